Source: an optimization exercise on an open RTL-to-GDS flow (aim: small area, a short achievable clock period and few clock cycles). Production flows keep margins and buffers that such runs may drop. Only simulation tests tie the RTL to the original design; equivalence was not proved. Runs are listed by start time; runs that overlapped did not see each other's results, and the first one shown may already differ from the original design. Some runs may be left out. An edit can pass the tests and still lose a function that they never use. The flow treats the clock pin as an ideal source, which a real chip does not have.

<file path="constraint.sdc">
create_clock -name core_clock -period 12.0 [get_ports {Clk}]
set_input_delay 2.4000 -clock core_clock [delete_from_list [all_inputs] [get_ports {Clk}]]
set_output_delay 2.4000 -clock core_clock [all_outputs]
set_load 0.01 [all_outputs]
</file>
<file path="config.mk">
export PLATFORM = sky130hd
export DESIGN_NAME = mips_top
export DESIGN_NICKNAME = mips_top
export VERILOG_FILES = /design/flow/design.v
export SDC_FILE = /design/flow/constraint.sdc
export NUM_CORES = 4
export LEC_CHECK = 0
export CAP_MARGIN = 20
export CORE_MARGIN = 2
export CORE_UTILIZATION = 35
export PLACE_DENSITY = 0.5
export SLEW_MARGIN = 20
</file>
<file path="run.sh">
#!/bin/bash
# synth_recipe.tcl (not shown) runs the flow's synth.tcl, then flattens the netlist and writes it again
# the make line also repeats each setting of config.mk as NAME=value (left out here)
make -C /OpenROAD-flow-scripts/flow DESIGN_CONFIG=/design/flow/config.mk WORK_HOME=/design/flow/orfs CLKGATE_MAP_FILE= SYNTH_SCRIPT=/design/flow/synth_recipe.tcl finish
</file>
<file path="design.v">
`timescale 1ns / 1ps
module ALU32Bit(ALUControl, A, B, ALUResult, Zero);
	input [3:0] ALUControl;  
	input [31:0] A, B;	     
	output reg [31:0] ALUResult;     
	output Zero;                 
    wire [31:0] sub_result;
    assign sub_result = A - B;
    wire [31:0] right_shifter_out;
    assign right_shifter_out = A >> B[10:6];
    wire [31:0] left_shifter_out;
    assign left_shifter_out = A << B[10:6];
    wire aIsNeg;
    assign aIsNeg = A[31];
    always @(*) begin
        case (ALUControl)
            0: begin
                ALUResult <= A + B;
            end
            1: begin
                ALUResult <= sub_result;
            end
            2: begin
                ALUResult <= A & B;
            end
            3: begin
                ALUResult <= A | B;
            end
            4: begin
                ALUResult <= A * B;
            end
            5: begin
                ALUResult <= ~(A | B);
            end
            6: begin
                ALUResult <= A ^ B;
            end
            7: begin
                ALUResult <= right_shifter_out;
            end
            8: begin
                ALUResult <= left_shifter_out;
            end
            9: begin  
                ALUResult <= {31'b0, sub_result[31]};
            end
            10: begin  
                ALUResult <= aIsNeg;
            end
            11: begin  
                ALUResult <= A == B;
            end
            12: begin  
                ALUResult <= aIsNeg | (A == 32'b0);
            end
            13: begin  
                ALUResult <= (aIsNeg == 32'b0) & ((A == 32'b0) ^ 32'b1);
            end
            14: begin  
                ALUResult <= (aIsNeg == 32'b0);
            end
            15: begin   
                ALUResult <= 0;
            end
            default: begin
                ALUResult <= 32'bX;
            end
        endcase
    end
    assign Zero = (ALUResult == 32'b0);
endmodule
`timescale 1ns / 1ps
module Controller(Instruction, RegWrite, ALUSrc, ALUControl, RegDst, MemWrite, MemRead, Branch, MemToReg, MemSize);
    input [31:0] Instruction;
    output reg RegWrite, ALUSrc, RegDst, MemWrite, MemRead, Branch, MemToReg;
    output reg [3:0] ALUControl;
    output reg [1:0] MemSize;
    always @(*) begin
        case (Instruction)
            32'b0: begin
                RegWrite = 0;
                ALUSrc = 0;
                RegDst = 0;
                MemWrite = 0;
                MemRead = 0;
                Branch = 0;
                MemToReg = 0;
                MemSize = 2'b00;
                ALUControl = 0;
            end
            default: begin
        RegWrite = 0;
        ALUSrc = 0;
        RegDst = 0;
        MemWrite = 0;
        MemRead = 0;
        Branch = 0;
        MemToReg = 0;
        MemSize = 2'b00;
        ALUControl = 0;
        case (Instruction[31:26])  
            6'b00_0000: begin
                RegWrite = 1;
                ALUSrc = 0;
                RegDst = 1;
                MemWrite = 0;
                MemRead = 0;
                Branch = 0;
                MemToReg = 1;
                MemSize = 2'b00;
                case (Instruction[5:0])  
                    6'b10_0000: begin
                        ALUControl = 0;
                    end
                    6'b10_0010: begin  
                        ALUControl = 1;
                    end
                    6'b10_0100: begin  
                        ALUControl = 2;
                    end
                    6'b10_0101: begin  
                        ALUControl = 3;
                    end
                    6'b10_0111: begin  
                        ALUControl = 5;
                    end
                    6'b10_0110: begin  
                        ALUControl = 6;
                    end
                    6'b00_0000: begin  
                        ALUControl = 8;
                        ALUSrc = 1;
                    end
                    6'b10_1010: begin  
                        ALUControl = 9;
                    end
                    6'b00_0010: begin  
                        ALUControl = 7;
                        ALUSrc = 1;
                    end
                    6'b00_1000: begin  
                        ALUSrc = 1'b0;
                        RegWrite = 0;
                        RegDst = 1'b0;
                        ALUControl = 15;
                        MemWrite = 0;
                        MemRead = 0;
                        Branch = 1'b0;
                        MemToReg = 1'b0;
                        MemSize = 2'b00;
                    end
                endcase
            end
            6'b00_0001: begin
                ALUSrc = 0;
                RegWrite = 0;
                RegDst = 1'b0;
                MemWrite = 0;
                MemRead = 0;
                Branch = 1;
                MemToReg = 1'b0;
                MemSize = 2'b00;
                case (Instruction[20:16])
                    5'b0_0001: begin  
                        ALUControl = 10;
                    end
                    5'b0_0000: begin  
                        ALUControl = 14;
                    end
                endcase
            end
            6'b00_0110: begin  
                ALUSrc = 0;
                RegWrite = 0;
                RegDst = 1'b0;
                ALUControl = 13;
                MemWrite = 0;
                MemRead = 0;
                Branch = 1;
                MemToReg = 1'b0;
                MemSize = 2'b00;
            end
            6'b00_0111: begin  
                ALUSrc = 0;
                RegWrite = 0;
                RegDst = 1'b0;
                ALUControl = 12;
                MemWrite = 0;
                MemRead = 0;
                Branch = 1;
                MemToReg = 1'b0;
                MemSize = 2'b00;
            end
            6'b00_0101: begin  
                ALUSrc = 0;
                RegWrite = 0;
                RegDst = 1'b0;
                ALUControl = 11;
                MemWrite = 0;
                MemRead = 0;
                Branch = 1;
                MemToReg = 1'b0;
                MemSize = 2'b00;
            end
            6'b00_0100: begin  
                ALUSrc = 0;
                RegWrite = 0;
                RegDst = 1'b0;
                ALUControl = 6;
                MemWrite = 0;
                MemRead = 0;
                Branch = 1;
                MemToReg = 1'b0;
                MemSize = 2'b00;
            end
            6'b00_1010: begin  
                ALUSrc = 1;
                RegWrite = 1;
                RegDst = 0;
                ALUControl = 9;
                MemWrite = 0;
                MemRead = 0;
                Branch = 0;
                MemToReg = 1;
                MemSize = 2'b00;
            end
            6'b00_1110: begin  
                ALUSrc = 1;
                RegWrite = 1;
                RegDst = 0;
                ALUControl = 6;
                MemWrite = 0;
                MemRead = 0;
                Branch = 0;
                MemToReg = 1;
                MemSize = 2'b00;
            end
            6'b00_1101: begin  
                ALUSrc = 1;
                RegWrite = 1;
                RegDst = 0;
                ALUControl = 3;
                MemWrite = 0;
                MemRead = 0;
                Branch = 0;
                MemToReg = 1;
                MemSize = 2'b00;
            end
            6'b00_1100: begin  
                ALUSrc = 1;
                RegWrite = 1;
                RegDst = 0;
                ALUControl = 2;
                MemWrite = 0;
                MemRead = 0;
                Branch = 0;
                MemToReg = 1;
                MemSize = 2'b00;
            end
            6'b00_1000: begin  
                ALUSrc = 1;
                RegWrite = 1;
                RegDst = 0;
                ALUControl = 0;
                MemWrite = 0;
                MemRead = 0;
                Branch = 0;
                MemToReg = 1;
                MemSize = 2'b00;
            end
            6'b10_0011: begin  
                ALUSrc = 1;
                RegWrite = 1;
                RegDst = 0;
                ALUControl = 0;
                MemWrite = 0;
                MemRead = 1;
                Branch = 0;
                MemToReg = 0;
                MemSize = 0;  
            end
            6'b10_1011: begin  
                ALUSrc = 1;
                RegWrite = 0;
                RegDst = 1'b0;
                ALUControl = 0;
                MemWrite = 1;
                MemRead = 0;
                Branch = 0;
                MemToReg = 1'b0;
                MemSize = 0;  
            end
            6'b10_1000: begin  
                ALUSrc = 1;
                RegWrite = 0;
                RegDst = 1'b0;
                ALUControl = 0;
                MemWrite = 1;
                MemRead = 0;
                Branch = 0;
                MemToReg = 1'b0;
                MemSize = 2;  
            end
            6'b10_0001: begin  
                ALUSrc = 1;
                RegWrite = 1;
                RegDst = 0;
                ALUControl = 0;
                MemWrite = 0;
                MemRead = 1;
                Branch = 0;
                MemToReg = 0;
                MemSize = 1;  
            end
            6'b10_0000: begin  
                ALUSrc = 1;
                RegWrite = 1;
                RegDst = 0;
                ALUControl = 0;
                MemWrite = 0;
                MemRead = 1;
                Branch = 0;
                MemToReg = 0;
                MemSize = 2;  
            end
            6'b10_1001: begin  
                ALUSrc = 1;
                RegWrite = 0;
                RegDst = 1'b0;
                ALUControl = 0;
                MemWrite = 1;
                MemRead = 0;
                Branch = 0;
                MemToReg = 1'b0;
                MemSize = 1;  
            end
            6'b011100: begin  
                if (Instruction[5:0] == 2) begin
                    RegWrite = 1;
                    ALUSrc = 0;
                    RegDst = 1;
                    MemWrite = 0;
                    MemRead = 0;
                    Branch = 0;
                    MemToReg = 1;
                    ALUControl = 4;
                    MemSize = 2'b00;
                end else begin
                    RegWrite = 1'b0;
                    ALUSrc = 1'b0;
                    RegDst = 1'b0;
                    MemWrite = 1'b0;
                    MemRead = 1'b0;
                    Branch = 1'b0;
                    MemToReg = 1'b0;
                    ALUControl = 4'b0000;
                    MemSize = 2'b00;
                end
            end
            6'b00_0010: begin  
                ALUSrc = 1'b0;
                RegWrite = 0;
                RegDst = 1'b0;
                ALUControl = 15;
                MemWrite = 0;
                MemRead = 0;
                Branch = 0;
                MemToReg = 1'b0;
                MemSize = 2'b00;
            end
            6'b00_0011: begin  
                ALUSrc = 1'b0;
                RegWrite = 1;
                RegDst = 1'b0;
                ALUControl = 15;
                MemWrite = 0;
                MemRead = 0;
                Branch = 1'b0;
                MemToReg = 1;
                MemSize = 2'b00;
            end
            default: begin
                RegWrite = 1'b0;
                ALUSrc = 1'b0;
                RegDst = 1'b0;
                MemWrite = 1'b0;
                MemRead = 1'b0;
                Branch = 1'b0;
                MemToReg = 1'b0;
                ALUControl = 4'b0000;
                MemSize = 2'b00;
            end
        endcase
            end
        endcase
    end
endmodule
`timescale 1ns / 1ps
module HazardUnit(PCWrite, IF_ID_Write, ID_ControlMux, IF_Flush,
                  ID_rs, ID_rt, ID_Branch, ID_ALUControl,
                  EX_regWrite, EX_RegDstMux, EX_Branch,
                  MEM_regWrite, MEM_RegDstMux, MEM_Branch,
                  ID_opcode);
    output reg PCWrite, IF_ID_Write, ID_ControlMux, IF_Flush;
    input [4:0] ID_rs, ID_rt;
    input ID_Branch;
    input [3:0] ID_ALUControl;
    input EX_regWrite, MEM_regWrite;
    input [4:0] EX_RegDstMux, MEM_RegDstMux;
    input EX_Branch, MEM_Branch;
    input [5:0] ID_opcode;
    wire readData2Important = ~(ID_opcode == 8 ||    
                                ID_opcode == 35 ||   
                                ID_opcode == 33 ||   
                                ID_opcode == 32 ||   
                                ID_opcode == 12 ||   
                                ID_opcode == 13 ||   
                                ID_opcode == 14 ||   
                                ID_opcode == 10 ||   
                                ID_opcode == 1);     
    always @(*) begin
        PCWrite = 1;
        IF_ID_Write = 1;
        ID_ControlMux = 1;
        IF_Flush = 0;
        if (EX_regWrite == 1 &&
            (EX_RegDstMux == ID_rs || (EX_RegDstMux == ID_rt && readData2Important))) begin
            PCWrite = 0;
            IF_ID_Write = 0;
            ID_ControlMux = 0;
            IF_Flush = 0;
        end
        else if (MEM_regWrite == 1 &&
            (MEM_RegDstMux == ID_rs || MEM_RegDstMux == ID_rt && readData2Important)) begin
            PCWrite = 0;
            IF_ID_Write = 0;
            ID_ControlMux = 0;
            IF_Flush = 0;
        end
        else if (ID_Branch) begin
            PCWrite = 0;
            IF_ID_Write = 1;
            ID_ControlMux = 1;
            IF_Flush = 1;
        end
        else if (EX_Branch) begin
            PCWrite = 0;
            IF_ID_Write = 0;
            ID_ControlMux = 0;
            IF_Flush = 0;
        end
        else if (MEM_Branch) begin
            PCWrite = 1;
            IF_ID_Write = 0;
            ID_ControlMux = 0;
            IF_Flush = 0;
        end
        else if (ID_ALUControl == 15) begin  
            PCWrite = 1;
            IF_ID_Write = 1;
            ID_ControlMux = 1;
            IF_Flush = 1;
        end
    end
endmodule
`timescale 1ns / 1ps
module RegisterFile(ReadRegister1, ReadRegister2, WriteRegister, WriteData, RegWrite, Clk, ReadData1, ReadData2, Rst,
                    ReadData3, ReadData4);
    input [4:0] ReadRegister1;
    input [4:0] ReadRegister2;
    input [4:0] WriteRegister;
    input [31:0] WriteData;
    input RegWrite;
    input Clk, Rst;
    output reg [31:0] ReadData1;
    output reg [31:0] ReadData2;
    output reg [31:0] ReadData3;
    output reg [31:0] ReadData4;
    reg [31:0] registers [1:31];
    integer i;
    always @(posedge Clk or posedge Rst) begin
        if (Rst) begin
            for (i = 1; i < 32; i = i + 1) begin
                registers[i] <= 0;
            end
        end else if (RegWrite && WriteRegister != 0) begin
            registers[WriteRegister] <= WriteData;
        end
    end
    wire bypass1 = RegWrite && WriteRegister != 0 && WriteRegister == ReadRegister1;
    wire bypass2 = RegWrite && WriteRegister != 0 && WriteRegister == ReadRegister2;
    always @(*) begin
        ReadData1 = (ReadRegister1 == 0) ? 32'b0 : (bypass1 ? WriteData : registers[ReadRegister1]);
        ReadData2 = (ReadRegister2 == 0) ? 32'b0 : (bypass2 ? WriteData : registers[ReadRegister2]);
        ReadData3 = registers[2];
        ReadData4 = registers[3];
    end
endmodule
`timescale 1ns / 1ps
module ProgramCounter(Address, PCResult, Reset, Clk, PCWrite);
	input [31:0] Address;
	input Reset, Clk;
    input PCWrite;
	output reg [31:0] PCResult;
    always @(posedge Clk or posedge Reset) begin
        if (Reset) begin
            PCResult <= 0;
        end
        else begin
            if (PCWrite) begin
                PCResult <= Address;
            end
        end
    end
endmodule
`timescale 1ns / 1ps
module IF_ID_Register(Clk, Rst, IF_ID_Write, Instruction, PC, Instruction_out, PC_out, myPC, myPC_out);
    input Clk, Rst;
    input IF_ID_Write;
    input [31:0] Instruction;
    input [31:0] PC;
    input [31:0] myPC;
    output reg [31:0] Instruction_out;
    output reg [31:0] PC_out;
    output reg [31:0] myPC_out;
    always @(posedge Clk or posedge Rst) begin
        if (Rst) begin
            Instruction_out <= 0;
            PC_out <= 0;
            myPC_out <= 0;
        end else begin
            if (IF_ID_Write) begin
                PC_out <= PC;
                Instruction_out <= Instruction;
                myPC_out <= myPC;
            end
        end
    end
endmodule
`timescale 1ns / 1ps
module ID_EX_Register(Clk, Rst,
                      regDst_in, regDst_out,
                      aluSrc_in, aluSrc_out,
                      aluControl_in, aluControl_out,
                      memSize_in, memSize_out,
                      memRead_in, memRead_out,
                      memWrite_in, memWrite_out,
                      branch_in, branch_out,
                      regWrite_in, regWrite_out,
                      memToReg_in, memToReg_out,
                      pc_in, pc_out,
                      regRead1_in, regRead1_out,
                      regRead2_in, regRead2_out,
                      signExtend_in, signExtend_out,
                      instruction20_16_in, instruction20_16_out,
                      instruction15_11_in, instruction15_11_out,
                      myPC_in, myPC_out);
    input Clk, Rst;
    input regDst_in; output reg regDst_out;
    input aluSrc_in; output reg aluSrc_out;
    input [3:0] aluControl_in; output reg [3:0] aluControl_out;
    input [1:0] memSize_in; output reg [1:0] memSize_out;
    input memRead_in; output reg memRead_out;
    input memWrite_in; output reg memWrite_out;
    input branch_in; output reg branch_out;
    input regWrite_in; output reg regWrite_out;
    input memToReg_in; output reg memToReg_out;
    input [31:0] pc_in; output reg [31:0] pc_out;
    input [31:0] regRead1_in; output reg [31:0] regRead1_out;
    input [31:0] regRead2_in; output reg [31:0] regRead2_out;
    input [31:0] signExtend_in; output reg [31:0] signExtend_out;
    input [4:0] instruction20_16_in; output reg [4:0] instruction20_16_out;
    input [4:0] instruction15_11_in; output reg [4:0] instruction15_11_out;
    input [31:0] myPC_in; output reg [31:0] myPC_out;
    always @(posedge Clk or posedge Rst) begin
        if (Rst) begin
            regDst_out <= 0;
            aluSrc_out <= 0;
            aluControl_out <= 0;
            memSize_out <= 0;
            memRead_out <= 0;
            memWrite_out <= 0;
            branch_out <= 0;
            regWrite_out <= 0;
            memToReg_out <= 0;
            pc_out <= 0; 
            regRead1_out <= 0;
            regRead2_out <= 0;
            signExtend_out <= 0;
            instruction20_16_out <= 0;
            instruction15_11_out <= 0;
            myPC_out <= 0;
        end else begin
            regDst_out <= regDst_in;
            aluSrc_out <= aluSrc_in;
            aluControl_out <= aluControl_in;
            memSize_out <= memSize_in;
            memRead_out <= memRead_in;
            memWrite_out <= memWrite_in;
            branch_out <= branch_in;
            regWrite_out <= regWrite_in;
            memToReg_out <= memToReg_in;
            pc_out <= pc_in; 
            regRead1_out <= regRead1_in;
            regRead2_out <= regRead2_in;
            signExtend_out <= signExtend_in;
            instruction20_16_out <= instruction20_16_in;
            instruction15_11_out <= instruction15_11_in;
            myPC_out <= myPC_in;
        end
    end
endmodule
`timescale 1ns / 1ps
module EX_MEM_Register(Clk, Rst,
                       memRead_in, memRead_out,
                       memWrite_in, memWrite_out,
                       branch_in, branch_out,
                       regWrite_in, regWrite_out,
                       regRead2_in, regRead2_out,
                       ALUZero_in, ALUZero_out,
                       regDstMux_in, regDstMux_out,
                       memToReg_in, memToReg_out,
                       ALUResult_in, ALUResult_out,
                       memSize_in, memSize_out,
                       myPC_in, myPC_out,
                       pc_in, pc_out);
    input Clk, Rst;
    input memRead_in; output reg memRead_out;
    input memWrite_in; output reg memWrite_out;
    input branch_in; output reg branch_out;
    input regWrite_in; output reg regWrite_out;
    input [31:0] regRead2_in; output reg [31:0] regRead2_out;
    input ALUZero_in; output reg ALUZero_out;
    input [4:0] regDstMux_in; output reg [4:0] regDstMux_out;
    input memToReg_in; output reg memToReg_out;
    input [31:0] ALUResult_in; output reg [31:0] ALUResult_out;
    input [1:0] memSize_in; output reg [1:0] memSize_out;
    input [31:0] myPC_in; output reg [31:0] myPC_out;
    input [31:0] pc_in; output reg [31:0] pc_out;
    always @(posedge Clk or posedge Rst) begin
        if (Rst) begin
            memRead_out <= 0; 
            memWrite_out <= 0;
            branch_out <= 0;
            regWrite_out <= 0;
            regRead2_out <= 0;
            ALUZero_out <= 0;
            regDstMux_out <= 0;
            memToReg_out <= 0;
            ALUResult_out <= 0;
            memSize_out <= 0;
            myPC_out <= 0;
            pc_out <= 0;
        end else begin
            memRead_out <= memRead_in; 
            memWrite_out <= memWrite_in;
            branch_out <= branch_in;
            regWrite_out <= regWrite_in;
            regRead2_out <= regRead2_in;
            ALUZero_out <= ALUZero_in;
            regDstMux_out <= regDstMux_in;
            memToReg_out <= memToReg_in;
            ALUResult_out <= ALUResult_in;
            memSize_out <= memSize_in;
            myPC_out <= myPC_in;
            pc_out <= pc_in;
        end
    end
endmodule
`timescale 1ns / 1ps
module MEM_WB_Register(Clk, Rst,
                       regWrite_in, regWrite_out,
                       memToReg_in, memToReg_out,
                       readData_in, readData_out,
                       ALUResult_in, ALUResult_out,
                       regDstMux_in, regDstMux_out,
                       myPC_in, myPC_out);
    input Clk, Rst;
    input regWrite_in; output reg regWrite_out;
    input memToReg_in; output reg memToReg_out;
    input [31:0] readData_in; output reg [31:0] readData_out;
    input [31:0] ALUResult_in; output reg [31:0] ALUResult_out;
    input [4:0] regDstMux_in; output reg [4:0] regDstMux_out;
    input [31:0] myPC_in; output reg [31:0] myPC_out;
    always @(posedge Clk or posedge Rst)begin
        if (Rst) begin
            regWrite_out <= 0;
            memToReg_out <= 0;
            readData_out <= 0;
            ALUResult_out <= 0;
            regDstMux_out <= 0;
            myPC_out <= 0;
        end else begin
            regWrite_out <= regWrite_in;
            memToReg_out <= memToReg_in;
            readData_out <= readData_in;
            ALUResult_out <= ALUResult_in;
            regDstMux_out <= regDstMux_in;
            myPC_out <= myPC_in;
        end
    end
endmodule
`timescale 1ns / 1ps
module PCAdder(PCResult, PCAddResult);
    input [31:0] PCResult;
    output [31:0] PCAddResult;
    assign PCAddResult = PCResult + 4;
endmodule
`timescale 1ns / 1ps
module SignExtension(in, out);
    input [15:0] in;
    output [31:0] out;
    assign out = {{16{in[15]}}, in};
endmodule
`timescale 1ns / 1ps
module Mux32Bit2To1(out, inA, inB, sel);
    output reg [31:0] out;
    input [31:0] inA;
    input [31:0] inB;
    input sel;
    always @(*) begin
        if (sel == 1'b0) begin
            out = inA;  
        end else begin
            out = inB;  
        end
    end 
endmodule
`timescale 1ns / 1ps
module mips_top(Clk, Rst, imem_addr, imem_rdata,
                dmem_addr, dmem_wdata, dmem_wstrb, dmem_rdata,
                RegFileV0, RegFileV1);
    input Clk, Rst;
    output wire [31:0] imem_addr;
    input [31:0] imem_rdata;
    output wire [31:0] dmem_addr;
    output wire [31:0] dmem_wdata;
    output wire [3:0] dmem_wstrb;
    input [31:0] dmem_rdata;
    output wire [31:0] RegFileV0, RegFileV1;
    wire [31:0] WB_myPC, WB_WriteData;
    wire [31:0] IF_instr;
    wire [31:0] IF_pcAddResult;
    wire [31:0] IF_nextPC;
    wire [31:0] IF_realNextPC;
    wire [31:0] IF_tempInstr;
    wire [31:0] IF_myPC;
    wire [31:0] IF_curPC;
    wire [31:0] ID_instr;
    wire [31:0] ID_pc;
    wire [31:0] ID_readData1, ID_readData2;
    wire [31:0] ID_32imm;
    wire ID_regWrite, ID_ALUSrc, ID_RegDst, ID_MemWrite, ID_MemRead, ID_Branch, ID_MemToReg;
    wire [3:0] ID_ALUControl;
    wire [1:0] ID_MemSize;
    wire [31:0] ID_jumpAddr;
    wire [31:0] ID_myPC;
    wire PCWrite, IF_ID_Write, ID_ControlMux, IF_Flush;
    wire EX_RegDst;
    wire EX_ALUSrc;
    wire [3:0] EX_ALUControl;
    wire [1:0] EX_MemSize;
    wire EX_MemRead;
    wire EX_MemWrite;
    wire EX_Branch;
    wire EX_regWrite;
    wire EX_MemToReg;
    wire [31:0] EX_pc;
    wire [31:0] EX_readData1;
    wire [31:0] EX_readData2;
    wire [31:0] EX_32imm;
    wire [4:0] EX_instr20_16;
    wire [4:0] EX_instr15_11;
    wire [31:0] EX_ALUResult;
    wire EX_ALUZero;
    wire [31:0] EX_aluA;
    wire [31:0] EX_aluB;
    wire [4:0] EX_RegDstMux;
    wire [4:0] EX_tempRegDstMux;
    wire [31:0] EX_pcAddResult;
    wire [31:0] EX_tempALUResult;
    wire [31:0] EX_myPC;
    wire MEM_MemRead;
    wire MEM_MemWrite;
    wire MEM_Branch;
    wire MEM_regWrite;
    wire [31:0] MEM_readData2;
    wire MEM_ALUZero;
    wire [4:0] MEM_RegDstMux;
    wire MEM_MemToReg;
    wire [31:0] MEM_ALUResult;
    wire [1:0] MEM_MemSize;
    wire MEM_PCSrc;
    wire [31:0] MEM_ReadData;
    wire [31:0] MEM_myPC;
    wire [31:0] MEM_pc;
    wire WB_regWrite;
    wire WB_MemToReg;
    wire [31:0] WB_ReadData;
    wire [31:0] WB_ALUResult;
    wire [4:0] WB_RegDstMux;
    IF_ID_Register IF_ID_reg(Clk, Rst, IF_ID_Write,
                             IF_instr & {32{~IF_Flush}},
                             IF_pcAddResult & {32{~IF_Flush}},
                             ID_instr,
                             ID_pc,
                             IF_myPC & {32{~IF_Flush}},
                             ID_myPC);
    ID_EX_Register ID_EX_reg(Clk, Rst,
                             ID_RegDst & {1{ID_ControlMux}}, EX_RegDst,
                             ID_ALUSrc & {1{ID_ControlMux}}, EX_ALUSrc,
                             ID_ALUControl & {4{ID_ControlMux}}, EX_ALUControl,
                             ID_MemSize & {2{ID_ControlMux}}, EX_MemSize,
                             ID_MemRead & {1{ID_ControlMux}}, EX_MemRead,
                             ID_MemWrite & {1{ID_ControlMux}}, EX_MemWrite,
                             ID_Branch & {1{ID_ControlMux}}, EX_Branch,
                             ID_regWrite & {1{ID_ControlMux}}, EX_regWrite,
                             ID_MemToReg & {1{ID_ControlMux}}, EX_MemToReg,
                             ID_pc & {32{ID_ControlMux}}, EX_pc,
                             ID_readData1 & {32{ID_ControlMux}}, EX_readData1,
                             ID_readData2 & {32{ID_ControlMux}}, EX_readData2,
                             ID_32imm & {32{ID_ControlMux}}, EX_32imm,
                             ID_instr[20:16] & {5{ID_ControlMux}}, EX_instr20_16,
                             ID_instr[15:11] & {5{ID_ControlMux}}, EX_instr15_11,
                             ID_myPC & {32{ID_ControlMux}}, EX_myPC);
    EX_MEM_Register EX_MEM_reg(Clk, Rst,
                               EX_MemRead, MEM_MemRead,
                               EX_MemWrite, MEM_MemWrite,
                               EX_Branch, MEM_Branch,
                               EX_regWrite, MEM_regWrite,
                               EX_readData2, MEM_readData2,
                               EX_ALUZero, MEM_ALUZero,
                               EX_RegDstMux, MEM_RegDstMux,
                               EX_MemToReg, MEM_MemToReg,
                               EX_ALUResult, MEM_ALUResult,
                               EX_MemSize, MEM_MemSize,
                               EX_myPC, MEM_myPC,
                               EX_pcAddResult, MEM_pc);
    MEM_WB_Register MEM_WB_reg(Clk, Rst,
                               MEM_regWrite, WB_regWrite,
                               MEM_MemToReg, WB_MemToReg,
                               MEM_ReadData, WB_ReadData,
                               MEM_ALUResult, WB_ALUResult,
                               MEM_RegDstMux, WB_RegDstMux,
                               MEM_myPC, WB_myPC);
    assign IF_nextPC = ({32{~MEM_PCSrc}} & IF_pcAddResult) | ({32{MEM_PCSrc}} & MEM_pc);
    Mux32Bit2To1 IF_jumpMux(IF_realNextPC, IF_nextPC, ID_jumpAddr, ID_ALUControl == 15);
    ProgramCounter IF_pc_reg(IF_realNextPC, IF_curPC, Rst, Clk, PCWrite & (~MEM_Branch | MEM_PCSrc));
    assign imem_addr = IF_curPC;
    assign IF_tempInstr = imem_rdata;
    assign IF_instr = IF_tempInstr & {32{ID_ALUControl != 15}};
    PCAdder IF_pcadder(IF_curPC, IF_pcAddResult);
    assign IF_myPC = IF_curPC;
    Mux32Bit2To1 ID_jumpAddrMux(ID_jumpAddr, ID_readData1, {ID_pc[31:28], ID_instr[25:0], 2'b0}, ID_instr[31:26] == 2 | ID_instr[31:26] == 3);
    RegisterFile ID_regfile(ID_instr[25:21], ID_instr[20:16],
                            WB_RegDstMux, WB_WriteData, WB_regWrite, Clk,
                            ID_readData1, ID_readData2, Rst,
                            RegFileV0, RegFileV1);
    SignExtension ID_signEx(ID_instr[15:0], ID_32imm);
    Controller ID_controller(ID_instr, ID_regWrite, ID_ALUSrc, ID_ALUControl,
                             ID_RegDst, ID_MemWrite, ID_MemRead, ID_Branch,
                             ID_MemToReg, ID_MemSize);
    HazardUnit ID_hazardUnit(PCWrite, IF_ID_Write, ID_ControlMux, IF_Flush,
                             ID_instr[25:21], ID_instr[20:16], ID_Branch, ID_ALUControl,
                             EX_regWrite, EX_RegDstMux, EX_Branch,
                             MEM_regWrite, MEM_RegDstMux, MEM_Branch,
                             ID_instr[31:26]);
    Mux32Bit2To1 EX_shiftMux(EX_aluA, EX_readData1, EX_readData2, EX_ALUControl == 7 | EX_ALUControl == 8);
    assign EX_aluB = ({32{~EX_ALUSrc}} & EX_readData2) | ({32{EX_ALUSrc}} & EX_32imm);
    assign EX_tempRegDstMux = ({5{~EX_RegDst}} & EX_instr20_16) | ({5{EX_RegDst}} & EX_instr15_11);
    assign EX_pcAddResult = EX_pc + {EX_32imm[29:0], 2'b0};
    ALU32Bit EX_alu(EX_ALUControl, EX_aluA, EX_aluB, EX_tempALUResult, EX_ALUZero);
    Mux32Bit2To1 EX_ALUResultMux(EX_ALUResult, EX_tempALUResult, EX_pc, EX_ALUControl == 15);
    assign EX_RegDstMux = (EX_tempRegDstMux & {5{EX_ALUControl != 15}}) | (31 & {5{EX_ALUControl == 15}});
    assign MEM_PCSrc = MEM_Branch & MEM_ALUZero;
    assign dmem_addr = MEM_ALUResult;
    assign dmem_wdata = (MEM_MemSize == 2) ? {4{MEM_readData2[7:0]}} :
                        (MEM_MemSize == 1) ? {2{MEM_readData2[15:0]}} :
                                             MEM_readData2;
    assign dmem_wstrb = ~MEM_MemWrite ? 4'b0000 :
                        (MEM_MemSize == 2) ? (4'b0001 << MEM_ALUResult[1:0]) :
                        (MEM_MemSize == 1) ? (MEM_ALUResult[1] ? 4'b1100 : 4'b0011) :
                                             4'b1111;
    wire [15:0] MEM_half = MEM_ALUResult[1] ? dmem_rdata[31:16] : dmem_rdata[15:0];
    reg [7:0] MEM_byte;
    always @(*) begin
        case (MEM_ALUResult[1:0])
            2'd0: MEM_byte = dmem_rdata[7:0];
            2'd1: MEM_byte = dmem_rdata[15:8];
            2'd2: MEM_byte = dmem_rdata[23:16];
            default: MEM_byte = dmem_rdata[31:24];
        endcase
    end
    assign MEM_ReadData = ~MEM_MemRead ? 32'b0 :
                          (MEM_MemSize == 2) ? {{24{MEM_byte[7]}}, MEM_byte} :
                          (MEM_MemSize == 1) ? {{16{MEM_half[15]}}, MEM_half} :
                                               dmem_rdata;
    assign WB_WriteData = {32{WB_regWrite}} & (({32{~WB_MemToReg}} & WB_ReadData) | ({32{WB_MemToReg}} & WB_ALUResult));
endmodule
</file>
==> summary.txt, run 1 <==
Critical path
  • Max Fanout on Critical Path: 50
  • R2R Path End: EX_MEM_reg.ALUZero_out
  • Largest delay share family, worst path: adder cells
  • Path length in cells of the critical path: 31
  • CP Launch Type: flop
  • Worst Setup EP: EX_MEM_reg.ALUZero_out
  • CP max stage delay: 0.65 ns
  • Crit. End Element: flop
  • Reg2Reg Depth: 31
  • Reg2reg start: ID_EX_reg.aluControl_out[3]
  • Req. time, crit path: ~13 ns
  • Buf/Inv on CP: 5
  • WP data arrival: 12.09 ns
  • Top cell by count, worst path: fa_1
  • Worst Setup SP: ID_EX_reg.aluControl_out[3]
  • Flop2flop setup slack: between 0.6 and 0.7 ns
  • Slowest-stage cell, CP: inv_1
  • CP Class: flop to flop

Timing
  • Slew margin rel.: 14.3%
  • Setup Skew: 0.0492 ns
  • Hold Fails Final Rpt: 0
  • Transition time of the tightest slew-check pin: 1.29 ns
  • Finish-stage setup viols: 0
  • RSZ-0062 raised after global routing: false
  • Period utilisation layout: a little over nine tenths
  • Max-slew violations: 0
  • Fmax: slightly below 90 MHz
  • Minimum clock period: 11.38 ns
  • Sum of negative setup slack: 0 ns

Logic synthesis
  • Yosys reg bits: 1398
  • Synth async-reset ratio: 100%
  • Post-synthesis compound-gate area fraction: 22.6%
  • Mux cell area share after synthesis: 2.63%
  • Xor/xnor share of the synthesized area: approximately 1.8%
  • Synth area leader: dfrtp_1
  • Post-synthesis cell count: 10100
  • Unique cell type count in the Yosys netlist: 91
  • Sequential area share after synthesis: 38.7%
  • Post-synth EDFFs: 0
  • Adder-cell share of the synthesized area: 12.5%
  • Mapped Area: ~91000 µm²
  • Largest family of logic cells by synthesized area: compound AO/OA/AOI/OAI gates
  • Yosys warnings: 12
  • Avg Cell Area, Syn: 8.95 µm²
  • Synth area leaders: dfrtp_1 (39%), fa_1 (9.1%), o21ai_0 (6.6%)
  • Most used DFF post-synth: dfrtp_1
  • Simple-Gate Fraction of Synth Area: 15.9%
  • Synth top area share: 38.7%

Routing
  • Per-cell routed wire length: 39.5 µm
  • Vias: 89200
  • Routed wl met3: 61.3 mm
  • Number of detailed-route iterations in the first pass: 10
  • DRC: 0
  • Vias per inst: 6.60
  • DRT met1 WL: between 200 and 250 mm
  • Routed WL: 533 mm
  • Antenna violation net count after detailed routing: 0
  • Initial DRC count: about 14000
  • DR top layer: met5
  • Met2 WL post-DR: 222 mm

Clock network
  • Htree depth: 4
  • Worst-path clk slew: ~0.060 ns
  • Clock sinks: ~1400
  • Clock buffer count from CTS: 149
  • Post-cts sizing count: 0
  • Clock latency (worst-skew pair): ~0.85 ns
  • Setup repair bufs after CTS: 0
  • Max Buffers Root-to-Sink: 3
  • Root Buffer: clkbuf_16
  • # hold bufs at CTS: 0
  • TritonCTS clock tree: yes

Floorplan
  • Starting Density: 35.2%
  • # rows: 186
  • Core Region: 257000 µm²
  • Die Area: between 200000 and 300000 µm²
  • Die height: 513 µm
  • Die W: 513 µm
  • Ports: 230

Placed design
  • Count of input and output buffers: 229
  • Detail Placement HPWL: between 300 and 400 mm
  • Gp weighted congestion: 1.06
  • Area after DPL: 97400 µm²

Finish
  • Multi-input gate area: between 50000 and 60000 µm²
  • Fin nets: 10700
  • Final instance area: approximately 100000 µm²
  • Share of cells above drive strength 1: a little under a tenth
  • Syn-to-layout area delta: 13.5%
  • # fillers: 25700
  • Seq. cell area: 35000 µm²

Global route
  • Global-route wire length before repair: 727 mm
  • Vias in the first global route: 86000
  • Antenna violations before repair: 31
  • Pin count of the biggest net entering global routing: 179
  • Total Routing Usage GR: 39.6%
  • GRT overflow: 0

Run
  • Max-Cap Viols: 0

Status
  • Run status: timing/DRC/antenna clean

Min path
  • Min-delay worst type: flop to flop
==> metrics by stage <==
step | cells | worst slack, ns | utilization, % | hold slack (ns)
after detailed placement | 13200 | 0.592 | 37.9 | 0.346
after CTS | 13500 | 0.507 | 39.9 | 0.362
final | 13500 | 0.619 | 40.0 | 0.365
after global routing | 13500 | 0.258 | 40.0 | 0.376
after global placement | 13200 | 0.696 | 37.9 | 0.337
after floorplan | 10100 | -9.75 | - | 0.331
==> synth_stat cells (19+ instances only) <==
cell	number
a21o_1	43
o22a_1	22
nor3_1	141
mux4_2	44
nor2b_1	75
mux2_2	66
xnor2_1	122
a22oi_1	414
o21ai_0	1194
o221ai_1	20
buf_2	42
o221a_2	19
o211ai_1	37
nor4_1	47
nand2_1	1555
o22ai_1	28
o2111ai_1	21
clkbuf_1	738
dfrtp_1	1398
o21a_1	32
a211oi_1	88
mux2i_1	65
a222oi_1	67
fa_1	411
inv_1	496
nand2b_1	40
nand3_1	135
nor2_1	778
a22o_1	260
nor4bb_1	32
a21oi_1	281
a221oi_1	295
buf_1	66
and3_1	59
o21bai_1	27
nand4_1	169
a31oi_1	77
or3_1	35
and2_1	98
xor2_1	61
ha_1	248
==> metal layers <==
layer / up-vias / global-route usage (%)
met5: - / 0
met4: 18 / 29.0
met3: 2198 / 12.0
met2: 6902 / 57.7
met1: 44400 / 49.6
li1: 35700 / -
==> cell type report <==
cell class | count | area share [%]
well taps | 3384 | 4.12
clock buffers | 202 | 4.10
repair buffers | 580 | 5.00
diodes | 24 | 0.0585
inverters | 512 | 1.87
multi-input cells | 7341 | 49.9
flip-flops and latches | 1398 | 34.1
clock inverters | 72 | 0.900
==> worst register-to-register path, delay by kind of cell (launching register included) <==
| family | cells | cell delay (ns) |
|---|---|---|
| AND/OR/NAND/NOR | 7 | 1.79 |
| AO/OA/AOI/OAI | 10 | 2.92 |
| buffers and inverters | 5 | 1.55 |
| adder cells (fa/ha/maj) | 9 | 4.41 |
| flip-flops | 1 | 0.61 |
==> flip-flops by register name (all words and copies together) (netlist names), 32 cells and up, named ones only <==
register and flops:
EX_MEM_reg.ALUResult_out 32, EX_MEM_reg.pc_out 32, EX_MEM_reg.regRead2_out 32, ID_EX_reg.pc_out 32
ID_EX_reg.regRead1_out 32, ID_EX_reg.regRead2_out 32, ID_regfile.registers 992, IF_ID_reg.Instruction_out 32
IF_ID_reg.PC_out 32, MEM_WB_reg.ALUResult_out 32, MEM_WB_reg.readData_out 32
==> cells in the final DEF, fill, tap and decap left out, types with 260 or more instances in the layout <==
master / count
nand2_1: 1523
dfrtp_1: 1392
o21ai_0: 1193
nor2_1: 709
inv_1: 491
a22oi_1: 414
fa_1: 411
buf_4: 335
a221oi_1: 282
a21oi_1: 277
a22o_1: 260
==> worst min path at each step <==
stage / startpoint / to / slack, ns / depth (start not counted)
CTS: ID_EX_reg.memToReg_out / EX_MEM_reg.memToReg_out / 0.36 / 0
global placement: ID_EX_reg.memToReg_out / EX_MEM_reg.memToReg_out / 0.34 / 0
finish: ID_EX_reg.memRead_out / EX_MEM_reg.memRead_out / 0.37 / 0
floorplan: ID_EX_reg.memRead_out / EX_MEM_reg.memRead_out / 0.33 / 0
global route: ID_EX_reg.memToReg_out / EX_MEM_reg.memToReg_out / 0.38 / 0
detailed placement: ID_EX_reg.memToReg_out / EX_MEM_reg.memToReg_out / 0.35 / 0
==> logic make-up (layout without fill, tap and decap cells) <==
family / Yosys count / after routing
adders and majority gates: 660 / 660
and+or+nand+nor: 3248 / 3248
xor gates and xnor gates: 184 / 184
buffers and inverters: 1377 / 1366
other: 0 / 24
muxes: 175 / 175
AOI/OAI and AO/OA: 3074 / 3074
DFF: 1398 / 1398
Testbench counts, summed over its fixed seeds: cycles 567,410.
Power of run 1 is not shown: the default activity estimate is doubtful for this run.
==> run 2, diff against run 1 <==
==> design.v (replaced) <==
`timescale 1ns / 1ps
module mips_top(Clk, Rst, imem_addr, imem_rdata,
                dmem_addr, dmem_wdata, dmem_wstrb, dmem_rdata,
                RegFileV0, RegFileV1);
    input Clk, Rst;
    output wire [31:0] imem_addr;
    input [31:0] imem_rdata;
    output wire [31:0] dmem_addr;
    output wire [31:0] dmem_wdata;
    output wire [3:0] dmem_wstrb;
    input [31:0] dmem_rdata;
    output wire [31:0] RegFileV0, RegFileV1;
    wire        wen;
    wire [4:0]  wa;
    wire [31:0] wd;
    wire [31:0] R [0:31];
    assign R[0] = 32'b0;
    genvar gi;
    generate
        for (gi = 1; gi < 32; gi = gi + 1) begin : regs
            reg [31:0] q;
            always @(posedge Clk)
                if (Rst) q <= 32'b0;
                else if (wen && wa == gi) q <= wd;
            assign R[gi] = q;
        end
    endgenerate
    assign RegFileV0 = R[2];
    assign RegFileV1 = R[3];
    reg  [9:0] pc;
    wire [31:0] ir = imem_rdata;
    wire [5:0] op = ir[31:26];
    wire [4:0] rs = ir[25:21];
    wire [4:0] rt = ir[20:16];
    wire [4:0] rd = ir[15:11];
    wire [5:0] fn = ir[5:0];
    wire rtype  = (op == 6'h00);
    wire d_add  = rtype & (fn == 6'h20);
    wire d_sub  = rtype & (fn == 6'h22);
    wire d_and  = rtype & (fn == 6'h24);
    wire d_or   = rtype & (fn == 6'h25);
    wire d_xor  = rtype & (fn == 6'h26);
    wire d_nor  = rtype & (fn == 6'h27);
    wire d_slt  = rtype & (fn == 6'h2A);
    wire d_sll  = rtype & (fn == 6'h00);
    wire d_srl  = rtype & (fn == 6'h02);
    wire d_jr   = rtype & (fn == 6'h08);
    wire d_mul  = (op == 6'h1C) & (fn == 6'h02);
    wire d_addi = (op == 6'h08);
    wire d_slti = (op == 6'h0A);
    wire d_andi = (op == 6'h0C);
    wire d_ori  = (op == 6'h0D);
    wire d_xori = (op == 6'h0E);
    wire d_lw   = (op == 6'h23);
    wire d_lh   = (op == 6'h21);
    wire d_lb   = (op == 6'h20);
    wire d_sw   = (op == 6'h2B);
    wire d_sh   = (op == 6'h29);
    wire d_sb   = (op == 6'h28);
    wire d_beq  = (op == 6'h04);
    wire d_bne  = (op == 6'h05);
    wire d_blez = (op == 6'h06);
    wire d_bgtz = (op == 6'h07);
    wire d_bltz = (op == 6'h01) & (rt == 5'd0);
    wire d_bgez = (op == 6'h01) & (rt == 5'd1);
    wire d_j    = (op == 6'h02);
    wire d_jal  = (op == 6'h03);
    wire d_ld   = d_lw | d_lh | d_lb;
    wire d_st   = d_sw | d_sh | d_sb;
    wire d_imm  = d_addi | d_slti | d_andi | d_ori | d_xori | d_ld | d_st;
    wire d_bz   = d_blez | d_bgtz;
    wire [4:0] d_dst = d_jal ? 5'd31 : rtype | d_mul ? rd : rt;
    wire d_wr   = (d_add | d_sub | d_and | d_or | d_xor | d_nor | d_slt | d_sll |
                   d_srl | d_mul | d_addi | d_slti | d_andi | d_ori | d_xori |
                   d_ld | d_jal) & (d_dst != 5'd0);
    wire [31:0] simm = {{16{ir[15]}}, ir[15:0]};
    reg        e_wr, e_st, e_br, e_jr, e_mul, mph;
    reg [4:0]  e_dst;
    reg        e_sub, e_ld;
    reg [1:0]  e_sz;        
    reg        e_beq, e_bne, e_blez, e_bgtz, e_bltz, e_bgez;
    reg        r_add, r_slt, r_and, r_or, r_xor, r_nor, r_sll, r_srl, r_link;
    reg [4:0]  e_sh;
    reg [10:0] e_pcv;       
    reg [31:0] ea, eb, esd;
    reg [31:0] m_lo;
    reg [15:0] m_hi;
    wire [31:0] bx  = e_sub ? ~eb : eb;
    wire [32:0] s33 = {ea, 1'b1} + {bx, e_sub};
    wire [31:0] sum = s33[32:1];
    wire eq = (ea == eb);
    wire taken = (e_beq & eq) | (e_bne & ~eq) | (e_blez & (ea[31] | eq)) |
                 (e_bgtz & ~ea[31] & ~eq) | (e_bltz & ea[31]) | (e_bgez & ~ea[31]);
    wire redirect = (e_br & taken) | e_jr;
    wire [9:0] target = e_jr ? ea[11:2] : e_pcv[9:0];
    wire stall = e_mul & ~mph;
    wire [31:0] mres = m_lo + {m_hi, 16'b0};
    wire [15:0] ld_half = sum[1] ? dmem_rdata[31:16] : dmem_rdata[15:0];
    reg  [7:0]  ld_byte;
    always @(*) begin
        case (sum[1:0])
            2'd0: ld_byte = dmem_rdata[7:0];
            2'd1: ld_byte = dmem_rdata[15:8];
            2'd2: ld_byte = dmem_rdata[23:16];
            default: ld_byte = dmem_rdata[31:24];
        endcase
    end
    wire [31:0] ld_data = (e_sz == 2'd2) ? {{24{ld_byte[7]}}, ld_byte} :
                          (e_sz == 2'd1) ? {{16{ld_half[15]}}, ld_half} :
                                           dmem_rdata;
    wire [31:0] ex_res =
        ({32{r_add}}  & sum) |
        ({32{r_slt}}  & {31'b0, sum[31]}) |
        ({32{r_and}}  & (ea & eb)) |
        ({32{r_or}}   & (ea | eb)) |
        ({32{r_xor}}  & (ea ^ eb)) |
        ({32{r_nor}}  & ~(ea | eb)) |
        ({32{r_sll}}  & (eb << e_sh)) |
        ({32{r_srl}}  & (eb >> e_sh)) |
        ({32{r_link}} & {19'b0, e_pcv, 2'b0}) |
        ({32{e_mul}}  & mres) |
        ({32{e_ld}}   & ld_data);
    assign wen = e_wr & ~stall;
    assign wa  = e_dst;
    assign wd  = ex_res;
    assign dmem_addr  = {16'b0, sum[15:0]};
    assign dmem_wdata = esd;
    assign dmem_wstrb = ~e_st ? 4'b0000 :
                        (e_sz == 2'd2) ? (4'b0001 << sum[1:0]) :
                        (e_sz == 2'd1) ? (sum[1] ? 4'b1100 : 4'b0011) :
                                         4'b1111;
    wire fa = e_wr & (e_dst == rs);
    wire fb = e_wr & (e_dst == rt);
    wire [31:0] va = fa ? ex_res : R[rs];
    wire [31:0] vb = fb ? ex_res : R[rt];
    wire [10:0] pc1 = {1'b0, pc} + 11'd1;
    wire valid_d = ~redirect;
    assign imem_addr = {20'b0, pc, 2'b0};
    always @(posedge Clk or posedge Rst) begin
        if (Rst) begin
            pc <= 10'd0;
            e_wr <= 1'b0; e_st <= 1'b0; e_br <= 1'b0; e_jr <= 1'b0;
            e_mul <= 1'b0; mph <= 1'b0;
        end else if (stall) begin
            mph <= 1'b1;
        end else begin
            mph <= 1'b0;
            pc <= redirect ? target : (d_j | d_jal) ? ir[9:0] : pc1[9:0];
            e_wr  <= valid_d & d_wr;
            e_st  <= valid_d & d_st;
            e_br  <= valid_d & (d_beq | d_bne | d_bz | d_bltz | d_bgez);
            e_jr  <= valid_d & d_jr;
            e_mul <= valid_d & d_mul;
        end
    end
    always @(posedge Clk) begin
        if (stall) begin
            m_lo <= ea * eb[15:0];
            m_hi <= ea[15:0] * eb[31:16];
        end else begin
            e_dst <= d_dst;
            e_sub <= d_sub | d_slt | d_slti;
            e_ld  <= valid_d & d_ld;
            e_sz  <= (d_lb | d_sb) ? 2'd2 : (d_lh | d_sh) ? 2'd1 : 2'd0;
            e_beq <= d_beq; e_bne <= d_bne; e_blez <= d_blez; e_bgtz <= d_bgtz;
            e_bltz <= d_bltz; e_bgez <= d_bgez;
            r_add <= d_add | d_sub | d_addi;
            r_slt <= d_slt | d_slti;
            r_and <= d_and | d_andi;
            r_or  <= d_or | d_ori;
            r_xor <= d_xor | d_xori;
            r_nor <= d_nor;
            r_sll <= d_sll;
            r_srl <= d_srl;
            r_link <= d_jal;
            e_sh  <= ir[10:6];
            e_pcv <= d_jal ? pc1 : {1'b0, pc1[9:0] + ir[9:0]};
            ea    <= va;
            eb    <= d_imm ? simm : d_bz ? 32'b0 : vb;
            esd   <= d_sb ? {4{vb[7:0]}} : d_sh ? {2{vb[15:0]}} : vb;
        end
    end
endmodule
==> run 2 against run 1 <==
Flip-flop and latch count decreased by 206. Worst hold slack improved by 0.15 ns. Register-to-register slack improved by 3.4 ns. First-iteration DRC count decreased by 16%. Largest cell class unchanged. Final area decreased by 15%. Cell count decreased by 13%. Maximum frequency increased by 43%. Highest routed layer unchanged.
==> summary.txt, run 2 <==
Finish
  • Share of cells above drive strength 1: 8.80% (-0.30 points)
  • Largest Register: regs.q
  • Largest register FFs: 992 (unchanged)
  • Most common cell after layout, fill and taps aside: nor2_1
  • Most frequent cells in the layout: nor2_1 (1304), dfxtp_1 (992), a211oi_1 (938)
  • Syn-to-layout area delta: 12.9%
  • Fin util: 39.6% (-0.36 points)
  • Fin nets: 9346 (-13%)
  • Post-route insts no fill: 11800 (-13%)

Logic synthesis
  • Avg Cell Area, Syn: 8.72 µm² (-2.5%)
  • Commonest cells in the netlist: nor2_1 (1386), dfxtp_1 (992), a211oi_1 (940)
  • Post-synthesis cell count: 8916 (-12%)
  • Mux cell area share after synthesis: 4.28% (+1.6 points)
  • Sequential area share after synthesis: 33.2% (-5.5 points)
  • Count leader, synth: nor2_1
  • Unique cell type count in the Yosys netlist: 97 (+6.6%)
  • Xor/xnor share of the synthesized area: 2.01% (+0.22 points)
  • Adder-cell share of the synthesized area: 13.7% (+1.2 points)
  • Yosys warnings: 1 (-11)
  • Mapped Area: 77800 µm² (-14%)
  • Synth top area share: 25.5% (-13 points)
  • Most used DFF post-synth: dfxtp_1
  • Simple-Gate Fraction of Synth Area: 14.3% (-1.7 points)
  • Post-synthesis compound-gate area fraction: 25.3% (+2.7 points)
  • Synth async-reset ratio: 1.34% (-99 points)
  • Synth area leader: dfxtp_1
  • Largest family of logic cells by synthesized area: compound AO/OA/AOI/OAI gates
  • Post-synth EDFFs: 184 (+184)
  • Yosys reg bits: 1192 (-15%)
  • Synth area leaders: dfxtp_1 (26%), fa_1 (9.9%), a211oi_1 (9.1%)

Timing
  • RSZ-0062 raised after global routing: false
  • Minimum clock period: 7.94 ns (-3.44 ns)
  • Fmax: 126 MHz (+43%)
  • Sum of negative setup slack: 0 ns (unchanged)
  • Setup Skew: 0.0589 ns (+0.00967 ns)
  • Transition time of the tightest slew-check pin: 1.30 ns (+0.0179 ns)
  • Finish-stage setup viols: 0 (unchanged)
  • Period utilisation layout: 66.2% (-29 points)
  • Max-slew violations: 0 (unchanged)
  • Hold Fails Final Rpt: 0 (unchanged)
  • Slew margin rel.: 13.1% (-1.2 points)

Critical path
  • Max Fanout on Critical Path: 15 (-70%)
  • Crit. End Element: flop
  • CP Launch Type: flop
  • Slowest-stage cell, CP: edfxtp_1
  • Worst Setup SP: ea[1]
  • CP max stage delay: 1.16 ns (+0.51 ns)
  • CP Class: flop to flop
  • Reg2reg start: ea[1]
  • Req. time, crit path: 12.59 ns (-0.12 ns)
  • Critical-path cell list: inv_1 > buf_4 > nor2_1 > fa_1 > ha_1 > inv_1 > fa_1 > fa_1 > inv_1 > fa_1 > inv_1 > fa_1 > inv_1 > ha_1 > a211oi_1 > nand3b_1 > o311a_1 > nor3_1 > nor3_1 > o41ai_1 > nand3_1 > o311ai_0
  • WP data arrival: 8.53 ns (-3.56 ns)

Global route
  • Vias in the first global route: 74100 (-14%)
  • Antenna violations before repair: 20 (-35%)
  • Total Routing Usage GR: 37.8% (-1.8 points)
  • Global-route wire length before repair: 603 mm (-17%)
  • GRT overflow: 0 (unchanged)
  • Pin count of the biggest net entering global routing: 182 (+1.7%)

Floorplan
  • Die height: 475 µm (-7.2%)
  • Die Area: 226000 µm² (-14%)
  • Die W: 475 µm (-7.2%)
  • # rows: 173 (-7.0%)
  • Ports: 230 (unchanged)
  • Core Region: 222000 µm² (-14%)
  • Starting Density: 35.1% (-0.14 points)

Clock network
  • Clock sinks: 1192 (-15%)
  • Setup repair bufs after CTS: 0 (unchanged)
  • Clock buffer count from CTS: 140 (-6.0%)
  • # hold bufs at CTS: 0 (unchanged)
  • Post-cts sizing count: 0 (unchanged)
  • Clock latency (worst-skew pair): 0.85 ns (about the same)
  • Htree depth: 4 (unchanged)
  • TritonCTS clock tree: yes
  • Worst-path clk slew: 0.06 ns (about the same)
  • Root Buffer: clkbuf_16
  • Max Buffers Root-to-Sink: 3 (unchanged)

Routing
  • Vias: 77400 (-13%)
  • Initial DRC count: 11900 (-16%)
  • DRC: 0 (unchanged)
  • Antenna violation net count after detailed routing: 0 (unchanged)
  • Vias per inst: 6.58 (-0.38%)
  • Routed WL: 440 mm (-18%)
  • Per-cell routed wire length: 37.4 µm (-5.3%)
  • Number of detailed-route iterations in the first pass: 13 (+3)

Placed design
  • Dpl cells: 11500 (-13%)
  • Detail Placement HPWL: 286 mm (-22%)
  • Count of input and output buffers: 191 (-17%)
  • Gp weighted congestion: 1.02 (-3.5%)

Run
  • Max-Cap Viols: 0 (unchanged)

Status
  • Run status: timing/DRC/antenna clean

Min path
  • Min-delay src: regs[10].q[28]
  • Min-delay worst type: flop to flop
-- run 2: cell types whose count changed after synthesis, sizes merged, moves of 80 or more --
cell and change:
a211oi +856, a22o -129, o21ai -1001, nand3 +80
dfrtp -1382, and2 -82, dfxtp +992, buf +80
a221oi -151, nor2 +608, a22oi +239, nand2 -983
edfxtp +184
-- run 2: critical path, delay by kind of cell (launching register included) --
family / cells / cell delay [ns]
flops: 1 / 1.16
buf+inv: 6 / 1.05
fa+ha+maj: 7 / 2.97
compound gates: 4 / 1.32
simple gates: 5 / 1.18
-- run 2: area by class of cell --
class                           instances  area [µm²]
Timing Repair Buffer                  454        3940
Inverter                              546        2050
Clock buffer                          198        4110
Multi-Input combinational cell       6326       47400
Sequential cell                      1192       25800
Clock inverter                         61         813
Antenna cell                           14        35.0
Fill cell                           22400      134000
Tap cell                             2975        3720
-- run 2: worst paths after layout --
path	to	slack, ns	depth (start not counted)
max	m_lo[30]	4.06	22
min	regs[10].q[28]	0.52	2
max reg2reg	m_lo[30]	4.06	22
min reg2reg	regs[10].q[28]	0.52	2
max in group asynchronous	e_jr	9.63	2
min in group asynchronous	e_wr	1.96	2
-- run 2: per-stage QoR --
stage | setup slack [ns] | hold slack, ns | area, µm²
after floorplan | 5.36 | 0.449 | 77900
after global placement | 4.20 | 0.489 | 82700
after detailed placement | 4.20 | 0.497 | 82800
after CTS | 4.19 | 0.510 | 87800
after global routing | 3.81 | 0.531 | 87800
final | 4.06 | 0.518 | 87800
-- run 2: logic make-up after synthesis --
kind of cell / Yosys count
AO/OA/AOI/OAI: 2654
XOR/XNOR: 178
adder cells (fa/ha/maj): 620
buffers and inverters: 1435
flip-flops: 1192
multiplexers: 237
other: 1
AND/OR/NAND/NOR: 2599
-- run 2: routing by layer --
metal  vias to the layer above  wire (µm)  track usage, %
li1                      31800          -               -
met3                      1839      51900            11.2
met2                      5977     187000            56.6
met5                         -        149          0.0853
met4                        16      37800            26.8
met1                     37700     163000            46.3
Testbench counts for the RTL of run 2, summed over its fixed seeds: cycles 271,171.
Power of run 2 is not shown: the default activity estimate is doubtful for this run.
==> run 3, diff against run 2 <==
==> design.v (replaced) <==
`timescale 1ns / 1ps
module mips_top(Clk, Rst, imem_addr, imem_rdata,
                dmem_addr, dmem_wdata, dmem_wstrb, dmem_rdata,
                RegFileV0, RegFileV1);
    input Clk, Rst;
    output wire [31:0] imem_addr;
    input [31:0] imem_rdata;
    output wire [31:0] dmem_addr;
    output wire [31:0] dmem_wdata;
    output wire [3:0] dmem_wstrb;
    input [31:0] dmem_rdata;
    output wire [31:0] RegFileV0, RegFileV1;
    wire        wen;
    wire [4:0]  wa;
    wire [31:0] wd;
    wire [31:0] R [0:31];
    wire [31:0] wdr = wd & {32{~Rst}};
    assign R[0] = 32'b0;
    genvar gi;
    generate
        for (gi = 1; gi < 32; gi = gi + 1) begin : regs
            reg [31:0] q;
            always @(posedge Clk)
                if (Rst | (wen && wa == gi)) q <= wdr;
            assign R[gi] = q;
        end
    endgenerate
    assign RegFileV0 = R[2];
    assign RegFileV1 = R[3];
    reg  [9:0] pc;
    wire [31:0] ir = imem_rdata;
    wire [5:0] op = ir[31:26];
    wire [4:0] rs = ir[25:21];
    wire [4:0] rt = ir[20:16];
    wire [4:0] rd = ir[15:11];
    wire [5:0] fn = ir[5:0];
    wire rtype  = (op == 6'h00);
    wire d_add  = rtype & (fn == 6'h20);
    wire d_sub  = rtype & (fn == 6'h22);
    wire d_and  = rtype & (fn == 6'h24);
    wire d_or   = rtype & (fn == 6'h25);
    wire d_xor  = rtype & (fn == 6'h26);
    wire d_nor  = rtype & (fn == 6'h27);
    wire d_slt  = rtype & (fn == 6'h2A);
    wire d_sll  = rtype & (fn == 6'h00);
    wire d_srl  = rtype & (fn == 6'h02);
    wire d_jr   = rtype & (fn == 6'h08);
    wire d_mul  = (op == 6'h1C) & (fn == 6'h02);
    wire d_addi = (op == 6'h08);
    wire d_slti = (op == 6'h0A);
    wire d_andi = (op == 6'h0C);
    wire d_ori  = (op == 6'h0D);
    wire d_xori = (op == 6'h0E);
    wire d_lw   = (op == 6'h23);
    wire d_lh   = (op == 6'h21);
    wire d_lb   = (op == 6'h20);
    wire d_sw   = (op == 6'h2B);
    wire d_sh   = (op == 6'h29);
    wire d_sb   = (op == 6'h28);
    wire d_beq  = (op == 6'h04);
    wire d_bne  = (op == 6'h05);
    wire d_blez = (op == 6'h06);
    wire d_bgtz = (op == 6'h07);
    wire d_bltz = (op == 6'h01) & (rt == 5'd0);
    wire d_bgez = (op == 6'h01) & (rt == 5'd1);
    wire d_j    = (op == 6'h02);
    wire d_jal  = (op == 6'h03);
    wire d_ld   = d_lw | d_lh | d_lb;
    wire d_st   = d_sw | d_sh | d_sb;
    wire d_imm  = d_addi | d_slti | d_andi | d_ori | d_xori | d_ld | d_st;
    wire d_bz   = d_blez | d_bgtz;
    wire [4:0] d_dst = d_jal ? 5'd31 : (rtype | d_mul) ? rd : rt;
    wire d_wr   = (d_add | d_sub | d_and | d_or | d_xor | d_nor | d_slt | d_sll |
                   d_srl | d_mul | d_addi | d_slti | d_andi | d_ori | d_xori |
                   d_ld | d_jal) & (d_dst != 5'd0);
    wire use_rs = ~(d_j | d_jal);
    wire use_rt = rtype | d_mul | d_beq | d_bne | d_st;
    wire [31:0] simm = {{16{ir[15]}}, ir[15:0]};
    reg        e_wr, e_st, e_br, e_jr, e_mul, e_ld;
    reg [2:0]  mcnt;
    reg [4:0]  e_dst;
    reg        e_sub;
    reg [1:0]  e_sz;        
    reg        e_beq, e_bne, e_blez, e_bgtz, e_bltz, e_bgez;
    reg        r_add, r_slt, r_and, r_or, r_xor, r_nor, r_sll, r_srl, r_link;
    reg [4:0]  e_sh;
    reg [10:0] e_pcv;       
    reg [31:0] ea, eb, esd;
    reg        m_wr, m_ld, m_mul;
    reg [3:0]  m_wstrb;
    reg [4:0]  m_dst;
    reg [1:0]  m_sz;
    reg [31:0] m_res, m_wdata;
    wire [31:0] bx  = e_sub ? ~eb : eb;
    wire [32:0] s33 = {ea, 1'b1} + {bx, e_sub};
    wire [31:0] sum = s33[32:1];
    wire eq = (ea == eb);
    wire taken = (e_beq & eq) | (e_bne & ~eq) | (e_blez & (ea[31] | eq)) |
                 (e_bgtz & ~ea[31] & ~eq) | (e_bltz & ea[31]) | (e_bgez & ~ea[31]);
    wire redirect = (e_br & taken) | e_jr;
    wire [9:0] target = e_jr ? ea[11:2] : e_pcv[9:0];
    function [31:0] rev32(input [31:0] x);
        integer i;
        begin
            for (i = 0; i < 32; i = i + 1) rev32[i] = x[31 - i];
        end
    endfunction
    wire [31:0] shr = (r_sll ? rev32(eb) : eb) >> e_sh;
    wire [31:0] ex_res =
        ({32{r_add}}  & sum) |
        ({32{r_slt}}  & {31'b0, sum[31]}) |
        ({32{r_and}}  & (ea & eb)) |
        ({32{r_or}}   & (ea | eb)) |
        ({32{r_xor}}  & (ea ^ eb)) |
        ({32{r_nor}}  & ~(ea | eb)) |
        ({32{r_sll}}  & rev32(shr)) |
        ({32{r_srl}}  & shr) |
        ({32{r_link}} & {19'b0, e_pcv, 2'b0});
    wire [3:0] wstrb = ~e_st ? 4'b0000 :
                       (e_sz == 2'd2) ? (4'b0001 << sum[1:0]) :
                       (e_sz == 2'd1) ? (sum[1] ? 4'b1100 : 4'b0011) :
                                        4'b1111;
    reg [3:0] mnib;
    always @(*) begin
        case (mcnt)
            3'd0: mnib = eb[31:28];
            3'd1: mnib = eb[27:24];
            3'd2: mnib = eb[23:20];
            3'd3: mnib = eb[19:16];
            3'd4: mnib = eb[15:12];
            3'd5: mnib = eb[11:8];
            3'd6: mnib = eb[7:4];
            default: mnib = eb[3:0];
        endcase
    end
    wire        mfirst = (mcnt == 3'd0);
    wire [31:0] acc_s = mfirst ? 32'b0 : {m_res[27:0], 4'b0};
    wire [31:0] acc_c = mfirst ? 32'b0 : {m_wdata[27:0], 4'b0};
    wire [31:0] pp0 = ea & {32{mnib[0]}};
    wire [31:0] pp1 = {ea[30:0], 1'b0} & {32{mnib[1]}};
    wire [31:0] pp2 = {ea[29:0], 2'b0} & {32{mnib[2]}};
    wire [31:0] pp3 = {ea[28:0], 3'b0} & {32{mnib[3]}};
    wire [31:0] s1 = pp0 ^ pp1 ^ pp2;
    wire [31:0] c1 = {((pp0 & pp1) | (pp0 & pp2) | (pp1 & pp2)), 1'b0};
    wire [31:0] s2 = pp3 ^ acc_s ^ acc_c;
    wire [31:0] c2 = {((pp3 & acc_s) | (pp3 & acc_c) | (acc_s & acc_c)), 1'b0};
    wire [31:0] s3 = s1 ^ c1 ^ s2;
    wire [31:0] c3 = {((s1 & c1) | (s1 & s2) | (c1 & s2)), 1'b0};
    wire [31:0] ms = s3 ^ c3 ^ c2;
    wire [31:0] mc = {((s3 & c3) | (s3 & c2) | (c3 & c2)), 1'b0};
    wire mbusy = e_mul & (mcnt != 3'd7);
    wire [15:0] ld_half = m_res[1] ? dmem_rdata[31:16] : dmem_rdata[15:0];
    reg  [7:0]  ld_byte;
    always @(*) begin
        case (m_res[1:0])
            2'd0: ld_byte = dmem_rdata[7:0];
            2'd1: ld_byte = dmem_rdata[15:8];
            2'd2: ld_byte = dmem_rdata[23:16];
            default: ld_byte = dmem_rdata[31:24];
        endcase
    end
    wire [31:0] ld_data = (m_sz == 2'd2) ? {{24{ld_byte[7]}}, ld_byte} :
                          (m_sz == 2'd1) ? {{16{ld_half[15]}}, ld_half} :
                                           dmem_rdata;
    wire [31:0] m_val = m_ld ? ld_data : m_mul ? m_res + m_wdata : m_res;
    assign wen = m_wr;
    assign wa  = m_dst;
    assign wd  = m_val;
    assign dmem_addr  = {16'b0, m_res[15:0]};
    assign dmem_wdata = m_wdata;
    assign dmem_wstrb = m_wstrb;
    wire fa_e = e_wr & (e_dst == rs);
    wire fb_e = e_wr & (e_dst == rt);
    wire fa_m = m_wr & (m_dst == rs);
    wire fb_m = m_wr & (m_dst == rt);
    wire [31:0] va = fa_e ? ex_res : fa_m ? m_val : R[rs];
    wire [31:0] vb = fb_e ? ex_res : fb_m ? m_val : R[rt];
    wire luse = (e_ld | e_mul) & ((fa_e & use_rs) | (fb_e & use_rt));
    wire [10:0] pc1 = {1'b0, pc} + 11'd1;
    wire hold_d = mbusy | luse;             
    wire bub_e  = luse | redirect;          
    assign imem_addr = {20'b0, pc, 2'b0};
    always @(posedge Clk or posedge Rst) begin
        if (Rst) begin
            pc <= 10'd0;
            e_wr <= 1'b0; e_st <= 1'b0; e_br <= 1'b0; e_jr <= 1'b0;
            e_mul <= 1'b0; e_ld <= 1'b0; mcnt <= 3'd0;
            m_wr <= 1'b0; m_wstrb <= 4'b0;
        end else begin
            m_wr    <= e_wr & ~mbusy;
            m_wstrb <= wstrb;
            mcnt <= mbusy ? mcnt + 3'd1 : 3'd0;
            if (!mbusy) begin
                e_wr  <= ~bub_e & d_wr;
                e_st  <= ~bub_e & d_st;
                e_br  <= ~bub_e & (d_beq | d_bne | d_bz | d_bltz | d_bgez);
                e_jr  <= ~bub_e & d_jr;
                e_mul <= ~bub_e & d_mul;
                e_ld  <= ~bub_e & d_ld;
            end
            if (!hold_d)
                pc <= redirect ? target : (d_j | d_jal) ? ir[9:0] : pc1[9:0];
        end
    end
    always @(posedge Clk) begin
        m_dst   <= e_dst;
        m_ld    <= e_ld;
        m_sz    <= e_sz;
        m_mul   <= e_mul;
        m_res   <= e_mul ? ms : ex_res;
        m_wdata <= e_mul ? mc : (e_sz == 2'd2) ? {4{esd[7:0]}} :
                                 (e_sz == 2'd1) ? {2{esd[15:0]}} : esd;
        if (!mbusy) begin
            e_dst <= d_dst;
            ea    <= va;
            eb    <= d_imm ? simm : d_bz ? 32'b0 : vb;
        end
        esd   <= vb;
        e_sub <= d_sub | d_slt | d_slti;
        e_sz  <= (d_lb | d_sb) ? 2'd2 : (d_lh | d_sh) ? 2'd1 : 2'd0;
        e_beq <= d_beq; e_bne <= d_bne; e_blez <= d_blez; e_bgtz <= d_bgtz;
        e_bltz <= d_bltz; e_bgez <= d_bgez;
        r_add <= d_add | d_sub | d_addi | d_ld | d_st;
        r_slt <= d_slt | d_slti;
        r_and <= d_and | d_andi;
        r_or  <= d_or | d_ori;
        r_xor <= d_xor | d_xori;
        r_nor <= d_nor;
        r_sll <= d_sll;
        r_srl <= d_srl;
        r_link <= d_jal;
        e_sh  <= ir[10:6];
        e_pcv <= d_jal ? pc1 : {1'b0, pc1[9:0] + ir[9:0]};
    end
endmodule
==> flow/run.sh (new file) <==
#!/bin/bash
# Standard ORFS layout, with timing repair asked to leave extra setup slack
# (the SDC and its clock period are unchanged).
set -euo pipefail
bash standard.sh SETUP_SLACK_MARGIN=8 finish > standard_make.log 2>&1
==> standard.sh (new file) <==
#!/bin/bash
# synth_recipe.tcl (not shown) runs the flow's synth.tcl, then flattens the netlist and writes it again
# the make line also repeats each setting of config.mk as NAME=value (left out here)
make -C /OpenROAD-flow-scripts/flow DESIGN_CONFIG=/design/flow/config.mk WORK_HOME=/design/flow/orfs CLKGATE_MAP_FILE= SYNTH_SCRIPT=/design/flow/synth_recipe.tcl "${@:-finish}"
removed: run.sh
==> run 3 against run 2 <==
Still clean. First-iteration DRC count up 5.0%. Synthesized area decreased by 14%. Register-to-register slack gained 3.9 ns. Clock skew is 0.012 ns lower. Worst hold slack got worse by 0.088 ns. Final area rose by 1.1%. Synthesized cell count shrank 34%. Core utilization up 7.1 points. Via count decreased by 17%. Critical endpoint is now eb[24].
==> summary.txt, run 3 <==
Status
  • Run status: timing/DRC/antenna clean

Critical path
  • Req. time, crit path: 12.54 ns (-0.05 ns)
  • Critical-path cell list: buf_16 > nand3b_1 > nor2_4 > buf_12 > a222oi_1 > nand3_1 > nor4_4 > buf_4 > nor2_4 > a2111oi_4 > a311oi_1
  • Flop2flop setup slack: 7.94 ns (+3.88 ns)
  • Reg2reg start: m_res[22]
  • CP Class: input port to flop
  • Reg2Reg Depth: 10 (-55%)
  • Crit. End Element: flop
  • Slowest-stage cell, CP: nor4_4
  • Max Fanout on Critical Path: 32 (+17)
  • WP data arrival: 5.01 ns (-3.52 ns)
  • Top cell by count, worst path: nor2_4
  • R2R Path End: eb[31]
  • CP max stage delay: 0.60 ns (-0.56 ns)
  • CP Launch Type: input port

Global route
  • GRT overflow: 0 (unchanged)
  • Global-route wire length before repair: 514 mm (-15%)
  • Antenna violations before repair: 31 (+55%)
  • Vias in the first global route: 59100 (-20%)
  • Pin count of the biggest net entering global routing: 76 (-58%)
  • Total Routing Usage GR: 38.8% (+0.96 points)

Logic synthesis
  • Xor/xnor share of the synthesized area: 1.54% (-0.47 points)
  • Synth top area share: 47.6% (+22 points)
  • Yosys warnings: 1 (unchanged)
  • Most used DFF post-synth: edfxtp_1
  • Avg Cell Area, Syn: 11.4 µm² (+31%)
  • Synth area leader: edfxtp_1
  • Unique cell type count in the Yosys netlist: 86 (-11%)
  • Commonest cells in the netlist: edfxtp_1 (1061), a22oi_1 (868), nand2_1 (551)
  • Adder-cell share of the synthesized area: 6.14% (-7.6 points)
  • Synth async-reset ratio: 1.96% (+0.62 points)
  • Post-synthesis compound-gate area fraction: 19.0% (-6.2 points)
  • Synth area leaders: edfxtp_1 (48%), a22oi_1 (9.7%), dfxtp_1 (4.2%)
  • Mux cell area share after synthesis: 5.24% (+0.96 points)
  • Mapped Area: 66900 µm² (-14%)
  • Count leader, synth: edfxtp_1
  • Yosys reg bits: 1224 (+2.7%)
  • Largest family of logic cells by synthesized area: compound AO/OA/AOI/OAI gates
  • Simple-Gate Fraction of Synth Area: 10.9% (-3.4 points)
  • Post-synth EDFFs: 1061 (+480%)
  • Post-synthesis cell count: 5868 (-34%)
  • Sequential area share after synthesis: 52.7% (+20 points)

Placed design
  • Place WS: 4.85 ns (+0.643 ns)
  • Gp weighted congestion: 0.969 (-5.1%)
  • Count of input and output buffers: 191 (unchanged)
  • Detail Placement HPWL: 226 mm (-21%)

Routing
  • DRC: 0 (unchanged)
  • Initial DRC count: 12500 (+5.0%)
  • Routed WL: 397 mm (-9.7%)
  • Number of detailed-route iterations in the first pass: 15 (+2)
  • Vias per inst: 6.95 (+5.7%)
  • Antenna violation net count after detailed routing: 0 (unchanged)
  • Per-cell routed wire length: 43.0 µm (+15%)
  • Vias: 64200 (-17%)

Clock network
  • Htree depth: 4 (unchanged)
  • Clock buffer count from CTS: 140 (unchanged)
  • Clock sinks: 1224 (+2.7%)
  • TritonCTS clock tree: yes
  • Worst-path clk slew: 0.06 ns (about the same)
  • # hold bufs at CTS: 0 (unchanged)
  • Clock latency (worst-skew pair): 0.85 ns (about the same)
  • Max Buffers Root-to-Sink: 3 (unchanged)
  • Root Buffer: clkbuf_16

Finish
  • Most frequent cells in the layout: edfxtp_1 (1061), a22oi_1 (774), nand2_1 (517)
  • Share of cells above drive strength 1: 28.4% (+20 points)
  • Fin util: 46.7% (+7.1 points)
  • Largest Register: regs.q
  • Syn-to-layout area delta: 32.8%
  • Most common cell after layout, fill and taps aside: edfxtp_1
  • Largest register FFs: 992 (unchanged)
  • Fin nets: 6913 (-26%)

Timing
  • Max-slew violations: 0 (unchanged)
  • Period utilisation layout: 37.2% (-29 points)
  • Transition time of the tightest slew-check pin: 1.18 ns (-0.122 ns)
  • Slew margin rel.: 20.2% (+7.1 points)
  • Setup Skew: 0.0473 ns (-0.0116 ns)
  • Finish-stage setup viols: 0 (unchanged)
  • Fmax: 224 MHz (+78%)
  • Sum of negative setup slack: 0 ns (unchanged)
  • Minimum clock period: 4.47 ns (-3.47 ns)
  • RSZ-0062 raised after global routing: true
  • Fin worst setup slack: 7.53 ns (+3.47 ns)
  • Hold Fails Final Rpt: 0 (unchanged)

Floorplan
  • Die W: 441 µm (-7.2%)
  • # rows: 160 (-7.5%)
  • Ports: 230 (unchanged)
  • Die height: 441 µm (-7.2%)
  • Starting Density: 35.2% (+0.12 points)
  • Die Area: 195000 µm² (-14%)
  • Core Region: 190000 µm² (-14%)

Min path
  • Hold Crit Endpoint: m_ld
  • Min-delay src: e_ld
  • Min-delay worst type: flop to flop
  • Hold Crit Depth: 0 (-2)

Run
  • Max-Cap Viols: 0 (unchanged)
## run 3: changes by cell type after synthesis, moves of 89 or more
cell	delta
a211oi_1	-907
a22o_1	-89
a22oi_1	+215
and2_1	+197
clkbuf_1	-315
dfxtp_1	-853
edfxtp_1	+877
fa_1	-274
inv_1	-276
nor2_1	-1136
## run 3: cell families (layout without fill, tap and decap cells)
| logic type | count (synthesis) | count (layout) |
|---|---|---|
| AO/OA/AOI/OAI | 1763 | 1770 |
| AND/OR/NAND/NOR | 1516 | 1528 |
| flip-flops | 1224 | 1224 |
| buffers and inverters | 729 | 1503 |
| adder cells (fa/ha/maj) | 261 | 261 |
| multiplexers | 256 | 256 |
| XOR/XNOR | 118 | 118 |
| other | 1 | 58 |
## run 3: area by class of cell
| type | instances | area [µm²] |
|---|---|---|
| multi-input combinational | 3971 | 33200 |
| tap | 2511 | 3140 |
| antenna | 20 | 50.0 |
| clock inverter | 83 | 922 |
| fill | 17000 | 101000 |
| clock buffer | 171 | 3680 |
| sequential | 1224 | 35400 |
| inverter | 254 | 965 |
| timing repair buffer | 995 | 11500 |
## run 3: per-stage QoR
| stage | instance area [µm²] | instances | hold slack (ns) |
|---|---|---|---|
| 3_3_place_gp | 72900 | 8336 | 0.392 |
| 4_1_cts | 84900 | 9020 | 0.416 |
| 3_5_place_dp | 73000 | 8339 | 0.402 |
| 6_report | 88800 | 9229 | 0.430 |
| 2_1_floorplan | 69000 | 5905 | 0.329 |
| 5_1_grt | 88800 | 9212 | 0.429 |
## run 3: how the worst max path moves through the flow
stage               slack, ns           start     end  cells past startpoint
finish                   7.53  imem_rdata[19]  eb[24]                     11
global route             7.67  imem_rdata[18]  eb[24]                     14
CTS                      7.73   dmem_rdata[7]  eb[11]                     10
detailed placement       4.85  imem_rdata[19]  eb[24]                     12
global placement         4.44  imem_rdata[19]  eb[24]                     12
floorplan                7.41  imem_rdata[17]  eb[19]                     11
## run 3: timing repair
| action | CTS | global route |
|---|---|---|
| gates cloned | 42 | 21 |
| pin swaps | 172 | 267 |
| setup endpoints to repair | 2058 | 826 |
| setup buffers | 385 | 167 |
| resized for setup | 918 | 466 |
## run 3: worst max-delay path, delay by kind of cell
kind | cells | cell delay (ns)
and+or+nand+nor | 5 | 1.16
buffers and inverters | 3 | 0.56
AOI/OAI and AO/OA | 3 | 0.80
## run 3: per-layer routing
layer	wire length (µm)	vias to the layer above	GRT usage (%)
met5	822	-	0.684
met3	59000	2038	16.1
met1	135000	31600	46.0
met4	38800	32	28.5
li1	-	24200	-
met2	163000	6340	56.1
Testbench counts for the RTL of run 3, summed over its fixed seeds: cycles 295,693.
Power of run 3 is not shown: the default activity estimate is doubtful for this run.
==> run 4, diff against run 3 <==
--- a/design.v
+++ b/design.v
@@ -80,2 +80,3 @@
     reg [2:0]  mcnt;
+    reg        mrun;
     reg [4:0]  e_dst;
@@ -135,5 +136,13 @@
     end
-    wire        mfirst = (mcnt == 3'd0);
-    wire [31:0] acc_s = mfirst ? 32'b0 : {m_res[27:0], 4'b0};
-    wire [31:0] acc_c = mfirst ? 32'b0 : {m_wdata[27:0], 4'b0};
+    wire [31:0] acc_s = {m_res[27:0], 4'b0};
+    wire [31:0] acc_c = {m_wdata[27:0], 4'b0};
+    wire [7:0] nz;
+    genvar ni;
+    generate
+        for (ni = 0; ni < 8; ni = ni + 1) begin : nzs
+            assign nz[ni] = |eb[31 - 4 * ni -: 4];
+        end
+    endgenerate
+    wire [2:0] mlz = nz[0] ? 3'd0 : nz[1] ? 3'd1 : nz[2] ? 3'd2 : nz[3] ? 3'd3 :
+                     nz[4] ? 3'd4 : nz[5] ? 3'd5 : nz[6] ? 3'd6 : 3'd7;
     wire [31:0] pp0 = ea & {32{mnib[0]}};
@@ -150,3 +159,3 @@
     wire [31:0] mc = {((s3 & c3) | (s3 & c2) | (c3 & c2)), 1'b0};
-    wire mbusy = e_mul & (mcnt != 3'd7);
+    wire mbusy = e_mul & ~(mrun & (mcnt == 3'd7));
     wire [15:0] ld_half = m_res[1] ? dmem_rdata[31:16] : dmem_rdata[15:0];
@@ -186,3 +195,3 @@
             e_wr <= 1'b0; e_st <= 1'b0; e_br <= 1'b0; e_jr <= 1'b0;
-            e_mul <= 1'b0; e_ld <= 1'b0; mcnt <= 3'd0;
+            e_mul <= 1'b0; e_ld <= 1'b0; mcnt <= 3'd0; mrun <= 1'b0;
             m_wr <= 1'b0; m_wstrb <= 4'b0;
@@ -191,3 +200,4 @@
             m_wstrb <= wstrb;
-            mcnt <= mbusy ? mcnt + 3'd1 : 3'd0;
+            mrun <= mbusy;
+            mcnt <= ~mrun ? mlz : mcnt + 3'd1;
             if (!mbusy) begin
@@ -209,4 +219,4 @@
         m_mul   <= e_mul;
-        m_res   <= e_mul ? ms : ex_res;
-        m_wdata <= e_mul ? mc : (e_sz == 2'd2) ? {4{esd[7:0]}} :
+        m_res   <= e_mul ? (mrun ? ms : 32'b0) : ex_res;
+        m_wdata <= e_mul ? (mrun ? mc : 32'b0) : (e_sz == 2'd2) ? {4{esd[7:0]}} :
                                  (e_sz == 2'd1) ? {2{esd[15:0]}} : esd;
==> flow/run.sh (replaced) <==
#!/bin/bash
set -euo pipefail
M1=8
bash standard.sh SETUP_SLACK_MARGIN=$M1 cts > make_to_cts.log 2>&1
R=orfs/reports/sky130hd/mips_top/base/4_cts_final.rpt
S=$(awk '/report_worst_slack/{f=1} f && /worst slack max/{print $4; exit}' $R)
M2=$(awk -v s="$S" -v m="$M1" 'BEGIN{x = s - 0.05; if (x > m) x = m; if (x < 0) x = 0; printf "%.2f", x}')
echo "cts worst slack $S, margin after cts $M2" > margins.log
bash standard.sh SETUP_SLACK_MARGIN=$M2 finish > make_finish.log 2>&1
--- a/config.mk
+++ b/config.mk
@@ -9,4 +9,5 @@
 export CORE_MARGIN = 2
-export CORE_UTILIZATION = 35
-export PLACE_DENSITY = 0.5
+export CORE_UTILIZATION = 55
+export CTS_BUF_LIST = sky130_fd_sc_hd__clkbuf_8
+export PLACE_DENSITY = 0.7
 export SLEW_MARGIN = 20
==> run 4 against run 3 <==
Routed wire length down 14%. Die area down 37%. Maximum frequency up 0.50%. Highest routed layer unchanged. Global-route usage up 15 points. Critical path type unchanged. Clock skew up 0.027 ns. Sequential share of layout area up 4.6 points. Worst setup slack better by 0.022 ns. Synthesized cell count down 3.5%. Clock-buffer cell count up 32. Worst hold slack better by 0.0012 ns. Register-to-register slack worse by 0.27 ns.
==> summary.txt, run 4 <==
Global route
  • Total Routing Usage GR: 54.2% (+15 points)
  • Pin count of the biggest net entering global routing: 73 (-3.9%)
  • GRT overflow: 0 (unchanged)
  • Vias in the first global route: 57400 (-2.8%)
  • Antenna violations before repair: 23 (-26%)
  • Global-route wire length before repair: 455 mm (-11%)

Floorplan
  • Starting Density: 55.2% (+20 points)
  • Die height: 350 µm (-21%)
  • # rows: 127 (-21%)
  • Die Area: 123000 µm² (-37%)
  • Ports: 230 (unchanged)
  • Core Region: 119000 µm² (-37%)
  • Die W: 350 µm (-21%)

Logic synthesis
  • Synth area leaders: edfxtp_1 (48%), a22oi_1 (8.5%), dfxtp_1 (4.2%)
  • Yosys reg bits: 1225 (+0.082%)
  • Post-synthesis cell count: 5660 (-3.5%)
  • Sequential area share after synthesis: 53.5% (+0.82 points)
  • Post-synth EDFFs: 1061 (unchanged)
  • Synth area leader: edfxtp_1
  • Synth top area share: 48.3% (+0.71 points)
  • Count leader, synth: edfxtp_1
  • Yosys warnings: 1 (unchanged)
  • Most used DFF post-synth: edfxtp_1
  • Unique cell type count in the Yosys netlist: 93 (+8.1%)
  • Commonest cells in the netlist: edfxtp_1 (1061), a22oi_1 (748), nand2_1 (435)
  • Avg Cell Area, Syn: 11.6 µm² (+2.2%)
  • Mapped Area: 65900 µm² (-1.5%)
  • Synth async-reset ratio: 2.04% (+0.080 points)

Critical path
  • Buf/Inv on CP: 4 (+1)
  • Worst Setup SP: imem_rdata[18]
  • Path length in cells of the critical path: 13 (+2)
  • Largest delay share family, worst path: simple AND/OR/NAND/NOR gates
  • CP max stage delay: 0.48 ns (-0.12 ns)
  • CP Launch Type: input port
  • Max Fanout on Critical Path: 12 (-63%)
  • Reg2Reg Depth: 12 (+2)
  • Req. time, crit path: 12.74 ns (+0.20 ns)
  • Crit. End Element: flop
  • Critical-path cell list: buf_6 > or3_4 > nor2_4 > buf_4 > buf_12 > a22oi_1 > nand4_1 > nor3_1 > a21oi_2 > nor2_1 > inv_1 > o211ai_1 > o211ai_1
  • Top cell by count, worst path: o211ai_1
  • Slowest-stage cell, CP: or3_4
  • Reg2reg start: mcnt[1]
  • WP data arrival: 5.18 ns (+0.17 ns)
  • CP Class: input port to flop

Routing
  • Routed WL: 341 mm (-14%)
  • Initial DRC count: 14000 (+12%)
  • DRC: 0 (unchanged)
  • Number of detailed-route iterations in the first pass: 22 (+7)
  • Vias per inst: 7.86 (+13%)
  • Per-cell routed wire length: 43.2 µm (+0.30%)
  • Antenna violation net count after detailed routing: 0 (unchanged)
  • Vias: 62000 (-3.3%)

Timing
  • Slew margin rel.: 15.2% (-4.9 points)
  • Period utilisation layout: 37.1% (-0.18 points)
  • Minimum clock period: 4.45 ns (-0.0222 ns)
  • Max-slew violations: 0 (unchanged)
  • Finish-stage setup viols: 0 (unchanged)
  • Sum of negative setup slack: 0 ns (unchanged)
  • Hold Fails Final Rpt: 0 (unchanged)
  • RSZ-0062 raised after global routing: true
  • Transition time of the tightest slew-check pin: 1.26 ns (+0.0762 ns)
  • Setup Skew: 0.0746 ns (+0.0273 ns)
  • Fmax: 225 MHz (+0.50%)

Finish
  • Largest register FFs: 992 (unchanged)
  • # fillers: 8770 (-48%)
  • Syn-to-layout area delta: 21.1%
  • Most common cell after layout, fill and taps aside: edfxtp_1
  • Fin nets: 6436 (-6.9%)
  • Share of cells above drive strength 1: 23.8% (-4.7 points)
  • Most frequent cells in the layout: edfxtp_1 (1061), a22oi_1 (728), nand2_1 (414)
  • Largest Register: regs.q

Clock network
  • Htree depth: 4 (unchanged)
  • Max Buffers Root-to-Sink: 3 (unchanged)
  • Root Buffer: clkbuf_8
  • # hold bufs at CTS: 0 (unchanged)
  • Clock latency (worst-skew pair): 0.96 ns (+0.11 ns)
  • Worst-path clk slew: 0.06 ns (about the same)
  • TritonCTS clock tree: yes
  • Clock buffer count from CTS: 190 (+36%)
  • Clock sinks: 1225 (+0.082%)

Run
  • Max-Cap Viols: 0 (unchanged)

Placed design
  • Detail Placement HPWL: 191 mm (-15%)
  • Count of input and output buffers: 191 (unchanged)
  • Gp weighted congestion: 1.06 (+8.9%)

Min path
  • Min-delay worst type: flop to flop
  • Hold Crit Depth: 0 (unchanged)
  • Min-delay src: e_ld

Status
  • Run status: timing/DRC/antenna clean
==> run 4: routing by layer <==
metal	vias to the layer above	GRT usage (%)	share of wire [%]
li1	23100	-	-
met3	2517	27.5	17
met4	46	47.6	12
met2	6844	73.5	39
met5	-	7.10	0.57
met1	29500	62.0	31
==> run 4: logic make-up (layout without fill, tap and decap cells) <==
group	after synthesis	in the layout	share of synthesized area, %
DFF	1225	1225	53.5
muxes	209	209	4.52
other	1	60	0.00569
xor gates and xnor gates	119	119	1.58
AOI/OAI and AO/OA	1784	1788	19.8
adders and majority gates	261	261	6.23
and+or+nand+nor	1382	1389	10.1
buffers and inverters	679	1230	4.30
==> run 4: metrics by stage <==
step | setup slack (ns) | util [%] | cells | hold WS, ns | instance area, µm²
final | 7.55 | 66.9 | 7893 | 0.431 | 79800
after global routing | 7.64 | 66.9 | 7882 | 0.432 | 79800
after CTS | 7.80 | 66.3 | 7839 | 0.425 | 79100
after detailed placement | 5.11 | 59.4 | 7184 | 0.410 | 70900
after global placement | 5.16 | 59.4 | 7184 | 0.403 | 70900
after floorplan | 7.51 | - | 5697 | 0.329 | 68200
==> run 4: area by class of cell <==
cell class	instances	area, µm²	share of cell area (%)
Timing Repair Buffer	693	7110	8.90
Clock buffer	203	2790	3.50
Multi-Input combinational cell	3804	30900	38.7
Antenna cell	22	55.1	0.0690
Clock inverter	139	769	0.964
Sequential cell	1225	35400	44.4
Inverter	195	741	0.928
Tap cell	1612	2020	2.53
==> run 4: final timing paths <==
check,to,slack [ns]
worst min-delay path,m_ld,0.43
worst min register to register,m_ld,0.43
max in group asynchronous,pc[6],9.67
worst max register to register,m_res[26],7.67
worst max-delay path,eb[24],7.55
min in group asynchronous,m_wr,1.91
==> run 4: what timing repair did <==
action	4_1_cts	5_1_grt
gates resized for setup	1002	58
pin swaps	71	21
cloned	23	6
endpoints found under the setup margin	1917	94
buffers inserted	290	26
Testbench counts for the RTL of run 4, summed over its fixed seeds: cycles 286,609.
Power of run 4 is not shown: the default activity estimate is doubtful for this run.
==> run 5, diff against run 4 <==
--- a/design.v
+++ b/design.v
@@ -79,3 +79,3 @@
     reg        e_wr, e_st, e_br, e_jr, e_mul, e_ld;
-    reg [2:0]  mcnt;
+    reg [3:0]  mcnt;
     reg        mrun;
@@ -123,39 +123,19 @@
                                         4'b1111;
-    reg [3:0] mnib;
+    wire [1:0] mdig = esd[2 * (15 - mcnt) +: 2];
+    wire [31:0] acc_s = {m_res[29:0], 2'b0};
+    wire [31:0] acc_c = {m_wdata[29:0], 2'b0};
+    reg [3:0] mlz;
+    integer di;
     always @(*) begin
-        case (mcnt)
-            3'd0: mnib = eb[31:28];
-            3'd1: mnib = eb[27:24];
-            3'd2: mnib = eb[23:20];
-            3'd3: mnib = eb[19:16];
-            3'd4: mnib = eb[15:12];
-            3'd5: mnib = eb[11:8];
-            3'd6: mnib = eb[7:4];
-            default: mnib = eb[3:0];
-        endcase
-    end
-    wire [31:0] acc_s = {m_res[27:0], 4'b0};
-    wire [31:0] acc_c = {m_wdata[27:0], 4'b0};
-    wire [7:0] nz;
-    genvar ni;
-    generate
-        for (ni = 0; ni < 8; ni = ni + 1) begin : nzs
-            assign nz[ni] = |eb[31 - 4 * ni -: 4];
-        end
-    endgenerate
-    wire [2:0] mlz = nz[0] ? 3'd0 : nz[1] ? 3'd1 : nz[2] ? 3'd2 : nz[3] ? 3'd3 :
-                     nz[4] ? 3'd4 : nz[5] ? 3'd5 : nz[6] ? 3'd6 : 3'd7;
-    wire [31:0] pp0 = ea & {32{mnib[0]}};
-    wire [31:0] pp1 = {ea[30:0], 1'b0} & {32{mnib[1]}};
-    wire [31:0] pp2 = {ea[29:0], 2'b0} & {32{mnib[2]}};
-    wire [31:0] pp3 = {ea[28:0], 3'b0} & {32{mnib[3]}};
-    wire [31:0] s1 = pp0 ^ pp1 ^ pp2;
-    wire [31:0] c1 = {((pp0 & pp1) | (pp0 & pp2) | (pp1 & pp2)), 1'b0};
-    wire [31:0] s2 = pp3 ^ acc_s ^ acc_c;
-    wire [31:0] c2 = {((pp3 & acc_s) | (pp3 & acc_c) | (acc_s & acc_c)), 1'b0};
-    wire [31:0] s3 = s1 ^ c1 ^ s2;
-    wire [31:0] c3 = {((s1 & c1) | (s1 & s2) | (c1 & s2)), 1'b0};
-    wire [31:0] ms = s3 ^ c3 ^ c2;
-    wire [31:0] mc = {((s3 & c3) | (s3 & c2) | (c3 & c2)), 1'b0};
-    wire mbusy = e_mul & ~(mrun & (mcnt == 3'd7));
+        mlz = 4'd15;
+        for (di = 14; di >= 0; di = di - 1)
+            if (|esd[2 * (15 - di) +: 2]) mlz = di[3:0];
+    end
+    wire [31:0] pp0 = ea & {32{mdig[0]}};
+    wire [31:0] pp1 = {ea[30:0], 1'b0} & {32{mdig[1]}};
+    wire [31:0] s1 = pp0 ^ pp1 ^ acc_s;
+    wire [31:0] c1 = {((pp0 & pp1) | (pp0 & acc_s) | (pp1 & acc_s)), 1'b0};
+    wire [31:0] ms = s1 ^ c1 ^ acc_c;
+    wire [31:0] mc = {((s1 & c1) | (s1 & acc_c) | (c1 & acc_c)), 1'b0};
+    wire mbusy = e_mul & ~(mrun & (mcnt == 4'd15));
     wire [15:0] ld_half = m_res[1] ? dmem_rdata[31:16] : dmem_rdata[15:0];
@@ -188,2 +168,5 @@
     wire [10:0] pc1 = {1'b0, pc} + 11'd1;
+    wire [9:0] d_btgt = pc1[9:0] + ir[9:0];
+    wire fuse   = (d_beq | d_bne) & (rt == 5'd0) & fa_e & r_slt & ~e_mul;
+    wire ftaken = fuse & (d_beq ? ~sum[31] : sum[31]);
     wire hold_d = mbusy | luse;             
@@ -195,3 +178,3 @@
             e_wr <= 1'b0; e_st <= 1'b0; e_br <= 1'b0; e_jr <= 1'b0;
-            e_mul <= 1'b0; e_ld <= 1'b0; mcnt <= 3'd0; mrun <= 1'b0;
+            e_mul <= 1'b0; e_ld <= 1'b0; mcnt <= 4'd0; mrun <= 1'b0;
             m_wr <= 1'b0; m_wstrb <= 4'b0;
@@ -201,3 +184,3 @@
             mrun <= mbusy;
-            mcnt <= ~mrun ? mlz : mcnt + 3'd1;
+            mcnt <= ~mrun ? mlz : mcnt + 4'd1;
             if (!mbusy) begin
@@ -205,3 +188,3 @@
                 e_st  <= ~bub_e & d_st;
-                e_br  <= ~bub_e & (d_beq | d_bne | d_bz | d_bltz | d_bgez);
+                e_br  <= ~bub_e & ~fuse & (d_beq | d_bne | d_bz | d_bltz | d_bgez);
                 e_jr  <= ~bub_e & d_jr;
@@ -211,3 +194,3 @@
             if (!hold_d)
-                pc <= redirect ? target : (d_j | d_jal) ? ir[9:0] : pc1[9:0];
+                pc <= redirect ? target : ftaken ? d_btgt : (d_j | d_jal) ? ir[9:0] : pc1[9:0];
         end
@@ -225,5 +208,5 @@
             ea    <= va;
-            eb    <= d_imm ? simm : d_bz ? 32'b0 : vb;
-        end
-        esd   <= vb;
+            esd   <= vb;
+        end
+        eb    <= d_imm ? simm : d_bz ? 32'b0 : vb;
         e_sub <= d_sub | d_slt | d_slti;
@@ -242,3 +225,3 @@
         e_sh  <= ir[10:6];
-        e_pcv <= d_jal ? pc1 : {1'b0, pc1[9:0] + ir[9:0]};
+        e_pcv <= d_jal ? pc1 : {1'b0, d_btgt};
     end
==> run 5 against run 4 <==
First-iteration DRC count shrank 8.0%. Worst hold slack lost 0.0034 ns. Register-to-register slack gained 0.10 ns. Clock skew shrank 0.0017 ns. Routed wire length shrank 2.9%. Global-route usage shrank 0.63 points. Flip-flop and latch count grew 1. Cell count shrank 3.5%. Critical path type unchanged.
==> summary.txt, run 5 <==
Logic synthesis
  • Synth area leaders: edfxtp_1 (49%), a22oi_1 (7.1%), dfxtp_1 (4.3%)
  • Count leader, synth: edfxtp_1
  • Post-synthesis cell count: 5539 (-2.1%)
  • Yosys warnings: 1 (unchanged)
  • Commonest cells in the netlist: edfxtp_1 (1061), a22oi_1 (609), nand2_1 (469)
  • Synth async-reset ratio: 2.12% (+0.080 points)
  • Synth area leader: edfxtp_1
  • Yosys reg bits: 1226 (+0.082%)
  • Unique cell type count in the Yosys netlist: 111 (+19%)
  • Synth top area share: 49.2% (+0.88 points)
  • Most used DFF post-synth: edfxtp_1
  • Sequential area share after synthesis: 54.5% (+1.0 points)
  • Post-synth EDFFs: 1061 (unchanged)
  • Avg Cell Area, Syn: 11.7 µm² (+0.35%)
  • Mapped Area: 64700 µm² (-1.8%)

Placed design
  • Place WS: 5.35 ns (+0.244 ns)
  • Detail Placement HPWL: 188 mm (-1.9%)
  • Count of input and output buffers: 191 (unchanged)
  • Gp weighted congestion: 1.04 (-1.8%)
  • Dpl cells: 6996 (-2.6%)

Run
  • Max-Cap Viols: 0 (unchanged)

Floorplan
  • Core Region: 117000 µm² (-2.4%)
  • Starting Density: 55.6% (+0.32 points)
  • Die W: 347 µm (-0.89%)
  • # rows: 125 (-1.6%)
  • Die Area: 120000 µm² (-1.8%)
  • Ports: 230 (unchanged)
  • Die height: 347 µm (-0.89%)

Routing
  • Per-cell routed wire length: 43.5 µm (+0.70%)
  • DRC: 0 (unchanged)
  • Initial DRC count: 12900 (-8.0%)
  • Vias per inst: 7.96 (+1.3%)
  • Routed WL: 331 mm (-2.9%)
  • Vias: 60600 (-2.3%)
  • Antenna violation net count after detailed routing: 0 (unchanged)
  • Number of detailed-route iterations in the first pass: 15 (-32%)

Clock network
  • Worst-path clk slew: 0.06 ns (about the same)
  • TritonCTS clock tree: yes
  • Root Buffer: clkbuf_8
  • Clock sinks: 1226 (+0.082%)
  • Max Buffers Root-to-Sink: 3 (unchanged)
  • Htree depth: 4 (unchanged)
  • Clock latency (worst-skew pair): 0.96 ns (about the same)
  • # hold bufs at CTS: 0 (unchanged)
  • Clock buffer count from CTS: 197 (+3.7%)

Min path
  • Min-delay worst type: flop to flop
  • Min-delay src: e_ld

Finish
  • Largest register FFs: 992 (unchanged)
  • Post-route insts no fill: 7614 (-3.5%)
  • Most common cell after layout, fill and taps aside: edfxtp_1
  • Most frequent cells in the layout: edfxtp_1 (1061), a22oi_1 (582), nand2_1 (444)
  • Largest Register: regs.q
  • Syn-to-layout area delta: 19.3%
  • Share of cells above drive strength 1: 20.6% (-3.2 points)
  • Fin nets: 6182 (-3.9%)

Global route
  • Antenna violations before repair: 34 (+48%)
  • GRT overflow: 0 (unchanged)
  • Global-route wire length before repair: 446 mm (-2.0%)
  • Total Routing Usage GR: 53.6% (-0.63 points)
  • Pin count of the biggest net entering global routing: 63 (-14%)
  • Vias in the first global route: 56200 (-2.0%)

Timing
  • Minimum clock period: 4.39 ns (-0.0536 ns)
  • Period utilisation layout: 36.6% (-0.45 points)
  • Setup Skew: 0.0729 ns (-0.00168 ns)
  • Transition time of the tightest slew-check pin: 1.21 ns (-0.0451 ns)
  • Max-slew violations: 0 (unchanged)
  • Finish-stage setup viols: 0 (unchanged)
  • RSZ-0062 raised after global routing: true
  • Fin worst setup slack: 7.61 ns (+0.0536 ns)
  • Fmax: 228 MHz (+1.2%)
  • Slew margin rel.: 19.1% (+3.9 points)
  • Hold Fails Final Rpt: 0 (unchanged)
  • Fin Hold WS: 0.428 ns (-0.00341 ns)
  • Sum of negative setup slack: 0 ns (unchanged)

Status
  • Run status: timing/DRC/antenna clean

Critical path
  • Max Fanout on Critical Path: 16 (+4)
  • Crit. End Element: flop
  • Reg2reg start: m_res[0]
  • Req. time, crit path: 12.85 ns (+0.11 ns)
  • Flop2flop setup slack: 7.77 ns (+0.10 ns)
  • CP Launch Type: input port
  • WP data arrival: 5.24 ns (+0.06 ns)
  • CP Class: input port to flop
  • Worst Setup SP: imem_rdata[19]
[run 5: per-layer routing]
metal | vias up | share of wire, % | wire length, µm | track usage, %
li1 | 22700 | - | - | -
met1 | 28800 | 31 | 103000 | 61.2
met2 | 6702 | 40 | 131000 | 73.7
met3 | 2323 | 17 | 57400 | 26.9
met4 | 40 | 12 | 38700 | 45.9
met5 | - | 0.29 | 963 | 5.44
[run 5: layout make-up]
type | instances | area [µm²]
fillers | 8800 | 39300
flip-flops and latches | 1226 | 35400
multi-input cells | 3709 | 29200
repair buffers | 588 | 6180
clock buffers | 206 | 2840
well taps | 1524 | 1910
clock inverters | 145 | 961
inverters | 193 | 731
diodes | 23 | 57.6
[run 5: cells by family after synthesis]
| logic type | share of synthesized area (%) |
|---|---|
| AOI/OAI and AO/OA | 20.5 |
| and+or+nand+nor | 9.59 |
| DFF | 54.5 |
| buffers and inverters | 4.43 |
| muxes | 4.76 |
| adders and majority gates | 4.58 |
| xor gates and xnor gates | 1.61 |
| other | 0.00579 |
[run 5: repair_timing]
action / 4_1_cts / 5_1_grt
gates resized for setup: 798 / 9
setup buffers: 218 / 1
cloned: 24 / 0
setup endpoints to repair: 2030 / 20
pin swaps: 78 / 7
[run 5: worst paths after layout]
| kind | endpoint | depth (start not counted) |
|---|---|---|
| worst max-delay path | eb[29] | 11 |
| worst min-delay path | m_ld | 0 |
| worst max register to register | regs[5].q[19] | 11 |
| worst min register to register | m_ld | 0 |
| max in group asynchronous | pc[2] | 4 |
| min in group asynchronous | mrun | 3 |
[run 5: critical path, cell delays in order]
cell and delay, ns:
buf_4 0.18, or3b_4 0.47, nor2_4 0.39, bufbuf_16 0.49
a22oi_1 0.12, nand3_1 0.11, nor3_1 0.06, a21oi_2 0.43
a311oi_1 0.13, a21oi_2 0.27, a21o_1 0.15
[run 5: through the flow]
stage	util, %	instance area, µm²
4_1_cts	66.2	77100
3_5_place_dp	59.4	69200
2_1_floorplan	-	67100
3_3_place_gp	59.4	69200
6_report	66.3	77200
5_1_grt	66.2	77200
Testbench counts for the RTL of run 5, summed over its fixed seeds: cycles 274,469.
Power of run 5 is not shown: the default activity estimate is doubtful for this run.
==> run 6, diff against run 5 <==
--- a/design.v
+++ b/design.v
@@ -98,4 +98,5 @@
     wire eq = (ea == eb);
-    wire taken = (e_beq & eq) | (e_bne & ~eq) | (e_blez & (ea[31] | eq)) |
-                 (e_bgtz & ~ea[31] & ~eq) | (e_bltz & ea[31]) | (e_bgez & ~ea[31]);
+    wire az = (ea == 32'b0);
+    wire taken = (e_beq & eq) | (e_bne & ~eq) | (e_blez & (ea[31] | az)) |
+                 (e_bgtz & ~ea[31] & ~az) | (e_bltz & ea[31]) | (e_bgez & ~ea[31]);
     wire redirect = (e_br & taken) | e_jr;
@@ -210,3 +211,3 @@
         end
-        eb    <= d_imm ? simm : d_bz ? 32'b0 : vb;
+        eb    <= d_imm ? simm : vb;
         e_sub <= d_sub | d_slt | d_slti;
--- a/config.mk
+++ b/config.mk
@@ -9,5 +9,5 @@
 export CORE_MARGIN = 2
-export CORE_UTILIZATION = 55
+export CORE_UTILIZATION = 48
 export CTS_BUF_LIST = sky130_fd_sc_hd__clkbuf_8
-export PLACE_DENSITY = 0.7
+export PLACE_DENSITY = 0.65
 export SLEW_MARGIN = 20
==> run 6 against run 5 <==
Still clean. Non-clock buffer count grew 27. Flip-flop and latch count unchanged. Clock-buffer cell count increased by 8. Die area up 14%. Worst setup slack better by 0.033 ns. Clock skew up 0.0069 ns. Critical path type unchanged.
==> summary.txt, run 6 <==
Placed design
  • Gp weighted congestion: 1.04 (about the same)
  • Count of input and output buffers: 191 (unchanged)
  • Detail Placement HPWL: 201 mm (+7.3%)

Clock network
  • Clock latency (worst-skew pair): 1.01 ns (+0.05 ns)
  • Clock sinks: 1226 (unchanged)
  • Worst-path clk slew: 0.06 ns (about the same)
  • Htree depth: 4 (unchanged)
  • TritonCTS clock tree: yes
  • Root Buffer: clkbuf_8
  • Max Buffers Root-to-Sink: 3 (unchanged)
  • Clock buffer count from CTS: 197 (unchanged)

Critical path
  • CP Class: input port to flop
  • Max Fanout on Critical Path: 12 (-4)
  • WP data arrival: 5.25 ns (about the same)
  • Crit. End Element: flop
  • CP Launch Type: input port
  • Req. time, crit path: 12.89 ns (+0.04 ns)

Logic synthesis
  • Synth area leaders: edfxtp_1 (49%), a22oi_1 (7.4%), dfxtp_1 (4.3%)
  • Synth top area share: 49.2% (about the same)
  • Count leader, synth: edfxtp_1
  • Post-synth EDFFs: 1061 (unchanged)
  • Avg Cell Area, Syn: 11.6 µm² (-0.36%)
  • Post-synthesis cell count: 5562 (+0.42%)
  • Synth area leader: edfxtp_1
  • Most used DFF post-synth: edfxtp_1
  • Yosys warnings: 1 (unchanged)
  • Sequential area share after synthesis: 54.5% (about the same)
  • Commonest cells in the netlist: edfxtp_1 (1061), a22oi_1 (641), nand2_1 (435)
  • Yosys reg bits: 1226 (unchanged)
  • Unique cell type count in the Yosys netlist: 92 (-17%)
  • Synth async-reset ratio: 2.12% (unchanged)
  • Mapped Area: 64800 µm² (about the same)

Global route
  • Global-route wire length before repair: 462 mm (+3.7%)
  • Pin count of the biggest net entering global routing: 112 (+78%)
  • Antenna violations before repair: 22 (-35%)
  • Total Routing Usage GR: 48.9% (-4.7 points)
  • Vias in the first global route: 57200 (+1.8%)
  • GRT overflow: 0 (unchanged)

Routing
  • Vias: 61200 (+1.0%)
  • Per-cell routed wire length: 43.5 µm (+0.21%)
  • Vias per inst: 7.75 (-2.7%)
  • Initial DRC count: 13900 (+7.6%)
  • Antenna violation net count after detailed routing: 0 (unchanged)
  • Routed WL: 344 mm (+4.0%)
  • DRC: 0 (unchanged)
  • Number of detailed-route iterations in the first pass: 14 (-1)

Floorplan
  • Starting Density: 48.5% (-7.1 points)
  • Die Area: 138000 µm² (+14%)
  • # rows: 134 (+7.2%)
  • Die W: 371 µm (+7.0%)
  • Core Region: 134000 µm² (+15%)
  • Ports: 230 (unchanged)
  • Die height: 371 µm (+7.0%)

Timing
  • Max-slew violations: 0 (unchanged)
  • RSZ-0062 raised after global routing: true
  • Slew margin rel.: 26.0% (+6.9 points)
  • Transition time of the tightest slew-check pin: 1.11 ns (-0.107 ns)
  • Finish-stage setup viols: 0 (unchanged)
  • Period utilisation layout: 36.3% (-0.27 points)
  • Hold Fails Final Rpt: 0 (unchanged)
  • Sum of negative setup slack: 0 ns (unchanged)
  • Minimum clock period: 4.36 ns (-0.0328 ns)
  • Setup Skew: 0.0798 ns (+0.00685 ns)
  • Fmax: 229 MHz (+0.75%)

Finish
  • Largest Register: regs.q
  • # fillers: 10900 (+24%)
  • Share of cells above drive strength 1: 24.1% (+3.4 points)
  • Most frequent cells in the layout: edfxtp_1 (1061), a22oi_1 (575), nand2_1 (409)
  • Fin nets: 6227 (+0.73%)
  • Most common cell after layout, fill and taps aside: edfxtp_1
  • Syn-to-layout area delta: 20.8%
  • Largest register FFs: 992 (unchanged)

Min path
  • Min-delay worst type: flop to flop

Run
  • Max-Cap Viols: 0 (unchanged)

Status
  • Run status: timing/DRC/antenna clean
[run 6: cell count changes after synthesis, sizes merged, moves of 19 or more]
cell    before  now
a22o       166  147
nand3      188  209
clkbuf     306  349
a22oi      610  641
mux2        27   54
buf        147  111
nand2      469  435
[run 6: stage by stage]
step	utilization (%)	instances	cell area [µm²]	worst slack, ns	hold slack [ns]
4_1_cts	58.4	7880	78100	7.81	0.460
3_3_place_gp	52.4	7268	70100	5.26	0.445
6_report	58.5	7903	78200	7.64	0.457
2_1_floorplan	-	5599	67400	7.36	0.329
5_1_grt	58.5	7891	78200	7.67	0.467
3_5_place_dp	52.5	7269	70100	5.29	0.428
[run 6: final timing paths]
kind	from	end	slack (ns)	cells after the start
worst max-delay path	imem_rdata[19]	eb[12]	7.64	13
worst min-delay path	e_dst[1]	m_dst[1]	0.46	0
worst max register to register	m_res[3]	eb[13]	7.85	12
worst min register to register	e_dst[1]	m_dst[1]	0.46	0
max in group asynchronous	Rst	pc[0]	8.79	4
min in group asynchronous	Rst	mcnt[2]	2.17	3
[run 6: critical path: stages]
cell and delay [ns]:
buf_6 0.13, bufbuf_16 0.28, nand3b_1 0.20, buf_4 0.19, nor2_4 0.43, buf_12 0.29
a222oi_1 0.15, nand3_1 0.14, nor3_1 0.07, a21oi_2 0.34, a211oi_2 0.09, a21oi_2 0.28
mux2_4 0.21
[run 6: timing repair]
action / in CTS / in global routing
hold buffers: 0 / 0
pin swaps: 91 / 13
resized for setup: 1079 / 23
setup endpoints to repair: 2045 / 127
cloned: 25 / 1
setup buffers: 232 / 1
[run 6: logic make-up (layout without fill, tap and decap cells)]
logic type / count (synthesis) / count (layout) / synth area share [%]
AOI/OAI and AO/OA: 1769 / 1770 / 20.1
DFF: 1226 / 1226 / 54.5
adders and majority gates: 201 / 201 / 4.58
buffers and inverters: 660 / 1169 / 4.19
and+or+nand+nor: 1350 / 1356 / 9.79
muxes: 240 / 240 / 5.28
xor gates and xnor gates: 115 / 115 / 1.58
other: 1 / 58 / 0.00579
[run 6: metal layers]
layer  global-route usage [%]  share of wire [%]  vias to the layer above
met5                     1.89               0.13                        -
met4                     38.8                 11                       22
met3                     25.1                 17                     2292
met2                     67.5                 40                     6873
met1                     56.6                 32                    29200
li1                         -                  -                    22900
[run 6: area by class of cell]
| class | instances | area, µm² | share of cell area (%) |
|---|---|---|---|
| Inverter | 200 | 757 | 0.968 |
| Clock buffer | 214 | 2950 | 3.77 |
| Antenna cell | 20 | 50.0 | 0.0640 |
| Multi-Input combinational cell | 3720 | 29700 | 37.9 |
| Sequential cell | 1226 | 35500 | 45.4 |
| Clock inverter | 140 | 945 | 1.21 |
| Timing Repair Buffer | 615 | 6150 | 7.86 |
| Tap cell | 1768 | 2210 | 2.83 |
Testbench counts for the RTL of run 6, summed over its fixed seeds: cycles 274,469.
Power of run 6 is not shown: the default activity estimate is doubtful for this run.

-- afterwards: timing with drivers on the ports --
No port has a modelled driver above. Below, the same layouts with a new extraction and two added sets of constraints.
Step 1, drivers: a clkbuf_16 drives Clk and a buf_2 each remaining input, both assumed.
Step 2 also shifts input and output timing later by t, the mid clock arrival at the registers, as if the neighbouring blocks saw the same clock.
Three values: ideal ports, drivers, drivers and shift; two values: the first two.
| run | shift t [ns] | setup WS [ns] | pins driven straight from the clock port |
|---|---|---|---|
| run 1 | 0.917 | 0.619 / 0.619 / 0.619 | 1 |
| run 2 | 0.913 | 4.058 / 4.058 / 3.939 | 1 |
| run 3 | 0.915 | 7.530 / 7.373 / 6.457 | 1 |
| run 4 | 1.002 | 7.553 / 7.449 / 6.446 | 1 |
| run 5 | 0.999 | 7.606 / 7.533 / 6.534 | 1 |
| run 6 | 1.052 | 7.639 / 7.570 / 6.518 | 1 |
After both steps setup and hold are still met in every run listed. The setup slack of run 6, which loses most, moves by -0.069 ns with the drivers and by -1.121 ns with both steps.
